Context: an optimization exercise on an open-source flow, tuned for small area, a short achievable clock period and few clock cycles. The choices shown serve that exercise and are no tape-out recipe. Where RTL was checked, it was by simulation tests only, not by an equivalence proof against the original. Runs are listed by start time; runs that overlapped did not see each other's results, and the first one shown may already differ from the original design. The series may have gaps, and a smaller design here may also do less where the tests do not look. No functional check of the RTL was part of run 1.

**design/flow/config.mk**
```make
export PLATFORM = sky130hd
export DESIGN_NAME = muldiv_unit
export DESIGN_NICKNAME = muldiv_unit
export VERILOG_FILES = /design/flow/design.v
export SDC_FILE = /design/flow/constraint.sdc
export NUM_CORES = 4
export LEC_CHECK = 0
export CAP_MARGIN = 20
export CORE_MARGIN = 2
export CORE_UTILIZATION = 40
export SLEW_MARGIN = 20
```
**design/flow/constraint.sdc**
```tcl
create_clock -name core_clock -period 150.0 [get_ports {clk_i}]
set_input_delay 30.0000 -clock core_clock [delete_from_list [all_inputs] [get_ports {clk_i}]]
set_output_delay 30.0000 -clock core_clock [all_outputs]
set_load 0.01 [all_outputs]
```
**design/flow/design.v**
```verilog
module muldiv_unit (
    input  logic        clk_i,
    input  logic        rst_n_i,
    input  logic        start_i,
    input  logic [31:0] operand_a_i,
    input  logic [31:0] operand_b_i,
    input  logic [2:0]  muldiv_op_i,
    output logic [31:0] result_o,
    output logic        busy_o,
    output logic        done_o
);
    localparam int K  = 4;                  
    localparam int DW = 32 + K - 1;         
    localparam int NC = (32 + K - 1) / K;   
    localparam int CW = $clog2(NC + 1);
    logic          busy_q, done_q, first_q;
    logic          mul_q, sgn_q, rem_q;
    logic          neg_q, prev_q;
    logic [CW-1:0] cnt_q;
    logic [31:0]   x_q;       
    logic [DW-1:0] y_q;       
    logic [31:0]   z_q;       
    logic        sa, sb, bz;
    logic [31:0] abs_a, abs_b;
    logic [4:0]  la, lb;
    logic        az;
    logic signed [6:0] nq;
    logic [CW-1:0] c0;
    logic [DW-1:0] d0;
    assign sa    = sgn_q & x_q[31];
    assign sb    = sgn_q & y_q[31];
    assign abs_a = sa ? (~x_q + 32'd1) : x_q;
    assign abs_b = sb ? (~y_q[31:0] + 32'd1) : y_q[31:0];
    assign bz    = (y_q[31:0] == 32'd0);
    assign az    = (abs_a == 32'd0);
    always_comb begin
        la = 5'd0;
        lb = 5'd0;
        for (int i = 0; i < 32; i++) begin
            if (abs_a[i]) la = 5'(i);
            if (abs_b[i]) lb = 5'(i);
        end
    end
    assign nq = $signed({2'b00, la}) - $signed({2'b00, lb}) + 7'sd1;
    always_comb begin
        c0 = CW'(1);
        if (!az && !bz && nq > 0)
            c0 = CW'((nq + K - 1) / K);
    end
    always_comb begin
        d0 = '0;
        for (int c = 1; c <= NC; c++)
            if (c0 == CW'(c)) d0 = DW'({{(K-1){1'b0}}, abs_b} << (c * K - 1));
    end
    logic [31:0]   s   [0:K];
    logic [DW-1:0] dv;
    logic [K-1:0]  qb;
    logic [31:0]   t   [0:K-1];
    logic          co  [0:K-1];
    logic [2*K:0]  ybits;
    assign dv    = first_q ? d0 : y_q;
    assign ybits = {y_q[2*K-1:0], prev_q};
    always_comb begin
        logic [31:0] xs, pp, ib;
        logic [32:0] sum;
        logic        one, two, ng, hi;
        s[0] = mul_q ? z_q : (first_q ? abs_a : x_q);
        for (int j = 0; j < K; j++) begin
            one = ybits[2*j+1] ^ ybits[2*j];
            two = (ybits[2*j+2] & ~ybits[2*j+1] & ~ybits[2*j]) |
                  (~ybits[2*j+2] & ybits[2*j+1] & ybits[2*j]);
            ng  = ybits[2*j+2];
            xs  = x_q << (2 * j);
            pp  = ({32{one}} & xs) | ({32{two}} & (xs << 1));
            hi  = (j < K - 1) ? |(dv >> (32 + j)) : 1'b0;
            if (mul_q) ib = pp ^ {32{ng}};
            else       ib = ~(dv >> j);
            sum   = {1'b0, s[j]} + {1'b0, ib} + {32'd0, (mul_q ? ng : 1'b1)};
            t[j]  = sum[31:0];
            co[j] = sum[32];
            qb[K-1-j] = co[j] & ~hi;
            s[j+1] = (mul_q || qb[K-1-j]) ? t[j] : s[j];
        end
    end
    logic [31:0] qn, sel, res;
    logic        last, mterm, negn;
    logic [31:0] ynext;
    assign qn    = (z_q << K) | 32'(qb);
    assign negn  = first_q ? (sgn_q & (rem_q ? sa : (sa ^ sb))) : neg_q;
    assign sel   = rem_q ? s[K] : qn;
    assign res   = (negn ? (~sel + 32'd1) : sel) | {32{first_q & bz & ~rem_q}};
    assign last  = first_q ? (c0 == CW'(1)) : (cnt_q == CW'(1));
    assign ynext = $signed(y_q[31:0]) >>> (2 * K);
    assign mterm = (ynext == {32{y_q[2*K-1]}});
    always_ff @(posedge clk_i or negedge rst_n_i) begin
        if (!rst_n_i) begin
            busy_q  <= 1'b0;
            done_q  <= 1'b0;
            first_q <= 1'b0;
        end else begin
            if (!busy_q && !done_q) begin
                if (start_i) begin
                    busy_q  <= (muldiv_op_i <= 3'd4);
                    done_q  <= (muldiv_op_i >  3'd4);
                    first_q <= 1'b1;
                end
            end else if (busy_q) begin
                first_q <= 1'b0;
                if (mul_q ? mterm : last) begin
                    busy_q <= 1'b0;
                    done_q <= 1'b1;
                end
            end else begin
                done_q <= 1'b0;
            end
        end
    end
    always_ff @(posedge clk_i) begin
        if (!busy_q && !done_q) begin
            x_q    <= operand_a_i;
            y_q    <= DW'(operand_b_i);
            z_q    <= 32'd0;
            prev_q <= 1'b0;
            mul_q  <= (muldiv_op_i == 3'd0);
            sgn_q  <= (muldiv_op_i == 3'd1) || (muldiv_op_i == 3'd3);
            rem_q  <= (muldiv_op_i == 3'd3) || (muldiv_op_i == 3'd4);
        end else if (busy_q) begin
            if (mul_q) begin
                x_q    <= x_q << (2 * K);
                y_q    <= DW'(ynext);
                prev_q <= y_q[2*K-1];
                z_q    <= s[K];
            end else begin
                x_q   <= s[K];
                y_q   <= dv >> K;
                z_q   <= last ? res : qn;
                neg_q <= negn;
                cnt_q <= first_q ? (c0 - CW'(1)) : (cnt_q - CW'(1));
            end
        end
    end
    assign busy_o   = busy_q;
    assign done_o   = done_q;
    assign result_o = z_q;
endmodule
```
**design/flow/run.sh**
```bash
#!/bin/bash
# synth_recipe.tcl (not shown) runs the flow's synth.tcl, then flattens the netlist and writes it again
# the make line also repeats each setting of config.mk as NAME=value (left out here)
make -C /OpenROAD-flow-scripts/flow DESIGN_CONFIG=/design/flow/config.mk WORK_HOME=/design/flow/orfs CLKGATE_MAP_FILE= SYNTH_SCRIPT=/design/flow/synth_recipe.tcl finish
```
==> results of run 1 <==
-- routing by layer --
layer | global-route usage [%] | up-vias
met2 | 56.35 | 2184
met3 | 11.64 | 519
met5 | 0 | -
met4 | 26.48 | 4
li1 | - | 12940
met1 | 50.34 | 13820
-- registers in the layout (all words and copies together), names as in the netlist --
name,cells
x_q,32
neg_q,1
prev_q,1
cnt_q,4
mul_q,1
sgn_q,1
y_q,32
z_q,32
done_q,1
rem_q,1
first_q,1
busy_q,1
-- cell usage in the layout (no fill, tap or decap), types with 72 or more instances in the layout --
cell type and n:
a21oi_1 436, nor2_1 350, nand2_1 301, xnor2_1 266
o21ai_0 193, ha_1 149, a22oi_1 142, buf_4 119
clkdlybuf4s50_1 103, inv_1 100, nand3_1 85, a21o_1 78
edfxtp_1 72
-- final timing paths --
kind	depth (start not counted)	endpoint
hold / removal	2	z_q[24]
min in group asynchronous	1	busy_q
hold reg to reg	2	z_q[24]
setup reg to reg	103	z_q[31]
max in group asynchronous	1	done_q
setup / recovery	1	done_o
-- Yosys cell counts, types with 28 or more instances --
cell,n
dfxtp_1,33
a21oi_1,438
nand3_1,85
nor3_1,52
a22oi_1,142
a21boi_0,28
a31oi_1,40
mux2i_1,32
clkbuf_1,223
nand4_1,45
o221ai_1,36
nor2b_1,35
o22ai_1,37
inv_1,103
a211oi_1,34
o21a_1,38
xor2_1,67
a21o_1,78
nand2b_1,35
nor2_1,352
nand2_1,302
edfxtp_1,72
o31ai_1,41
xnor2_1,266
ha_1,150
mux2_2,44
o21ai_0,197
nor4_1,32
-- layout make-up --
cell class,instances,share of cell area (%)
Antenna cell,1,0.009424
Clock buffer,10,0.9424
Clock inverter,6,0.2733
Inverter,110,1.555
Multi-Input combinational cell,3010,75.37
Sequential cell,108,10.91
Tap cell,782,3.685
Timing Repair Buffer,222,7.247
-- cell families (layout without fill, tap and decap cells) --
group | Yosys count | after routing | synth area share, %
AO/OA/AOI/OAI | 1344 | 1344 | 36.18
XOR/XNOR | 334 | 334 | 12.05
adder cells (fa/ha/maj) | 159 | 159 | 8.411
buffers and inverters | 382 | 348 | 6.185
flip-flops | 108 | 108 | 11.91
multiplexers | 77 | 77 | 3.445
other | 0 | 1 | 0
AND/OR/NAND/NOR | 1096 | 1096 | 21.82
-- through the flow --
stage,setup WS (ns),area [sq um],instances,utilization [%]
floorplan,119.51,24340,3500,-
global placement,118.80,26230,4232,43.53
detailed placement,118.76,26230,4232,43.53
CTS,118.31,26550,4248,44.07
global route,118.27,26550,4248,44.07
finish,118.29,26550,4249,44.07
==> flow_metrics.tcl, run 1 <==
set metrics [dict create \
    outcome "timing/DRC/antenna clean" \
    start_util_pct 40.40 \
    highest_layer "met5" \
    cts_setup_buffers 0 \
    syn-cell-area_sq_um 24340 \
    worst-r2r-setup-slack_ns 120.15 \
    crit_path_start "done_q" \
    hold_violations 0 \
    rsz0062_at_grt "no" \
    dr_wl_met2_mm 50.99 \
    insertion_delay_ns 0.42 \
    synth_edf_count 72 \
    clk_pin_slew_ns 0.09 \
    via_per_inst 6.936 \
    drtAntennaViolNets 0 \
    cp_slowest_stage_delay_ns 0.65 \
    gp_congestion 1.071 \
    std_cell_rows 90 \
    crit_arrival_ns 1.71 \
    slew_viol_final 0 \
    io_buffers 103 \
    root_buffer "clkbuf_16" \
    register_area_sq_um 2898 \
    timing.fmax_ghz 0.03154 \
    async_reset_ff_share_pct 2.778 \
    syn_nets 3728 \
    die_w_microns 250.7 \
    r2r_start "y_q[1]" \
    layout.nets 3689 \
    drtIter0Drc 4420 \
    maxCapViolCount 0 \
    tns_ns 0 \
    dr.pass1.iters 6 \
    drc 0 \
    synth_area_leaders "xnor2_1, a21oi_1, edfxtp_1" \
    yosys_register_bits 108 \
    startpoint_type "register" \
    grt_max_degree 78 \
    yosys_warnings 4 \
    ys_seq_area_share_pct 11.91 \
    grt_overflow_total 0 \
    vias 29470 \
    critPathMaxFanout 10 \
    worstPathRequired_ns 120.00 \
    synth_area_per_cell_sq_um 6.953 \
    post-route-period-util_pct 21.14 \
    dp_hpwl_mm 97.83 \
    critical_path_class "reg -> out" \
    layout-drive-gt1-share_pct 7.617 \
    synthCells 3500 \
    grt_pass1_wl_mm 184.5 \
    grt_antenna_before_repair 3 \
    core-area_sq_um 60250 \
    yosysTopAreaCellShare_pct 9.573 \
    h-tree-depth 3 \
    ctsHoldBuffers 0 \
    grt_use_total_pct 39.21 \
    min_from "z_q[24]" \
    max_slew_margin_pct 14.79 \
    yosysTopAreaCell "xnor2_1" \
    cts_resized 0 \
    ys.flop_type "edfxtp_1" \
    final-setup-viol-count 0 \
    wl_mm 127.2 \
    clk_path_buf_depth 2 \
    grt_pass1_vias 27080 \
    cts_tree "yes" \
    whs_ns 0.5896 \
    critPathTopFamily "flip-flops" \
    cts_sinks 108 \
    cts_buffers 9 \
    fillCellCount 6346 \
    endpoint_kind "primary output" \
    crit_chain "clkdlybuf4s50_1" \
    hp-class "reg -> reg" \
    area_growth_pct 9.105 \
    ioPinCount 104 \
    finalClockSkew_ns 0.01530 \
    multiInputGateArea_sq_um 20010 \
    wl_per_cell_microns 29.95 \
    wl_met3_mm 17.18 \
    dieArea_sq_um 62830 \
    synth_cell_types 111 \
    cp_slowest_cell "dfrtp_1" \
    worstMarginPinSlew_ns 1.278 \
    dieHeight_microns 250.7 \
    drt-met1-wl_mm 48.95 \
    critPathBufInv 1 \
    period_needed_ns 31.71 \
]
Power of run 1 is not shown: default switching activity piles up to over one toggle a cycle in this logic, so the estimate is an artifact.
==> run 2: changes to the inputs <==
==> design/flow/design.v (replaced) <==
module muldiv_unit (
    input  logic        clk_i,
    input  logic        rst_n_i,
    input  logic        start_i,
    input  logic [31:0] operand_a_i,
    input  logic [31:0] operand_b_i,
    input  logic [2:0]  muldiv_op_i,
    output logic [31:0] result_o,
    output logic        busy_o,
    output logic        done_o
);
    localparam int K  = 4;                  
    localparam int DW = 33 + K - 1;         
    localparam int NC = (32 + K - 1) / K;   
    localparam int CW = 4;                  
    localparam int EW = 3;                  
    function automatic logic [32:0] add33(input logic [32:0] a,
                                          input logic [32:0] b,
                                          input logic        cin);
        logic [32:0] g, p, gg, pp;
        logic [32:0] c;
        g  = a & b;
        p  = a ^ b;
        gg = g;
        pp = p;
        gg[0] = g[0] | (p[0] & cin);
        for (int d = 1; d < 33; d = d * 2)
            for (int i = 2 * d - 1; i < 33; i = i + 2 * d) begin
                gg[i] = gg[i] | (pp[i] & gg[i-d]);
                pp[i] = pp[i] & pp[i-d];
            end
        for (int d = 16; d >= 1; d = d / 2)
            for (int i = 3 * d - 1; i < 33; i = i + 2 * d) begin
                gg[i] = gg[i] | (pp[i] & gg[i-d]);
                pp[i] = pp[i] & pp[i-d];
            end
        c[0] = cin;
        for (int i = 1; i < 33; i++) c[i] = gg[i-1];
        add33 = p ^ c;
    endfunction
    logic          busy_q, done_q, first_q, fix_q, negc_q;
    logic          mul_q, sgn_q, rem_q;
    logic          neg_q, prev_q, rs_q;
    logic [CW-1:0] cnt_q;
    logic [31:0]   x_q;       
    logic [DW-1:0] y_q;       
    logic [31:0]   z_q;       
    logic        sa, sb, bz, az, nz;
    logic [31:0] nx, abs_a, bm;
    logic [4:0]  la, lb;
    logic signed [6:0] nq;
    logic [CW-1:0] c0;
    logic [EW-1:0] e0;
    logic [DW-1:0] d0;
    assign sa    = sgn_q & x_q[31];
    assign sb    = sgn_q & y_q[31];
    assign nx    = ~x_q + 32'd1;
    assign abs_a = (sa | negc_q) ? nx : x_q;
    assign bm    = sb ? ~y_q[31:0] : y_q[31:0];
    assign bz    = (y_q[31:0] == 32'd0);
    assign az    = (abs_a == 32'd0);
    always_comb begin
        la = 5'd0;
        lb = 5'd0;
        for (int i = 0; i < 32; i++) begin
            if (abs_a[i]) la = 5'(i);
            if (bm[i])    lb = 5'(i);
        end
    end
    assign nq = $signed({2'b00, la}) - $signed({2'b00, lb}) + 7'sd1;
    assign nz = az || (nq <= 0);
    always_comb begin
        c0 = CW'(1);
        e0 = EW'(K);
        if (bz) begin
            e0 = EW'(K - 1);
        end else if (!nz) begin
            c0 = CW'((nq + K - 1) / K);
            e0 = EW'(((nq + K - 1) / K) * K - nq);
        end
    end
    always_comb begin
        d0 = '0;
        for (int c = 1; c <= NC; c++)
            if (c0 == CW'(c))
                d0 = DW'($signed({sb, y_q[31:0]})) << (c * K - 1);
    end
    logic [32:0]   s   [0:K];
    logic [DW-1:0] dv;
    logic [K-1:0]  qb;
    logic [2*K:0]  ybits;
    assign dv    = first_q ? d0 : y_q;
    assign ybits = {y_q[2*K-1:0], prev_q};
    always_comb begin
        logic [31:0] xs;
        logic [32:0] dj, ab;
        logic        one, two, inv, skip;
        if (first_q) s[0] = mul_q ? 33'd0 : {1'b0, abs_a};
        else         s[0] = mul_q ? {1'b0, z_q} : {rs_q, x_q};
        for (int j = 0; j < K; j++) begin
            xs   = x_q << (2 * j);
            dj   = 33'($signed(dv) >>> j);
            skip = (first_q && (EW'(j) < e0)) || (fix_q && j > 0);
            one  = 1'b0;
            two  = 1'b0;
            if (mul_q) begin
                one = ybits[2*j+1] ^ ybits[2*j];
                two = (ybits[2*j+2] & ~ybits[2*j+1] & ~ybits[2*j]) |
                      (~ybits[2*j+2] & ybits[2*j+1] & ybits[2*j]);
                inv = ybits[2*j+2];
                ab  = {1'b0, ({32{one}} & xs) | ({32{two}} & (xs << 1))};
            end else begin
                inv = ~skip & ~(s[j][32] ^ sb);
                ab  = {33{~skip}} & dj;
            end
            s[j+1]    = add33(s[j], ab ^ {33{inv}}, inv);
            qb[K-1-j] = ~skip & ~s[j+1][32];
        end
    end
    logic [31:0] qn, sel;
    logic        last, fin, mterm, negn, rfix;
    logic [31:0] ynext;
    assign qn    = (z_q << K) | 32'(qb);
    assign sel   = rem_q ? s[K][31:0] : qn;
    assign negn  = first_q ? (sgn_q & (rem_q ? sa : (sa ^ sb))) | (bz & ~rem_q)
                           : neg_q;
    assign last  = first_q ? (c0 == CW'(1)) : (cnt_q == CW'(1));
    assign fin   = fix_q | last;
    assign rfix  = rem_q & ~fix_q & s[K][32];
    assign ynext = $signed(y_q[31:0]) >>> (2 * K);
    assign mterm = (ynext == {32{y_q[2*K-1]}});
    logic idle_q;
    always_ff @(posedge clk_i or negedge rst_n_i) begin
        if (!rst_n_i) begin
            idle_q  <= 1'b1;
            busy_q  <= 1'b0;
            done_q  <= 1'b0;
            first_q <= 1'b0;
            fix_q   <= 1'b0;
            negc_q  <= 1'b0;
        end else begin
            if (idle_q) begin
                if (start_i) begin
                    idle_q  <= 1'b0;
                    busy_q  <= (muldiv_op_i <= 3'd4);
                    done_q  <= (muldiv_op_i >  3'd4);
                    first_q <= 1'b1;
                end
            end else if (busy_q) begin
                first_q <= 1'b0;
                if (negc_q) begin
                    negc_q <= 1'b0;
                    busy_q <= 1'b0;
                    done_q <= 1'b1;
                end else if (mul_q) begin
                    if (mterm) begin
                        busy_q <= 1'b0;
                        done_q <= 1'b1;
                    end
                end else if (fin) begin
                    fix_q <= rfix;
                    if (!rfix) begin
                        if (negn) negc_q <= 1'b1;
                        else begin
                            busy_q <= 1'b0;
                            done_q <= 1'b1;
                        end
                    end
                end
            end else begin
                done_q <= 1'b0;
                idle_q <= 1'b1;
            end
        end
    end
    always_ff @(posedge clk_i) begin
        if (!busy_q) begin
            x_q    <= operand_a_i;
            y_q    <= DW'(operand_b_i);
            z_q    <= 32'd0;
            prev_q <= 1'b0;
            rs_q   <= 1'b0;
            mul_q  <= (muldiv_op_i == 3'd0);
            sgn_q  <= (muldiv_op_i == 3'd1) || (muldiv_op_i == 3'd3);
            rem_q  <= (muldiv_op_i == 3'd3) || (muldiv_op_i == 3'd4);
        end else if (negc_q) begin
            z_q    <= abs_a;
        end else if (mul_q) begin
            x_q    <= x_q << (2 * K);
            y_q    <= DW'(ynext);
            prev_q <= y_q[2*K-1];
            z_q    <= s[K][31:0];
        end else begin
            neg_q  <= negn;
            cnt_q  <= first_q ? (c0 - CW'(1)) : (cnt_q - CW'(1));
            if (!fin) begin
                x_q  <= s[K][31:0];
                rs_q <= s[K][32];
                y_q  <= $signed(dv) >>> K;
                z_q  <= qn;
            end else if (rfix) begin
                x_q  <= s[K][31:0];
                rs_q <= 1'b1;
                y_q  <= $signed(dv) >>> (K - 1);
            end else if (negn) begin
                x_q  <= sel;
            end else begin
                z_q  <= sel;
            end
        end
    end
    assign busy_o   = busy_q;
    assign done_o   = done_q;
    assign result_o = z_q;
endmodule
--- a/design/flow/config.mk
+++ b/design/flow/config.mk
@@ -5,7 +5,8 @@
 export SDC_FILE = /design/flow/constraint.sdc
 export NUM_CORES = 4
 export LEC_CHECK = 0
+export ABC_AREA = 1
 export CAP_MARGIN = 20
 export CORE_MARGIN = 2
-export CORE_UTILIZATION = 40
+export CORE_UTILIZATION = 55
 export SLEW_MARGIN = 20
==> flow_metrics.tcl, run 2 <==
set metrics [dict create \
    cp_slowest_stage_delay_ns 0.92 \
    synth_area_per_cell_sq_um 6.434 \
    wl_mm 90.81 \
    io_buffers 103 \
    endpoint_kind "register" \
    ys_seq_area_share_pct 14.31 \
    hp-class "reg -> reg" \
    layout-drive-gt1-share_pct 5.913 \
    dp_hpwl_mm 67.78 \
    slew_viol_final 0 \
    dieHeight_microns 199.7 \
    crit_path_frequent_cell "nand2_1" \
    maxCapViolCount 0 \
    start_util_pct 55.91 \
    insertion_delay_ns 0.48 \
    max_slew_margin_pct 22.74 \
    area_growth_pct 8.668 \
    rsz0062_at_grt "no" \
    grt_pass1_vias 23010 \
    cts_tree "yes" \
    synth_area_leaders "nand2_1, edfxtp_1, ha_1" \
    cts_sinks 113 \
    layout_common_cells "nand2_1, inv_1, o21ai_0, a21oi_1, nor2_1" \
    layout.nets 3524 \
    hold_violations 0 \
    gp_congestion 1.048 \
    timing.fmax_ghz 0.03093 \
    post-route-period-util_pct 21.56 \
    drc 0 \
    drtAntennaViolNets 0 \
    drtIter0Drc 3759 \
    synthCells 3273 \
    period_needed_ns 32.33 \
    crit_arrival_ns 32.67 \
    cp_slowest_cell "dfrtp_1" \
    ys_top_cells_by_count "nand2_1, inv_1, o21ai_0" \
    grt_overflow_total 0 \
    core-area_sq_um 37670 \
    yosysTopAreaCellShare_pct 13.31 \
    yosysTopAreaCell "nand2_1" \
    syn_nets 3546 \
    startpoint_type "register" \
    yosys_register_bits 113 \
    cts_resized 0 \
    h-tree-depth 4 \
    grt_antenna_before_repair 0 \
    final-setup-viol-count 0 \
    layout_commonest_cell "nand2_1" \
    cts_setup_buffers 0 \
    dr.pass1.iters 6 \
    grt_use_total_pct 45.27 \
    clk_pin_slew_ns 0.06 \
    grt_max_degree 116 \
    yosys_warnings 2 \
    worstPathRequired_ns 150.33 \
    die_w_microns 199.7 \
    cts_buffers 17 \
    critPathMaxFanout 53 \
    outcome "timing/DRC/antenna clean" \
    clk_path_buf_depth 2 \
    async_reset_ff_share_pct 5.310 \
    fillCellCount 3685 \
    ctsHoldBuffers 0 \
    std_cell_rows 71 \
    top_register "y_q" \
    worstMarginPinSlew_ns 1.159 \
    top_regs "y_q (33), x_q (32), z_q (32)" \
    largest_reg_flops 33 \
    ys.flop_type "edfxtp_1" \
    dieArea_sq_um 39870 \
    synth_cell_types 58 \
    grt_pass1_wl_mm 135.2 \
    synth_edf_count 72 \
    root_buffer "clkbuf_16" \
    ioPinCount 104 \
    via_per_inst 6.611 \
    vias 24960 \
    tns_ns 0 \
    yosys.cell_count.top_type "nand2_1" \
    syn-cell-area_sq_um 21060 \
    finalClockSkew_ns 0.01950 \
    critical_path_class "reg -> reg" \
    wl_per_cell_microns 24.05 \
]
-- run 2: cell families after synthesis --
logic type                 synth area share (%)
and+or+nand+nor                           24.04
AOI/OAI and AO/OA                         26.91
buffers and inverters                     11.09
xor gates and xnor gates                  9.067
adders and majority gates                 14.38
DFF                                       14.31
muxes                                    0.1901
-- run 2: metal layers --
metal	vias to the layer above	part of all wire [%]	wire length, microns	global-route usage, %
met5	-	0	0	0
met4	0	6.6	5952	26.42
met3	408	15	13640	13.76
met2	1866	41	36830	65.69
met1	11580	38	34390	59.12
li1	11110	-	-	-
-- run 2: final timing paths --
kind,from,endpoint,slack (ns),cells after the start
worst max-delay path,negc_q,z_q[11],117.67,145
worst min-delay path,y_q[34],y_q[34],0.49,2
worst max register to register,negc_q,z_q[11],117.67,145
worst min register to register,y_q[34],y_q[34],0.49,2
max in group asynchronous,rst_n_i,idle_q,119.95,1
min in group asynchronous,rst_n_i,negc_q,29.77,1
-- run 2: layout make-up --
| cell class | count | area (sq um) | area share (%) |
|---|---|---|---|
| Inverter | 384 | 1448 | 6.326 |
| Antenna cell | 1 | 2.502 | 0.01093 |
| Sequential cell | 113 | 3015 | 13.18 |
| Tap cell | 511 | 639.4 | 2.794 |
| Multi-Input combinational cell | 2572 | 15720 | 68.69 |
| Timing Repair Buffer | 163 | 1501 | 6.561 |
| Clock buffer | 22 | 475.5 | 2.078 |
| Clock inverter | 10 | 83.83 | 0.3663 |
-- run 2: worst max-delay path, delay by kind of cell (launching register included) --
family                   cells  cell delay [ns]
AO/OA/AOI/OAI               50            15.58
XOR/XNOR                     3             0.62
adder cells (fa/ha/maj)      9             3.39
buffers and inverters       19             2.87
flip-flops                   1             0.92
AND/OR/NAND/NOR             64             8.66
-- run 2: stage by stage --
step	setup WS [ns]	area [sq um]	hold WS, ns	util, %	std cells
after floorplan	119.49	21060	0.4491	-	3273
after global placement	118.26	22300	0.4688	59.19	3742
after detailed placement	118.23	22320	0.4720	59.26	3743
after CTS	117.73	22880	0.4802	60.75	3775
after global routing	115.86	22880	0.5026	60.75	3775
final	117.67	22880	0.4854	60.76	3776
Testbench counts for the RTL of run 2, summed over its fixed seeds: cycles 74,658.
Power of run 2 is left out for the same reason.
==> run 3: changes to the inputs <==
--- a/design/flow/design.v
+++ b/design/flow/design.v
@@ -45,10 +45,11 @@
     logic [31:0]   x_q;       
     logic [DW-1:0] y_q;       
     logic [31:0]   z_q;       
-    logic        sa, sb, bz, az, nz;
-    logic [31:0] nx, abs_a, bm;
-    logic [4:0]  la, lb;
-    logic signed [6:0] nq;
+    logic        sa, sb, bz, az, nz, pa, pb;
+    logic [31:0] nx, abs_a, am, bm;
+    logic [4:0]  ma, mb, la, lb;
+    logic signed [5:0] df;
+    logic [4:0]  du;
     logic [CW-1:0] c0;
     logic [EW-1:0] e0;
     logic [DW-1:0] d0;
@@ -56,27 +57,33 @@
     assign sb    = sgn_q & y_q[31];
     assign nx    = ~x_q + 32'd1;
     assign abs_a = (sa | negc_q) ? nx : x_q;
-    assign bm    = sb ? ~y_q[31:0] : y_q[31:0];
     assign bz    = (y_q[31:0] == 32'd0);
-    assign az    = (abs_a == 32'd0);
-    always_comb begin
-        la = 5'd0;
-        lb = 5'd0;
+    assign az    = (x_q == 32'd0);
+    assign am = sa ? ~x_q : x_q;
+    assign bm = sb ? ~y_q[31:0] : y_q[31:0];
+    assign pa = sa && (am != 32'd0) && (((am >> 1) & ~am) == 32'd0);
+    assign pb = sb && (bm != 32'd0) && (((bm >> 1) & ~bm) == 32'd0);
+    always_comb begin
+        ma = 5'd0;
+        mb = 5'd0;
         for (int i = 0; i < 32; i++) begin
-            if (abs_a[i]) la = 5'(i);
-            if (bm[i])    lb = 5'(i);
-        end
-    end
-    assign nq = $signed({2'b00, la}) - $signed({2'b00, lb}) + 7'sd1;
-    assign nz = az || (nq <= 0);
+            if (am[i]) ma = 5'(i);
+            if (bm[i]) mb = 5'(i);
+        end
+    end
+    assign la = ma + 5'(pa);
+    assign lb = mb + 5'(pb);
+    assign df = $signed({1'b0, la}) - $signed({1'b0, lb});
+    assign du = df[4:0];
+    assign nz = az || df[5];
     always_comb begin
         c0 = CW'(1);
         e0 = EW'(K);
         if (bz) begin
             e0 = EW'(K - 1);
         end else if (!nz) begin
-            c0 = CW'((nq + K - 1) / K);
-            e0 = EW'(((nq + K - 1) / K) * K - nq);
+            c0 = CW'(du / K) + CW'(1);
+            e0 = EW'(K - 1) - EW'(du % K);
         end
     end
     always_comb begin
@@ -129,84 +136,99 @@
     assign rfix  = rem_q & ~fix_q & s[K][32];
     assign ynext = $signed(y_q[31:0]) >>> (2 * K);
     assign mterm = (ynext == {32{y_q[2*K-1]}});
-    logic idle_q;
+    logic idle_q, ld_q;
+    logic idle_d, busy_d, done_d, first_d, fix_d, negc_d;
+    always_comb begin
+        idle_d  = idle_q;
+        busy_d  = busy_q;
+        done_d  = done_q;
+        first_d = first_q;
+        fix_d   = fix_q;
+        negc_d  = negc_q;
+        if (idle_q) begin
+            if (start_i) begin
+                idle_d  = 1'b0;
+                busy_d  = (muldiv_op_i <= 3'd4);
+                done_d  = (muldiv_op_i >  3'd4);
+                first_d = 1'b1;
+            end
+        end else if (!ld_q) begin
+            first_d = 1'b0;
+            if (negc_q) begin
+                negc_d = 1'b0;
+                busy_d = 1'b0;
+                done_d = 1'b1;
+            end else if (mul_q) begin
+                if (mterm) begin
+                    busy_d = 1'b0;
+                    done_d = 1'b1;
+                end
+            end else if (fin) begin
+                fix_d = rfix;
+                if (!rfix) begin
+                    if (negn) negc_d = 1'b1;
+                    else begin
+                        busy_d = 1'b0;
+                        done_d = 1'b1;
+                    end
+                end
+            end
+        end else begin
+            done_d = 1'b0;
+            idle_d = 1'b1;
+        end
+    end
     always_ff @(posedge clk_i or negedge rst_n_i) begin
         if (!rst_n_i) begin
             idle_q  <= 1'b1;
+            ld_q    <= 1'b1;
             busy_q  <= 1'b0;
             done_q  <= 1'b0;
             first_q <= 1'b0;
             fix_q   <= 1'b0;
             negc_q  <= 1'b0;
         end else begin
-            if (idle_q) begin
-                if (start_i) begin
-                    idle_q  <= 1'b0;
-                    busy_q  <= (muldiv_op_i <= 3'd4);
-                    done_q  <= (muldiv_op_i >  3'd4);
-                    first_q <= 1'b1;
-                end
-            end else if (busy_q) begin
-                first_q <= 1'b0;
-                if (negc_q) begin
-                    negc_q <= 1'b0;
-                    busy_q <= 1'b0;
-                    done_q <= 1'b1;
-                end else if (mul_q) begin
-                    if (mterm) begin
-                        busy_q <= 1'b0;
-                        done_q <= 1'b1;
-                    end
-                end else if (fin) begin
-                    fix_q <= rfix;
-                    if (!rfix) begin
-                        if (negn) negc_q <= 1'b1;
-                        else begin
-                            busy_q <= 1'b0;
-                            done_q <= 1'b1;
-                        end
-                    end
-                end
-            end else begin
-                done_q <= 1'b0;
-                idle_q <= 1'b1;
-            end
+            idle_q  <= idle_d;
+            ld_q    <= !busy_d;
+            busy_q  <= busy_d;
+            done_q  <= done_d;
+            first_q <= first_d;
+            fix_q   <= fix_d;
+            negc_q  <= negc_d;
         end
     end
     always_ff @(posedge clk_i) begin
-        if (!busy_q) begin
-            x_q    <= operand_a_i;
-            y_q    <= DW'(operand_b_i);
-            z_q    <= 32'd0;
+        if (ld_q) begin
+            x_q <= operand_a_i;
+            y_q <= DW'(operand_b_i);
+            z_q <= 32'd0;
+        end else if (mul_q) begin
+            x_q <= x_q << (2 * K);
+            y_q <= DW'(ynext);
+            z_q <= s[K][31:0];
+        end else begin
+            x_q <= (fin && !rfix && negn && !rem_q) ? qn : s[K][31:0];
+            y_q <= (fin && rfix) ? DW'($signed(dv) >>> (K - 1)) : DW'($signed(dv) >>> K);
+            if (negc_q)
+                z_q <= abs_a;
+            else if (fin && !rfix && !negn && rem_q)
+                z_q <= s[K][31:0];
+            else
+                z_q <= qn;
+        end
+    end
+    always_ff @(posedge clk_i) begin
+        if (ld_q) begin
             prev_q <= 1'b0;
             rs_q   <= 1'b0;
             mul_q  <= (muldiv_op_i == 3'd0);
             sgn_q  <= (muldiv_op_i == 3'd1) || (muldiv_op_i == 3'd3);
             rem_q  <= (muldiv_op_i == 3'd3) || (muldiv_op_i == 3'd4);
-        end else if (negc_q) begin
-            z_q    <= abs_a;
-        end else if (mul_q) begin
-            x_q    <= x_q << (2 * K);
-            y_q    <= DW'(ynext);
+        end else begin
             prev_q <= y_q[2*K-1];
-            z_q    <= s[K][31:0];
-        end else begin
+            rs_q   <= s[K][32] | (fin & rfix);
             neg_q  <= negn;
             cnt_q  <= first_q ? (c0 - CW'(1)) : (cnt_q - CW'(1));
-            if (!fin) begin
-                x_q  <= s[K][31:0];
-                rs_q <= s[K][32];
-                y_q  <= $signed(dv) >>> K;
-                z_q  <= qn;
-            end else if (rfix) begin
-                x_q  <= s[K][31:0];
-                rs_q <= 1'b1;
-                y_q  <= $signed(dv) >>> (K - 1);
-            end else if (negn) begin
-                x_q  <= sel;
-            end else begin
-                z_q  <= sel;
-            end
         end
     end
     assign busy_o   = busy_q;
==> flow_metrics.tcl, run 3 <==
set metrics [dict create \
    ys_seq_area_share_pct 12.14 \
    maxCapViolCount 0 \
    critPathMaxFanout 2 \
    yosysTopAreaCell "nand2_1" \
    layout_common_cells "nand2_1, inv_1, o21ai_0, xor2_1, a21oi_1" \
    grt_overflow_total 0 \
    dr.pass1.iters 7 \
    synth_area_leaders "nand2_1, xor2_1, dfxtp_1" \
    drtIter0Drc 3537 \
    top_register "y_q" \
    start_util_pct 55.79 \
    dp_hpwl_mm 66.97 \
    yosysTopAreaCellShare_pct 11.01 \
    synth_edf_count 9 \
    tns_ns 0 \
    grt_max_degree 106 \
    wl_per_cell_microns 25.73 \
    cts_tree "yes" \
    gp_congestion 1.056 \
    yosys.cell_count.top_type "nand2_1" \
    insertion_delay_ns 0.47 \
    cp_slowest_stage_delay_ns 0.58 \
    synthCells 3037 \
    grt_antenna_before_repair 0 \
    crit_arrival_ns 1.49 \
    synth_area_per_cell_sq_um 6.534 \
    cts_setup_buffers 0 \
    ys_top_cells_by_count "nand2_1, inv_1, o21ai_0" \
    syn_nets 3310 \
    die_w_microns 193.9 \
    register_area_sq_um 2410 \
    endpoint_kind "primary output" \
    grt_pass1_wl_mm 133.4 \
    max_slew_margin_pct 25.94 \
    use_met2_pct 68.06 \
    post-route-period-util_pct 21.00 \
    yosys_register_bits 114 \
    final-setup-viol-count 0 \
    layout-drive-gt1-share_pct 5.117 \
    core-area_sq_um 35570 \
    via_per_inst 6.759 \
    outcome "timing/DRC/antenna clean" \
    top_regs "y_q (33), x_q (32), z_q (32)" \
    yosys_warnings 2 \
    multiInputGateArea_sq_um 15260 \
    slew_viol_final 0 \
    async_reset_ff_share_pct 6.140 \
    synthXorXnorAreaFrac_pct 12.71 \
    synth_mux_area_share_pct 0.05044 \
    worstPathRequired_ns 120.00 \
    grt_pass1_vias 22350 \
    cts_resized 0 \
    ctsHoldBuffers 0 \
    critical_path_class "reg -> out" \
    hp-class "reg -> reg" \
    synthAdderAreaFrac_pct 15.26 \
    root_buffer "clkbuf_16" \
    hold_violations 0 \
    worstMarginPinSlew_ns 1.110 \
    gr-usage-met1_pct 59.68 \
    cts_buffers 17 \
    timing.fmax_ghz 0.03175 \
    period_needed_ns 31.49 \
    drtAntennaViolNets 0 \
    layout_commonest_cell "nand2_1" \
    synth-compound-area-share_pct 27.78 \
    clk_pin_slew_ns 0.08 \
    met3_usage_pct 14.99 \
    fillCellCount 3358 \
    antenna_cells 0 \
    rsz0062_at_grt "no" \
    finalClockSkew_ns 0.02222 \
    ys.flop_type "dfxtp_1" \
    wl_mm 89.80 \
    synth_top_family_by_area "compound AO/OA/AOI/OAI gates" \
    grt.busiest_layer "met2" \
    std_cell_rows 69 \
    drc 0 \
    ioPinCount 104 \
    clk_path_buf_depth 2 \
    syn-cell-area_sq_um 19840 \
    critPathTopFamily "buffers and inverters" \
    dieHeight_microns 193.9 \
    synthSimpleGateAreaFrac_pct 20.86 \
    h-tree-depth 4 \
    layout.nets 3290 \
    vias 23590 \
    dieArea_sq_um 37610 \
    synth_cell_types 60 \
    cts_sinks 114 \
    grt_use_total_pct 46.36 \
    io_buffers 103 \
    cp_slowest_cell "clkdlybuf4s50_1" \
    startpoint_type "register" \
    crit_chain "clkdlybuf4s50_1" \
    critPathBufInv 1 \
    area_growth_pct 9.306 \
    largest_reg_flops 33 \
]
run 3: tightest hold or removal path: cells and delay by family, from the launching register on:
| kind | cells | cell delay, ns |
|---|---|---|
| and+or+nand+nor | 1 | 0.05 |
| AOI/OAI and AO/OA | 1 | 0.07 |
| DFF | 1 | 0.36 |
run 3: worst paths after layout:
path | cells past startpoint | slack, ns | to | startpoint
max | 1 | 118.51 | result_o[31] | z_q[31]
min | 2 | 0.52 | done_q | done_q
max reg2reg | 130 | 121.22 | z_q[30] | sgn_q
min reg2reg | 2 | 0.52 | done_q | done_q
max in group asynchronous | 1 | 119.89 | ld_q | rst_n_i
min in group asynchronous | 1 | 29.81 | done_q | rst_n_i
run 3: final cells by class:
| type | count | share of cell area (%) |
|---|---|---|
| multi-input combinational | 2355 | 70.33 |
| tap | 461 | 2.659 |
| inverter | 377 | 6.541 |
| clock inverter | 11 | 0.8076 |
| clock buffer | 20 | 2.111 |
| timing repair buffer | 152 | 6.437 |
| sequential | 114 | 11.11 |
run 3: per-layer routing:
layer	up-vias	routed length (microns)	share of wire, %
li1	10330	-	-
met1	10900	33580	37
met2	1862	36730	41
met3	493	13470	15
met4	0	6007	6.7
met5	-	0	0
run 3: logic make-up (layout without fill, tap and decap cells):
kind of cell | Yosys count | count (layout)
flops | 114 | 114
mux | 1 | 1
buf+inv | 568 | 560
compound gates | 894 | 894
fa+ha+maj | 203 | 203
xor+xnor | 288 | 288
simple gates | 969 | 969
run 3: per-stage QoR:
stage	hold WS [ns]	std cells	area, sq um	util, %	worst slack, ns
after floorplan	0.5134	3037	19840	-	119.40
after global placement	0.4760	3458	21050	59.17	118.87
after detailed placement	0.5025	3459	21050	59.18	118.78
after CTS	0.5179	3490	21680	60.96	118.55
after global routing	0.5417	3490	21690	60.98	118.52
final	0.5199	3490	21690	60.98	118.51
Testbench counts for the RTL of run 3, summed over its fixed seeds: cycles 74,649.
Power of run 3 is left out for the same reason.
==> run 4: changes to the inputs <==
--- a/design/flow/config.mk
+++ b/design/flow/config.mk
@@ -6,7 +6,8 @@
 export NUM_CORES = 4
 export LEC_CHECK = 0
 export ABC_AREA = 1
-export CAP_MARGIN = 20
+export CAP_MARGIN = 10
 export CORE_MARGIN = 2
 export CORE_UTILIZATION = 55
-export SLEW_MARGIN = 20
+export CTS_BUF_LIST = sky130_fd_sc_hd__clkbuf_4 sky130_fd_sc_hd__clkbuf_8
+export SLEW_MARGIN = 10
==> flow_metrics.tcl, run 4 <==
set metrics [dict create \
    crit_chain "clkdlybuf4s50_1" \
    fillCellCount 3412 \
    critPathTopFamily "buffers and inverters" \
    cp_slowest_stage_delay_ns 0.58 \
    grt_pass1_vias 22360 \
    layout_common_cells "nand2_1, inv_1, o21ai_0, xor2_1, a21oi_1" \
    yosysTopAreaCellShare_pct 11.01 \
    critPathBufInv 1 \
    startpoint_type "register" \
    cts_setup_buffers 0 \
    grt_max_degree 106 \
    clk_pin_slew_ns 0.11 \
    outcome "timing/DRC/antenna clean" \
    yosys_register_bits 114 \
    synth_cell_types 60 \
    area_growth_pct 8.298 \
    layout.nets 3289 \
    yosys.cell_count.top_type "nand2_1" \
    std_cell_rows 69 \
    h-tree-depth 4 \
    synth_area_leaders "nand2_1, xor2_1, dfxtp_1" \
    cts_buffers 17 \
    drc 0 \
    r2r_start "sgn_q" \
    dieHeight_microns 193.9 \
    vias 23570 \
    max_slew_margin_pct 14.57 \
    io_buffers 103 \
    dr.pass1.iters 13 \
    ioPinCount 104 \
    final-setup-viol-count 0 \
    start_util_pct 55.79 \
    hp-class "reg -> reg" \
    layout_commonest_cell "nand2_1" \
    worstPathRequired_ns 120.00 \
    async_reset_ff_share_pct 6.140 \
    yosysTopAreaCell "nand2_1" \
    cp_slowest_cell "clkdlybuf4s50_1" \
    syn-cell-area_sq_um 19840 \
    rsz0062_at_grt "no" \
    dp_hpwl_mm 67.01 \
    core-area_sq_um 35570 \
    cts_sinks 114 \
    dieArea_sq_um 37610 \
    slew_viol_final 0 \
    min_from "done_q" \
    worstMarginPinSlew_ns 1.281 \
    yosys_warnings 2 \
    path_depth 1 \
    antenna_cells 0 \
    whs_ns 0.5210 \
    finalClockSkew_ns 0.03197 \
    whs_path_depth 2 \
    crit_path_start "z_q[31]" \
    hold_violations 0 \
    synth_area_per_cell_sq_um 6.534 \
    drt-met1-wl_mm 33.86 \
    wl_per_cell_microns 25.84 \
    drtIter0Drc 3651 \
    die_w_microns 193.9 \
    top_register "y_q" \
    insertion_delay_ns 0.53 \
    grt_pass1_wl_mm 134.0 \
    ctsHoldBuffers 0 \
    largest_reg_flops 33 \
    grt_overflow_total 0 \
    dr_wl_met2_mm 37.15 \
    ys_seq_area_share_pct 12.14 \
    via_per_inst 6.755 \
    synth_edf_count 9 \
    syn_nets 3310 \
    layout-drive-gt1-share_pct 5.183 \
    ys_top_cells_by_count "nand2_1, inv_1, o21ai_0" \
    post-route-period-util_pct 21.03 \
    grt_use_total_pct 46.47 \
    cts_tree "yes" \
    gp_congestion 1.056 \
    clk_path_buf_depth 2 \
    period_needed_ns 31.55 \
    endpoint_kind "primary output" \
    root_buffer "clkbuf_8" \
    synthCells 3037 \
    maxCapViolCount 0 \
    drtAntennaViolNets 0 \
    r2r_cells 130 \
    cts_resized 0 \
    timing.fmax_ghz 0.03169 \
    wl_mm 90.18 \
    critical_path_class "reg -> out" \
    highest_layer "met4" \
    crit_arrival_ns 1.55 \
    critPathMaxFanout 2 \
    grt_antenna_before_repair 1 \
    top_regs "y_q (33), x_q (32), z_q (32)" \
    ys.flop_type "dfxtp_1" \
    tns_ns 0 \
    wl_met3_mm 13.68 \
]
## run 4: cell types whose count changed in the layout (fill, tap and decap cells not counted), sizes merged
cell      before  now
buf           49   48
clkinvlp       3    4
## run 4: per-stage QoR
stage	instances	cell area [sq um]	setup slack (ns)	util, %
3_5_place_dp	3458	21050	118.79	59.17
5_1_grt	3490	21490	118.46	60.42
6_report	3490	21490	118.45	60.42
2_1_floorplan	3037	19840	119.40	-
3_3_place_gp	3458	21050	118.87	59.17
4_1_cts	3490	21490	118.48	60.42
## run 4: routing by layer
layer  up-vias  GRT usage (%)
li1      10310              -
met1     10860          60.19
met2      1918          68.73
met3       485          15.20
met4         0          24.30
met5         -              0
## run 4: path summary, 6_finish.rpt
check | end | slack, ns
worst max-delay path | result_o[31] | 118.45
max in group asynchronous | ld_q | 119.95
worst min register to register | done_q | 0.52
worst max register to register | y_q[8] | 120.95
worst min-delay path | done_q | 0.52
min in group asynchronous | done_q | 29.75
## run 4: cell families (layout without fill, tap and decap cells)
| family | count (synthesis) | in the layout | share of synthesized area [%] |
|---|---|---|---|
| and+or+nand+nor | 969 | 969 | 20.86 |
| adders and majority gates | 203 | 203 | 15.26 |
| muxes | 1 | 1 | 0.05044 |
| AOI/OAI and AO/OA | 894 | 894 | 27.78 |
| DFF | 114 | 114 | 12.14 |
| buffers and inverters | 568 | 560 | 11.20 |
| xor gates and xnor gates | 288 | 288 | 12.71 |
## run 4: final cells by class
class | instances | area (sq um) | area share [%]
multi-input cells | 2355 | 15250 | 70.97
inverters | 377 | 1418 | 6.596
well taps | 461 | 576.8 | 2.684
clock buffers | 20 | 262.8 | 1.223
repair buffers | 151 | 1391 | 6.474
clock inverters | 12 | 181.4 | 0.8442
flip-flops and latches | 114 | 2410 | 11.21
Power of run 4 is left out for the same reason.
==> run 5: changes to the inputs <==
--- a/design/flow/design.v
+++ b/design/flow/design.v
@@ -10,8 +10,8 @@
     output logic        done_o
 );
     localparam int K  = 4;                  
-    localparam int DW = 33 + K - 1;         
-    localparam int NC = (32 + K - 1) / K;   
+    localparam int DW = 33 + K;             
+    localparam int NC = (32 + K) / K;       
     localparam int CW = 4;                  
     localparam int EW = 3;                  
     function automatic logic [32:0] add33(input logic [32:0] a,
@@ -46,17 +46,15 @@
     logic [DW-1:0] y_q;       
     logic [31:0]   z_q;       
     logic        sa, sb, bz, az, nz, pa, pb;
-    logic [31:0] nx, abs_a, am, bm;
+    logic [31:0] am, bm;
     logic [4:0]  ma, mb, la, lb;
     logic signed [5:0] df;
-    logic [4:0]  du;
+    logic [5:0]  du;
     logic [CW-1:0] c0;
     logic [EW-1:0] e0;
     logic [DW-1:0] d0;
     assign sa    = sgn_q & x_q[31];
-    assign sb    = sgn_q & y_q[31];
-    assign nx    = ~x_q + 32'd1;
-    assign abs_a = (sa | negc_q) ? nx : x_q;
+    assign sb    = sgn_q & (first_q ? y_q[31] : y_q[DW-1]);
     assign bz    = (y_q[31:0] == 32'd0);
     assign az    = (x_q == 32'd0);
     assign am = sa ? ~x_q : x_q;
@@ -74,13 +72,13 @@
     assign la = ma + 5'(pa);
     assign lb = mb + 5'(pb);
     assign df = $signed({1'b0, la}) - $signed({1'b0, lb});
-    assign du = df[4:0];
+    assign du = {1'b0, df[4:0]} + 6'd1;
     assign nz = az || df[5];
     always_comb begin
         c0 = CW'(1);
-        e0 = EW'(K);
+        e0 = EW'(K - 1);
         if (bz) begin
-            e0 = EW'(K - 1);
+            e0 = EW'(K - 2);
         end else if (!nz) begin
             c0 = CW'(du / K) + CW'(1);
             e0 = EW'(K - 1) - EW'(du % K);
@@ -102,15 +100,20 @@
         logic [31:0] xs;
         logic [32:0] dj, ab;
         logic        one, two, inv, skip;
-        if (first_q) s[0] = mul_q ? 33'd0 : {1'b0, abs_a};
-        else         s[0] = mul_q ? {1'b0, z_q} : {rs_q, x_q};
+        if (first_q || negc_q) s[0] = 33'd0;
+        else                   s[0] = mul_q ? {1'b0, z_q} : {rs_q, x_q};
         for (int j = 0; j < K; j++) begin
             xs   = x_q << (2 * j);
             dj   = 33'($signed(dv) >>> j);
-            skip = (first_q && (EW'(j) < e0)) || (fix_q && j > 0);
+            skip = (first_q && j > 0 && (EW'(j) <= e0)) ||
+                   ((fix_q || negc_q) && j > 0);
             one  = 1'b0;
             two  = 1'b0;
-            if (mul_q) begin
+            if (j == 0 && !mul_q && (first_q || negc_q)) begin
+                one = 1'b1;
+                inv = (sa & ~nz) | negc_q;
+                ab  = {sa, x_q};
+            end else if (mul_q) begin
                 one = ybits[2*j+1] ^ ybits[2*j];
                 two = (ybits[2*j+2] & ~ybits[2*j+1] & ~ybits[2*j]) |
                       (~ybits[2*j+2] & ybits[2*j+1] & ybits[2*j]);
@@ -121,7 +124,7 @@
                 ab  = {33{~skip}} & dj;
             end
             s[j+1]    = add33(s[j], ab ^ {33{inv}}, inv);
-            qb[K-1-j] = ~skip & ~s[j+1][32];
+            qb[K-1-j] = ~skip & ~s[j+1][32] & ~(j == 0 && first_q);
         end
     end
     logic [31:0] qn, sel;
@@ -129,11 +132,11 @@
     logic [31:0] ynext;
     assign qn    = (z_q << K) | 32'(qb);
     assign sel   = rem_q ? s[K][31:0] : qn;
-    assign negn  = first_q ? (sgn_q & (rem_q ? sa : (sa ^ sb))) | (bz & ~rem_q)
+    assign negn  = first_q ? (sgn_q & ~nz & (rem_q ? sa : (sa ^ sb))) | (bz & ~rem_q)
                            : neg_q;
     assign last  = first_q ? (c0 == CW'(1)) : (cnt_q == CW'(1));
     assign fin   = fix_q | last;
-    assign rfix  = rem_q & ~fix_q & s[K][32];
+    assign rfix  = rem_q & ~fix_q & s[K][32] & ~(first_q & nz);
     assign ynext = $signed(y_q[31:0]) >>> (2 * K);
     assign mterm = (ynext == {32{y_q[2*K-1]}});
     logic idle_q, ld_q;
@@ -209,9 +212,7 @@
         end else begin
             x_q <= (fin && !rfix && negn && !rem_q) ? qn : s[K][31:0];
             y_q <= (fin && rfix) ? DW'($signed(dv) >>> (K - 1)) : DW'($signed(dv) >>> K);
-            if (negc_q)
-                z_q <= abs_a;
-            else if (fin && !rfix && !negn && rem_q)
+            if (negc_q || (fin && !rfix && !negn && rem_q))
                 z_q <= s[K][31:0];
             else
                 z_q <= qn;
==> design/flow/config.mk (replaced) <==
export PLATFORM = sky130hd
export DESIGN_NAME = muldiv_unit
export DESIGN_NICKNAME = muldiv_unit
export VERILOG_FILES = /design/flow/design.v
export SDC_FILE = /design/flow/constraint.sdc
export NUM_CORES = 4
export LEC_CHECK = 0
export ABC_AREA = 1
export CAP_MARGIN = 20
export CORE_MARGIN = 2
export CORE_UTILIZATION = 50
export SLEW_MARGIN = 20
==> flow_metrics.tcl, run 5 <==
set metrics [dict create \
    period_needed_ns 31.43 \
    top_regs "y_q (34), x_q (32), z_q (32)" \
    ys_seq_area_share_pct 12.76 \
    synth_top_family_by_area "compound AO/OA/AOI/OAI gates" \
    dieArea_sq_um 39660 \
    yosys_register_bits 115 \
    largest_reg_flops 34 \
    post-route-period-util_pct 20.95 \
    die_w_microns 199.2 \
    synth_mux_area_share_pct 0.1643 \
    maxCapViolCount 0 \
    critPathMaxFanout 4 \
    min_from "done_q" \
    yosys.cell_count.top_type "nand2_1" \
    cts_resized 0 \
    core-area_sq_um 37580 \
    r2r_start "first_q" \
    grt_use_total_pct 41.33 \
    slew_viol_final 0 \
    layout-drive-gt1-share_pct 4.713 \
    synth-compound-area-share_pct 25.39 \
    drc 0 \
    worstPathRequired_ns 120.00 \
    dp_hpwl_mm 61.92 \
    grt_pass1_vias 20700 \
    yosys_warnings 2 \
    synthSimpleGateAreaFrac_pct 22.83 \
    synth_area_per_cell_sq_um 6.493 \
    wl_mm 82.06 \
    dr.pass1.iters 8 \
    grt_antenna_before_repair 2 \
    grt_pass1_wl_mm 122.8 \
    whs_ns 0.4776 \
    ys_top_cells_by_count "nand2_1, inv_1, o21ai_0" \
    syn_nets 3206 \
    hp-class "reg -> reg" \
    synthCells 2933 \
    dieHeight_microns 199.2 \
    timing.fmax_ghz 0.03182 \
    grt_max_degree 90 \
    worstMarginPinSlew_ns 1.170 \
    tns_ns 0 \
    std_cell_rows 71 \
    path_depth 1 \
    wl_per_cell_microns 23.70 \
    area_growth_pct 10.46 \
    h-tree-depth 4 \
    synth_edf_count 9 \
    r2r_cells 125 \
    critPathBufInv 1 \
    drtIter0Drc 2437 \
    synthXorXnorAreaFrac_pct 12.10 \
    crit_chain "clkdlybuf4s50_1" \
    io_buffers 103 \
    clk_path_buf_depth 2 \
    layout.nets 3209 \
    ys.flop_type "dfxtp_1" \
    clk_pin_slew_ns 0.06 \
    crit_path_start "z_q[6]" \
    via_per_inst 6.310 \
    cp_slowest_stage_delay_ns 0.56 \
    crit_arrival_ns 1.43 \
    drtAntennaViolNets 0 \
    root_buffer "clkbuf_16" \
    gp_congestion 0.9972 \
    cts_tree "yes" \
    critical_path_class "reg -> out" \
    layout_common_cells "nand2_1, inv_1, o21ai_0, nor2_1, nand3_1" \
    outcome "timing/DRC/antenna clean" \
    yosysTopAreaCell "dfxtp_1" \
    vias 21850 \
    grt_overflow_total 0 \
    layout_commonest_cell "nand2_1" \
    critPathTopFamily "buffers and inverters" \
    final-setup-viol-count 0 \
    cts_sinks 115 \
    ioPinCount 104 \
    startpoint_type "register" \
    yosysTopAreaCellShare_pct 10.41 \
    rsz0062_at_grt "no" \
    syn-cell-area_sq_um 19040 \
    synth_area_leaders "dfxtp_1, nand2_1, ha_1" \
    insertion_delay_ns 0.48 \
    max_slew_margin_pct 21.16 \
    whs_path_depth 2 \
    synth_cell_types 68 \
    cts_setup_buffers 0 \
    cts_buffers 17 \
    async_reset_ff_share_pct 6.087 \
    ctsHoldBuffers 0 \
    start_util_pct 50.68 \
    top_register "y_q" \
    endpoint_kind "primary output" \
    cp_slowest_cell "clkdlybuf4s50_1" \
    finalClockSkew_ns 0.01942 \
    hold_violations 0 \
    synthAdderAreaFrac_pct 15.90 \
]
run 5: changes by cell type in the layout (fill, tap and decap cells not counted), moves of 22 or more:
cell | previous run | this run
xor2_1 | 234 | 136
nand2_1 | 581 | 494
o22ai_1 | 67 | 96
a21oi_1 | 189 | 141
nor2_1 | 160 | 228
xnor2_1 | 54 | 124
nand3_1 | 109 | 165
a221oi_1 | 73 | 11
o221ai_1 | 37 | 59
run 5: routing by layer:
metal	up-vias	part of all wire (%)	track usage (%)
met5	-	0.0097	0
met1	10180	38	50.18
met3	312	11	10.77
met2	1363	45	66.69
li1	9996	-	-
met4	2	5.7	22.55
run 5: kinds of logic (layout without fill, tap and decap cells):
logic type / after synthesis / after routing
mux: 3 / 3
other cells: 0 / 3
simple gates: 1010 / 1010
buf+inv: 538 / 554
flops: 115 / 115
xor+xnor: 261 / 261
fa+ha+maj: 203 / 203
compound gates: 803 / 803
run 5: layout make-up:
cell class,count,area (sq um)
inverter,382,1439
antenna,3,7.507
sequential,115,2430
clock inverter,13,171.4
tap,511,639.4
timing repair buffer,140,1309
fill,3865,16540
clock buffer,19,464.2
multi-input combinational,2280,14580
run 5: path summary, 6_finish.rpt:
kind	to	slack (ns)
worst max-delay path	result_o[6]	118.57
worst min-delay path	done_q	0.48
worst max register to register	z_q[1]	120.40
worst min register to register	done_q	0.48
max in group asynchronous	idle_q	119.90
min in group asynchronous	busy_q	29.79
run 5: through the flow:
step	area (sq um)	setup WS, ns	std cells	utilization, %
after floorplan	19040	119.42	2933	-
after global placement	20390	118.80	3428	54.27
after detailed placement	20390	118.79	3428	54.27
after CTS	21030	118.57	3460	55.96
after global routing	21030	118.32	3460	55.96
final	21040	118.57	3463	55.98
run 5: worst reg2reg max path: cells and delay by family, from the launching register on:
family / cells / cell delay, ns
AOI/OAI and AO/OA: 41 / 12.32
xor gates and xnor gates: 5 / 1.30
and+or+nand+nor: 52 / 9.29
buffers and inverters: 19 / 3.91
adders and majority gates: 8 / 2.30
DFF: 1 / 0.32
Testbench counts for the RTL of run 5, summed over its fixed seeds: cycles 74,670.
Power of run 5 is left out for the same reason.
==> run 6: changes to the inputs <==
==> design/flow/flow/run.sh (new file) <==
#!/bin/bash
set -euo pipefail
bash standard.sh finish "BUFFER_PORTS_ARGS=-buffer_cell sky130_fd_sc_hd__buf_1" > standard.log 2>&1
==> design/flow/standard.sh (new file) <==
#!/bin/bash
# synth_recipe.tcl (not shown) runs the flow's synth.tcl, then flattens the netlist and writes it again
# the make line also repeats each setting of config.mk as NAME=value (left out here)
make -C /OpenROAD-flow-scripts/flow DESIGN_CONFIG=/design/flow/config.mk WORK_HOME=/design/flow/orfs CLKGATE_MAP_FILE= SYNTH_SCRIPT=/design/flow/synth_recipe.tcl "${@:-finish}"
removed: design/flow/run.sh
==> flow_metrics.tcl, run 6 <==
set metrics [dict create \
    wl_per_cell_microns 23.80 \
    slew_viol_final 0 \
    critical_path_class "reg -> out" \
    clk_pin_slew_ns 0.07 \
    outcome "timing/DRC/antenna clean" \
    cts_setup_buffers 0 \
    crit_path_start "z_q[0]" \
    insertion_delay_ns 0.50 \
    synth_area_per_cell_sq_um 6.493 \
    synth_cell_types 68 \
    ys_top_cells_by_count "nand2_1, inv_1, o21ai_0" \
    dp_hpwl_mm 61.89 \
    dieArea_sq_um 39660 \
    antenna_cells 0 \
    fin_util_pct 54.18 \
    grt_max_degree 93 \
    grt_antenna_before_repair 2 \
    synthCells 2933 \
    layout.nets 3214 \
    critPathMaxFanout 4 \
    dieHeight_microns 199.2 \
    ys.flop_type "dfxtp_1" \
    layout-drive-gt1-share_pct 4.909 \
    hold_violations 0 \
    yosys_warnings 2 \
    hp-class "reg -> reg" \
    layout_commonest_cell "nand2_1" \
    dr.pass1.iters 7 \
    std_cell_rows 71 \
    via_per_inst 6.317 \
    tns_ns 0 \
    h-tree-depth 4 \
    max_slew_margin_pct 24.87 \
    core-area_sq_um 37580 \
    worstPathRequired_ns 120.00 \
    ys_seq_area_share_pct 12.76 \
    crit_arrival_ns 1.05 \
    use_met2_pct 66.43 \
    io_buffers 103 \
    yosys.cell_count.top_type "nand2_1" \
    pre_cts_slack_ns 119.22 \
    vias 21890 \
    grt_overflow_total 0 \
    grt_pass1_wl_mm 123.3 \
    area_growth_pct 6.912 \
    crit_chain "buf_1" \
    ioPinCount 104 \
    yosysTopAreaCell "dfxtp_1" \
    syn_nets 3206 \
    finalClockSkew_ns 0.01573 \
    post-route-period-util_pct 20.70 \
    synth_edf_count 9 \
    cts_tree "yes" \
    grt_pass1_vias 20490 \
    wl_mm 82.47 \
    top_regs "y_q (34), x_q (32), z_q (32)" \
    yosys_register_bits 115 \
    drc 0 \
    worstMarginPinSlew_ns 1.115 \
    root_buffer "clkbuf_16" \
    maxCapViolCount 0 \
    critPathBufInv 1 \
    async_reset_ff_share_pct 6.087 \
    largest_reg_flops 34 \
    gr-usage-met1_pct 51.45 \
    start_util_pct 50.68 \
    gp_congestion 0.9950 \
    timing.fmax_ghz 0.03221 \
    endpoint_kind "primary output" \
    final-setup-viol-count 0 \
    clk_path_buf_depth 2 \
    grt.busiest_layer "met2" \
    worst_slack_ns 118.95 \
    cp_slowest_stage_delay_ns 0.38 \
    layout_common_cells "nand2_1, inv_1, o21ai_0, nor2_1, nand3_1" \
    cp_slowest_cell "dfxtp_1" \
    synth_area_leaders "dfxtp_1, nand2_1, ha_1" \
    ctsHoldBuffers 0 \
    met3_usage_pct 9.181 \
    critPathTopFamily "flip-flops" \
    die_w_microns 199.2 \
    cts_resized 0 \
    r2r_start "first_q" \
    rsz0062_at_grt "no" \
    startpoint_type "register" \
    drtIter0Drc 2534 \
    cts_buffers 17 \
    cts_sinks 115 \
    top_register "y_q" \
    grt_use_total_pct 41.97 \
    drtAntennaViolNets 0 \
    period_needed_ns 31.05 \
    min_from "done_q" \
    yosysTopAreaCellShare_pct 10.41 \
    syn-cell-area_sq_um 19040 \
]
-- run 6: cell counts after synthesis --
Identical to the previous run, type by type.
-- run 6: per-stage QoR --
stage          hold WS [ns]  instances  area (sq um)
6_report             0.4885       3465         20360
5_1_grt              0.5093       3465         20360
4_1_cts              0.4962       3465         20360
3_5_place_dp         0.4810       3433         19790
3_3_place_gp         0.4746       3433         19790
2_1_floorplan        0.4586       2933         19040
-- run 6: routing by layer --
layer	wire, microns	up-vias
li1	-	10010
met2	36380	1262
met4	5547	4
met3	8442	319
met5	26	-
met1	32070	10300
-- run 6: worst paths after layout --
kind                                    end  slack (ns)  cells past startpoint
worst max-delay path            result_o[0]      118.95                      1
worst min-delay path                 done_q        0.49                      2
worst max register to register      y_q[28]      120.21                    122
worst min register to register       done_q        0.49                      2
max in group asynchronous              ld_q      120.28                      1
min in group asynchronous           first_q       29.39                      1
-- run 6: kinds of logic after synthesis --
family / Yosys count / synth area share (%)
AND/OR/NAND/NOR: 1010 / 22.83
AO/OA/AOI/OAI: 803 / 25.39
buffers and inverters: 538 / 10.86
XOR/XNOR: 261 / 12.10
adder cells (fa/ha/maj): 203 / 15.90
flip-flops: 115 / 12.76
multiplexers: 3 / 0.1643
-- run 6: area by class of cell --
class / count / area (sq um)
Clock inverter: 15 / 146.4
Sequential cell: 115 / 2430
Multi-Input combinational cell: 2280 / 14580
Clock buffer: 17 / 425.4
Fill cell: 3908 / 17220
Timing Repair Buffer: 145 / 701.9
Inverter: 382 / 1439
Tap cell: 511 / 639.4
-- run 6: tightest hold or removal path, cell delays in order (launching register included) --
cell and delay, ns:
dfrtp_1 0.35, nand2_1 0.06, nand2_1 0.05
Power of run 6 is left out for the same reason.
==> run 7: changes to the inputs <==
--- a/design/flow/design.v
+++ b/design/flow/design.v
@@ -11,6 +11,7 @@
 );
     localparam int K  = 4;                  
     localparam int DW = 33 + K;             
+    localparam int YW = 33;                 
     localparam int NC = (32 + K) / K;       
     localparam int CW = 4;                  
     localparam int EW = 3;                  
@@ -43,7 +44,7 @@
     logic          neg_q, prev_q, rs_q;
     logic [CW-1:0] cnt_q;
     logic [31:0]   x_q;       
-    logic [DW-1:0] y_q;       
+    logic [YW-1:0] y_q;       
     logic [31:0]   z_q;       
     logic        sa, sb, bz, az, nz, pa, pb;
     logic [31:0] am, bm;
@@ -54,7 +55,7 @@
     logic [EW-1:0] e0;
     logic [DW-1:0] d0;
     assign sa    = sgn_q & x_q[31];
-    assign sb    = sgn_q & (first_q ? y_q[31] : y_q[DW-1]);
+    assign sb    = sgn_q & (first_q ? y_q[31] : y_q[YW-1]);
     assign bz    = (y_q[31:0] == 32'd0);
     assign az    = (x_q == 32'd0);
     assign am = sa ? ~x_q : x_q;
@@ -94,7 +95,7 @@
     logic [DW-1:0] dv;
     logic [K-1:0]  qb;
     logic [2*K:0]  ybits;
-    assign dv    = first_q ? d0 : y_q;
+    assign dv    = first_q ? d0 : DW'($signed(y_q));
     assign ybits = {y_q[2*K-1:0], prev_q};
     always_comb begin
         logic [31:0] xs;
@@ -203,15 +204,15 @@
     always_ff @(posedge clk_i) begin
         if (ld_q) begin
             x_q <= operand_a_i;
-            y_q <= DW'(operand_b_i);
+            y_q <= YW'(operand_b_i);
             z_q <= 32'd0;
         end else if (mul_q) begin
             x_q <= x_q << (2 * K);
-            y_q <= DW'(ynext);
+            y_q <= YW'(ynext);
             z_q <= s[K][31:0];
         end else begin
             x_q <= (fin && !rfix && negn && !rem_q) ? qn : s[K][31:0];
-            y_q <= (fin && rfix) ? DW'($signed(dv) >>> (K - 1)) : DW'($signed(dv) >>> K);
+            y_q <= (fin && rfix) ? YW'($signed(dv) >>> (K - 1)) : YW'($signed(dv) >>> K);
             if (negc_q || (fin && !rfix && !negn && rem_q))
                 z_q <= s[K][31:0];
             else
--- a/design/flow/config.mk
+++ b/design/flow/config.mk
@@ -9,4 +9,5 @@
 export CAP_MARGIN = 20
 export CORE_MARGIN = 2
 export CORE_UTILIZATION = 50
+export CTS_BUF_LIST = sky130_fd_sc_hd__clkbuf_4 sky130_fd_sc_hd__clkbuf_8
 export SLEW_MARGIN = 20
==> flow_metrics.tcl, run 7 <==
set metrics [dict create \
    clk_pin_slew_ns 0.09 \
    crit_arrival_ns 1.18 \
    grt_pass1_wl_mm 120.8 \
    ys_seq_area_share_pct 12.73 \
    yosys_warnings 2 \
    cts_tree "yes" \
    post-route-period-util_pct 20.79 \
    yosysTopAreaCell "dfxtp_1" \
    r2r_start "first_q" \
    synth_cell_types 68 \
    r2r_end "z_q[31]" \
    via_per_inst 6.278 \
    drtAntennaViolNets 0 \
    layout.nets 3203 \
    grt_overflow_total 0 \
    critical_path_class "reg -> out" \
    whs_ns 0.5001 \
    cts_setup_buffers 0 \
    dieArea_sq_um 39420 \
    h-tree-depth 4 \
    cts_resized 0 \
    layout_commonest_cell "nand2_1" \
    drc 0 \
    largest_reg_flops 33 \
    gp_congestion 1.006 \
    ioPinCount 104 \
    critPathTopFamily "flip-flops" \
    std_cell_rows 71 \
    rsz0062_at_grt "no" \
    dieHeight_microns 198.5 \
    ys.flop_type "dfxtp_1" \
    fillCellCount 3972 \
    layout_common_cells "nand2_1, inv_1, o21ai_0, nor2_1, nand3_1" \
    cp_slowest_cell "dfxtp_1" \
    grt_use_total_pct 40.98 \
    grt_pass1_vias 20080 \
    yosys_register_bits 114 \
    hp-class "reg -> reg" \
    synthCells 2922 \
    dp_hpwl_mm 61.41 \
    top_register "y_q" \
    syn-cell-area_sq_um 18920 \
    cts_buffers 17 \
    r2r_cells 127 \
    endpoint_kind "primary output" \
    critPathMaxFanout 4 \
    drtIter0Drc 2700 \
    yosysTopAreaCellShare_pct 10.37 \
    synth_edf_count 9 \
    wl_per_cell_microns 23.32 \
    worst-r2r-setup-slack_ns 121.29 \
    tns_ns 0 \
    finalClockSkew_ns 0.01477 \
    root_buffer "clkbuf_8" \
    clk_path_buf_depth 2 \
    min_from "done_q" \
    synth_area_per_cell_sq_um 6.477 \
    max_slew_margin_pct 22.39 \
    start_util_pct 50.48 \
    cts_sinks 114 \
    whs_path_depth 2 \
    hold_violations 0 \
    wl_mm 80.56 \
    startpoint_type "register" \
    yosys.cell_count.top_type "nand2_1" \
    critPathBufInv 1 \
    top_regs "y_q (33), x_q (32), z_q (32)" \
    vias 21690 \
    timing.fmax_ghz 0.03207 \
    dr.pass1.iters 8 \
    cp_slowest_stage_delay_ns 0.46 \
    die_w_microns 198.5 \
    crit_chain "buf_1" \
    grt_antenna_before_repair 1 \
    ys_top_cells_by_count "nand2_1, inv_1, o21ai_0" \
    maxCapViolCount 0 \
    final-setup-viol-count 0 \
    period_needed_ns 31.18 \
    layout-drive-gt1-share_pct 5.165 \
    insertion_delay_ns 0.54 \
    core-area_sq_um 37490 \
    worstPathRequired_ns 120.00 \
    grt_max_degree 91 \
    synth_area_leaders "dfxtp_1, nand2_1, ha_1" \
    worstMarginPinSlew_ns 1.161 \
    slew_viol_final 0 \
    syn_nets 3195 \
    async_reset_ff_share_pct 6.140 \
    io_buffers 103 \
    holdPathEnd "done_q" \
    ctsHoldBuffers 0 \
    area_growth_pct 6.235 \
    outcome "timing/DRC/antenna clean" \
]
[run 7: cell count changes after synthesis, sizes merged, moves of 14 or more]
| cell | delta |
|---|---|
| xnor2 | -14 |
| nand2 | +27 |
| o22ai | +19 |
| inv | -19 |
| nand3 | +24 |
| o21ai | -21 |
| clkbuf | +17 |
[run 7: worst max path at each step]
stage                     cells after the start            to      startpoint  slack [ns]
after global placement                        8        busy_q  muldiv_op_i[0]      119.15
after floorplan                               7        busy_q  muldiv_op_i[0]      119.40
after global routing                          1  result_o[15]         z_q[15]      118.81
after CTS                                     1  result_o[15]         z_q[15]      118.82
after detailed placement                      8        busy_q  muldiv_op_i[0]      119.16
final                                         1  result_o[15]         z_q[15]      118.82
[run 7: layout make-up]
cell class	instances	area (sq um)	share of cell area, %
multi-input cells	2295	14570	72.45
repair buffers	150	779.5	3.877
well taps	511	639.4	3.180
clock buffers	17	234.0	1.164
diodes	1	2.502	0.01245
inverters	352	1326	6.597
flip-flops and latches	114	2410	11.99
clock inverters	15	146.4	0.7282
[run 7: layer usage]
metal | up-vias | track usage [%] | share of wire, %
met4 | 2 | 21.67 | 5.6
met3 | 251 | 8.630 | 11
met2 | 1302 | 62.11 | 42
li1 | 9957 | - | -
met5 | - | 0 | 0.016
met1 | 10180 | 54.61 | 41
[run 7: cells by family after synthesis]
logic type               Yosys count  synth area share [%]
AO/OA/AOI/OAI                    775                 24.54
adder cells (fa/ha/maj)          203                 16.00
AND/OR/NAND/NOR                 1057                 24.18
buffers and inverters            513                 10.49
multiplexers                       2                0.1124
flip-flops                       114                 12.73
XOR/XNOR                         258                 11.94
[run 7: metrics by stage]
step	util (%)	instance area (sq um)	setup WS [ns]	std cells
4_1_cts	53.62	20100	118.82	3454
3_5_place_dp	52.61	19720	119.16	3422
6_report	53.63	20100	118.82	3455
3_3_place_gp	52.45	19660	119.15	3420
2_1_floorplan	-	18920	119.40	2922
5_1_grt	53.62	20100	118.81	3454
Testbench counts for the RTL of run 7, summed over its fixed seeds: cycles 74,670.
Power of run 7 is left out for the same reason.
==> run 8: changes to the inputs <==
--- a/design/flow/design.v
+++ b/design/flow/design.v
@@ -11,7 +11,6 @@
 );
     localparam int K  = 4;                  
     localparam int DW = 33 + K;             
-    localparam int YW = 33;                 
     localparam int NC = (32 + K) / K;       
     localparam int CW = 4;                  
     localparam int EW = 3;                  
@@ -44,7 +43,7 @@
     logic          neg_q, prev_q, rs_q;
     logic [CW-1:0] cnt_q;
     logic [31:0]   x_q;       
-    logic [YW-1:0] y_q;       
+    logic [31:0]   y_q;       
     logic [31:0]   z_q;       
     logic        sa, sb, bz, az, nz, pa, pb;
     logic [31:0] am, bm;
@@ -53,9 +52,8 @@
     logic [5:0]  du;
     logic [CW-1:0] c0;
     logic [EW-1:0] e0;
-    logic [DW-1:0] d0;
     assign sa    = sgn_q & x_q[31];
-    assign sb    = sgn_q & (first_q ? y_q[31] : y_q[YW-1]);
+    assign sb    = sgn_q & y_q[31];
     assign bz    = (y_q[31:0] == 32'd0);
     assign az    = (x_q == 32'd0);
     assign am = sa ? ~x_q : x_q;
@@ -85,17 +83,18 @@
             e0 = EW'(K - 1) - EW'(du % K);
         end
     end
-    always_comb begin
-        d0 = '0;
+    logic [CW-1:0] rc;
+    logic [DW-1:0] dv;
+    assign rc = first_q ? c0 : cnt_q;
+    always_comb begin
+        dv = '0;
         for (int c = 1; c <= NC; c++)
-            if (c0 == CW'(c))
-                d0 = DW'($signed({sb, y_q[31:0]})) << (c * K - 1);
+            if (rc == CW'(c))
+                dv = DW'($signed({sb, y_q})) << (c * K - 1);
     end
     logic [32:0]   s   [0:K];
-    logic [DW-1:0] dv;
     logic [K-1:0]  qb;
     logic [2*K:0]  ybits;
-    assign dv    = first_q ? d0 : DW'($signed(y_q));
     assign ybits = {y_q[2*K-1:0], prev_q};
     always_comb begin
         logic [31:0] xs;
@@ -107,7 +106,7 @@
             xs   = x_q << (2 * j);
             dj   = 33'($signed(dv) >>> j);
             skip = (first_q && j > 0 && (EW'(j) <= e0)) ||
-                   ((fix_q || negc_q) && j > 0);
+                   (negc_q && j > 0) || (fix_q && j < K - 1);
             one  = 1'b0;
             two  = 1'b0;
             if (j == 0 && !mul_q && (first_q || negc_q)) begin
@@ -135,7 +134,7 @@
     assign sel   = rem_q ? s[K][31:0] : qn;
     assign negn  = first_q ? (sgn_q & ~nz & (rem_q ? sa : (sa ^ sb))) | (bz & ~rem_q)
                            : neg_q;
-    assign last  = first_q ? (c0 == CW'(1)) : (cnt_q == CW'(1));
+    assign last  = (rc == CW'(1));
     assign fin   = fix_q | last;
     assign rfix  = rem_q & ~fix_q & s[K][32] & ~(first_q & nz);
     assign ynext = $signed(y_q[31:0]) >>> (2 * K);
@@ -204,15 +203,14 @@
     always_ff @(posedge clk_i) begin
         if (ld_q) begin
             x_q <= operand_a_i;
-            y_q <= YW'(operand_b_i);
+            y_q <= operand_b_i;
             z_q <= 32'd0;
         end else if (mul_q) begin
             x_q <= x_q << (2 * K);
-            y_q <= YW'(ynext);
+            y_q <= ynext;
             z_q <= s[K][31:0];
         end else begin
             x_q <= (fin && !rfix && negn && !rem_q) ? qn : s[K][31:0];
-            y_q <= (fin && rfix) ? YW'($signed(dv) >>> (K - 1)) : YW'($signed(dv) >>> K);
             if (negc_q || (fin && !rfix && !negn && rem_q))
                 z_q <= s[K][31:0];
             else
@@ -230,7 +228,7 @@
             prev_q <= y_q[2*K-1];
             rs_q   <= s[K][32] | (fin & rfix);
             neg_q  <= negn;
-            cnt_q  <= first_q ? (c0 - CW'(1)) : (cnt_q - CW'(1));
+            cnt_q  <= (fin && rfix) ? CW'(1) : (rc - CW'(1));
         end
     end
     assign busy_o   = busy_q;
==> flow_metrics.tcl, run 8 <==
set metrics [dict create \
    yosys.cell_count.top_type "nand2_1" \
    gp_congestion 0.9841 \
    worst-r2r-setup-slack_ns 123.66 \
    crit_arrival_ns 1.13 \
    finalClockSkew_ns 0.04207 \
    cp_slowest_cell "dfxtp_1" \
    tns_ns 0 \
    r2r_cells 124 \
    drc 0 \
    syn_nets 3139 \
    multiInputGateArea_sq_um 13770 \
    outcome "timing/DRC/antenna clean" \
    whs_ns 0.5157 \
    layout_common_cells "nand2_1, inv_1, o21ai_0, nor2_1, nand3_1" \
    critPathBufInv 1 \
    critical_path_class "reg -> out" \
    wl_mm 75.39 \
    grt_max_degree 89 \
    area_growth_pct 4.990 \
    yosys_warnings 2 \
    grt_pass1_vias 19390 \
    worstMarginPinSlew_ns 1.104 \
    start_util_pct 51.06 \
    clk_pin_slew_ns 0.09 \
    yosysTopAreaCell "nand2_1" \
    pre_cts_slack_ns 119.25 \
    ys_top_cells_by_count "nand2_1, inv_1, o21ai_0" \
    layout_commonest_cell "nand2_1" \
    rsz0062_at_grt "no" \
    insertion_delay_ns 0.54 \
    hold_violations 0 \
    endpoint_kind "primary output" \
    syn-cell-area_sq_um 18780 \
    wl_per_cell_microns 22.61 \
    worst_slack_ns 118.87 \
    std_cell_rows 70 \
    min_from "done_q" \
    fillCellCount 3884 \
    dieHeight_microns 197.8 \
    startpoint_type "register" \
    ctsHoldBuffers 0 \
    whs_path_depth 2 \
    dieArea_sq_um 39130 \
    synth_edf_count 40 \
    synth_area_per_cell_sq_um 6.542 \
    critPathMaxFanout 4 \
    maxCapViolCount 0 \
    register_area_sq_um 2704 \
    clk_path_buf_depth 2 \
    via_per_inst 6.107 \
    r2r_start "sgn_q" \
    root_buffer "clkbuf_8" \
    synth_area_leaders "nand2_1, ha_1, inv_1" \
    r2r_end "z_q[20]" \
    slew_viol_final 0 \
    yosys_register_bits 113 \
    yosysTopAreaCellShare_pct 9.913 \
    final-setup-viol-count 0 \
    grt_antenna_before_repair 2 \
    die_w_microns 197.8 \
    h-tree-depth 4 \
    dr.pass1.iters 8 \
    period_needed_ns 31.13 \
    grt_pass1_wl_mm 114.5 \
    io_buffers 103 \
    synth_cell_types 59 \
    layout-drive-gt1-share_pct 4.084 \
    ys_seq_area_share_pct 14.38 \
    cp_slowest_stage_delay_ns 0.42 \
    synthCells 2871 \
    drtAntennaViolNets 0 \
    cts_tree "yes" \
    vias 20370 \
    holdPathEnd "done_q" \
    worstPathRequired_ns 120.00 \
    cts_resized 0 \
    cts_buffers 17 \
    ioPinCount 104 \
    grt_overflow_total 0 \
    ys.flop_type "dfxtp_1" \
    critPathTopFamily "flip-flops" \
    drtIter0Drc 2235 \
    top_regs "x_q (32), y_q (32), z_q (32)" \
    max_slew_margin_pct 26.30 \
    crit_chain "buf_1" \
    grt_use_total_pct 38.89 \
    async_reset_ff_share_pct 6.195 \
    dp_hpwl_mm 56.32 \
    post-route-period-util_pct 20.75 \
    path_depth 1 \
    core-area_sq_um 36790 \
    timing.fmax_ghz 0.03212 \
    cts_setup_buffers 0 \
    cts_sinks 113 \
    layout.nets 3121 \
    hp-class "reg -> reg" \
]
-- run 8: cell types whose count changed in the layout (fill, tap and decap cells not counted), moves of 18 or more --
cell / delta
inv_1: +93
o22ai_1: -64
nand3_1: -38
dfxtp_1: -32
edfxtp_1: +31
a21oi_1: -28
a221oi_1: +28
nand2_1: -25
o21ai_0: -24
nor2_1: +19
o21a_1: +18
-- run 8: cell families after synthesis --
kind of cell / after synthesis / share of synthesized area [%]
xor gates and xnor gates: 260 / 12.12
DFF: 113 / 14.38
and+or+nand+nor: 1001 / 22.59
buffers and inverters: 605 / 12.49
AOI/OAI and AO/OA: 694 / 22.75
adders and majority gates: 198 / 15.67
-- run 8: final cells by class --
| cell class | count | share of cell area (%) |
|---|---|---|
| timing repair buffer | 131 | 3.027 |
| multi-input combinational | 2153 | 69.83 |
| inverter | 437 | 8.331 |
| sequential | 113 | 13.71 |
| clock buffer | 17 | 1.187 |
| antenna | 2 | 0.02538 |
| clock inverter | 14 | 0.9201 |
| tap | 468 | 2.970 |
-- run 8: through the flow --
stage	instance area [sq um]	util, %	cells
final	19720	53.61	3335
after global routing	19710	53.59	3333
after CTS	19710	53.59	3333
after detailed placement	19300	52.46	3302
after global placement	19300	52.46	3302
after floorplan	18780	-	2871
-- run 8: worst max path at each step --
stage,from,endpoint
floorplan,muldiv_op_i[0],busy_q
global placement,muldiv_op_i[0],busy_q
detailed placement,muldiv_op_i[0],busy_q
CTS,z_q[12],result_o[12]
global route,z_q[12],result_o[12]
finish,z_q[12],result_o[12]
-- run 8: routing by layer --
metal  track usage, %  vias to the layer above  wire length, microns
met5                0                        -                    10
met2            58.96                     1171                 31480
met4            14.87                        2                  3000
met1            53.85                     9475                 32140
li1                 -                     9532                     -
met3            8.482                      188                  8764
Testbench counts for the RTL of run 8, summed over its fixed seeds: cycles 74,670.
Power of run 8 is left out for the same reason.
==> run 9: changes to the inputs <==
--- a/design/flow/design.v
+++ b/design/flow/design.v
@@ -71,13 +71,13 @@
     assign la = ma + 5'(pa);
     assign lb = mb + 5'(pb);
     assign df = $signed({1'b0, la}) - $signed({1'b0, lb});
-    assign du = {1'b0, df[4:0]} + 6'd1;
+    assign du = {1'b0, df[4:0]} + 6'(sa);
     assign nz = az || df[5];
     always_comb begin
         c0 = CW'(1);
-        e0 = EW'(K - 1);
+        e0 = EW'(K) - EW'(sa);
         if (bz) begin
-            e0 = EW'(K - 2);
+            e0 = EW'(K - 1) - EW'(sa);
         end else if (!nz) begin
             c0 = CW'(du / K) + CW'(1);
             e0 = EW'(K - 1) - EW'(du % K);
@@ -100,16 +100,17 @@
         logic [31:0] xs;
         logic [32:0] dj, ab;
         logic        one, two, inv, skip;
-        if (first_q || negc_q) s[0] = 33'd0;
-        else                   s[0] = mul_q ? {1'b0, z_q} : {rs_q, x_q};
+        if ((first_q && (mul_q || sa)) || negc_q) s[0] = 33'd0;
+        else if (mul_q)                           s[0] = {1'b0, z_q};
+        else                                      s[0] = {rs_q & ~first_q, x_q};
         for (int j = 0; j < K; j++) begin
             xs   = x_q << (2 * j);
             dj   = 33'($signed(dv) >>> j);
-            skip = (first_q && j > 0 && (EW'(j) <= e0)) ||
+            skip = (first_q && EW'(j) >= EW'(sa) && EW'(j) < e0 + EW'(sa)) ||
                    (negc_q && j > 0) || (fix_q && j < K - 1);
             one  = 1'b0;
             two  = 1'b0;
-            if (j == 0 && !mul_q && (first_q || negc_q)) begin
+            if (j == 0 && !mul_q && ((first_q && sa) || negc_q)) begin
                 one = 1'b1;
                 inv = (sa & ~nz) | negc_q;
                 ab  = {sa, x_q};
@@ -124,7 +125,7 @@
                 ab  = {33{~skip}} & dj;
             end
             s[j+1]    = add33(s[j], ab ^ {33{inv}}, inv);
-            qb[K-1-j] = ~skip & ~s[j+1][32] & ~(j == 0 && first_q);
+            qb[K-1-j] = ~skip & ~s[j+1][32] & ~(j == 0 && first_q && sa);
         end
     end
     logic [31:0] qn, sel;
--- a/design/flow/config.mk
+++ b/design/flow/config.mk
@@ -8,6 +8,6 @@
 export ABC_AREA = 1
 export CAP_MARGIN = 20
 export CORE_MARGIN = 2
-export CORE_UTILIZATION = 50
-export CTS_BUF_LIST = sky130_fd_sc_hd__clkbuf_4 sky130_fd_sc_hd__clkbuf_8
+export CORE_UTILIZATION = 60
+export CTS_BUF_LIST = sky130_fd_sc_hd__clkbuf_8
 export SLEW_MARGIN = 20
==> flow_metrics.tcl, run 9 <==
set metrics [dict create \
    layout_common_cells "nand2_1, inv_1, o21ai_0, nor2_1, ha_1" \
    vias 21100 \
    cts_setup_buffers 0 \
    cts_resized 0 \
    grt_max_degree 101 \
    clk_path_buf_depth 2 \
    outcome "timing/DRC/antenna clean" \
    timing.fmax_ghz 0.03212 \
    wl_mm 72.53 \
    worst_slack_ns 118.87 \
    core-area_sq_um 31310 \
    r2r_cells 116 \
    start_util_pct 60.39 \
    grt_antenna_before_repair 3 \
    critical_path_class "reg -> out" \
    synth_cell_types 60 \
    top_regs "x_q (32), y_q (32), z_q (32)" \
    cts_sinks 113 \
    ys.flop_type "dfxtp_1" \
    worstMarginPinSlew_ns 1.315 \
    grt_use_total_pct 43.69 \
    drc 0 \
    path_depth 1 \
    critPathMaxFanout 4 \
    layout-drive-gt1-share_pct 4.096 \
    post-route-period-util_pct 20.75 \
    gp_congestion 1.031 \
    syn_nets 3139 \
    cp_slowest_cell "dfxtp_1" \
    crit_arrival_ns 1.13 \
    clk_pin_slew_ns 0.08 \
    layout.nets 3138 \
    dieArea_sq_um 32950 \
    dp_hpwl_mm 54.81 \
    hp-class "reg -> reg" \
    worstPathRequired_ns 120.00 \
    die_w_microns 181.5 \
    worst-r2r-setup-slack_ns 124.66 \
    period_needed_ns 31.13 \
    r2r_end "x_q[31]" \
    layout_commonest_cell "nand2_1" \
    rsz0062_at_grt "no" \
    synth_area_per_cell_sq_um 6.590 \
    yosysTopAreaCell "nand2_1" \
    cts_buffers 17 \
    wl_per_cell_microns 22.09 \
    ctsHoldBuffers 0 \
    yosys_warnings 2 \
    yosys.cell_count.top_type "nand2_1" \
    via_per_inst 6.425 \
    critPathTopFamily "flip-flops" \
    std_cell_rows 65 \
    dieHeight_microns 181.5 \
    yosys_register_bits 113 \
    maxCapViolCount 0 \
    async_reset_ff_share_pct 6.195 \
    io_buffers 103 \
    synth_area_leaders "nand2_1, ha_1, inv_1" \
    crit_chain "buf_1" \
    grt_pass1_wl_mm 110.8 \
    final-setup-viol-count 0 \
    slew_viol_final 0 \
    root_buffer "clkbuf_8" \
    endpoint "result_o[13]" \
    h-tree-depth 4 \
    pre_cts_slack_ns 119.20 \
    fin_util_pct 63.19 \
    register_area_sq_um 2704 \
    max_slew_margin_pct 11.41 \
    drtIter0Drc 2865 \
    yosysTopAreaCellShare_pct 9.886 \
    ys_top_cells_by_count "nand2_1, inv_1, o21ai_0" \
    cp_slowest_stage_delay_ns 0.44 \
    grt_pass1_vias 19420 \
    ys_seq_area_share_pct 14.28 \
    fillCellCount 3028 \
    finalClockSkew_ns 0.02230 \
    dr.pass1.iters 7 \
    synth_edf_count 40 \
    tns_ns 0 \
    ioPinCount 104 \
    insertion_delay_ns 0.51 \
    hold_violations 0 \
    grt_overflow_total 0 \
    area_growth_pct 4.645 \
    endpoint_kind "primary output" \
    startpoint_type "register" \
    cts_tree "yes" \
    drtAntennaViolNets 0 \
    critPathBufInv 1 \
    r2r_start "sgn_q" \
    crit_path_start "z_q[13]" \
    syn-cell-area_sq_um 18910 \
    synthCells 2869 \
    multiInputGateArea_sq_um 13990 \
]
[run 9: cells by family (layout without fill, tap and decap cells)]
family	after synthesis	in the layout	synth area share (%)
XOR/XNOR	261	261	12.13
AND/OR/NAND/NOR	965	965	21.66
adder cells (fa/ha/maj)	200	200	15.70
buffers and inverters	575	587	11.82
flip-flops	113	113	14.28
AO/OA/AOI/OAI	755	755	24.42
other	0	1	0
[run 9: layer usage]
metal  share of wire, %  global-route usage [%]  vias up
li1                   -                       -     9577
met3                 15                   13.70      250
met5              0.034                       0        -
met1                 40                   59.82     9777
met4                4.6                   18.28        4
met2                 41                   63.40     1491
[run 9: worst min path at each step]
stage	start	end	slack, ns	cells after the start
floorplan	fix_q	fix_q	0.50	2
global placement	done_q	done_q	0.49	2
detailed placement	z_q[2]	z_q[6]	0.51	2
CTS	z_q[2]	z_q[6]	0.52	2
global route	z_q[2]	z_q[6]	0.54	2
finish	z_q[2]	z_q[6]	0.52	2
[run 9: per-stage QoR]
stage	cells	instance area [sq um]	hold WS (ns)
2_1_floorplan	2869	18910	0.4953
3_3_place_gp	3251	19380	0.4895
3_5_place_dp	3251	19380	0.5056
4_1_cts	3283	19780	0.5169
5_1_grt	3283	19780	0.5421
6_report	3284	19790	0.5185
[run 9: layout make-up]
class	count	area share, %
Multi-Input combinational cell	2181	70.72
Sequential cell	113	13.67
Inverter	426	8.100
Timing Repair Buffer	129	2.940
Tap cell	402	2.542
Clock buffer	18	1.252
Clock inverter	14	0.7651
Antenna cell	1	0.01265
Testbench counts for the RTL of run 9, summed over its fixed seeds: cycles 73,970.
Power of run 9 is left out for the same reason.
==> run 10: changes to the inputs <==
--- a/design/flow/config.mk
+++ b/design/flow/config.mk
@@ -8,6 +8,6 @@
 export ABC_AREA = 1
 export CAP_MARGIN = 20
 export CORE_MARGIN = 2
-export CORE_UTILIZATION = 60
-export CTS_BUF_LIST = sky130_fd_sc_hd__clkbuf_8
+export CORE_UTILIZATION = 50
+export CTS_BUF_LIST = sky130_fd_sc_hd__clkbuf_4 sky130_fd_sc_hd__clkbuf_8
 export SLEW_MARGIN = 20
==> flow_metrics.tcl, run 10 <==
set metrics [dict create \
    ioPinCount 104 \
    dieHeight_microns 198.5 \
    grt_pass1_vias 18830 \
    maxCapViolCount 0 \
    antenna_cells 0 \
    synth_area_per_cell_sq_um 6.590 \
    cts_resized 0 \
    critical_path_class "reg -> out" \
    clk_pin_slew_ns 0.08 \
    holdPathEnd "done_q" \
    grt_pass1_wl_mm 115.0 \
    crit_chain "buf_1" \
    via_per_inst 6.074 \
    ys_top_cells_by_count "nand2_1, inv_1, o21ai_0" \
    layout-drive-gt1-share_pct 4.229 \
    cp_slowest_cell "dfxtp_1" \
    critPathBufInv 1 \
    r2r_end "x_q[31]" \
    tns_ns 0 \
    startpoint_type "register" \
    whs_path_depth 2 \
    die_w_microns 198.5 \
    layout.nets 3142 \
    min_from "done_q" \
    dieArea_sq_um 39390 \
    synth_cell_types 60 \
    yosys.cell_count.top_type "nand2_1" \
    slew_viol_final 0 \
    async_reset_ff_share_pct 6.195 \
    grt_overflow_total 0 \
    period_needed_ns 31.15 \
    clk_path_buf_depth 2 \
    fin_area_sq_um 20000 \
    top_regs "x_q (32), y_q (32), z_q (32)" \
    dr.pass1.iters 6 \
    start_util_pct 50.44 \
    final-setup-viol-count 0 \
    yosys_register_bits 113 \
    yosys_warnings 2 \
    root_buffer "clkbuf_8" \
    layout_common_cells "nand2_1, inv_1, o21ai_0, nor2_1, ha_1" \
    hold_violations 0 \
    wl_mm 76.61 \
    cts_buffers 17 \
    insertion_delay_ns 0.53 \
    finalClockSkew_ns 0.01725 \
    drtIter0Drc 2566 \
    placed_area_sq_um 19560 \
    hp-class "reg -> reg" \
    critPathTopFamily "flip-flops" \
    grt_use_total_pct 38.98 \
    grt_max_degree 151 \
    core-area_sq_um 37490 \
    syn_nets 3139 \
    gp_congestion 0.9872 \
    outcome "timing/DRC/antenna clean" \
    r2r_start "sgn_q" \
    vias 20630 \
    drtAntennaViolNets 0 \
    whs_ns 0.4916 \
    area_growth_pct 5.790 \
    wl_per_cell_microns 22.56 \
    endpoint_kind "primary output" \
    ctsHoldBuffers 0 \
    r2r_cells 123 \
    syn-cell-area_sq_um 18910 \
    ys_seq_area_share_pct 14.28 \
    dp_hpwl_mm 58.14 \
    rsz0062_at_grt "no" \
    worstPathRequired_ns 120.00 \
    grt_antenna_before_repair 0 \
    timing.fmax_ghz 0.03210 \
    worstMarginPinSlew_ns 0.9988 \
    layout_commonest_cell "nand2_1" \
    max_slew_margin_pct 33.17 \
    synthCells 2869 \
    yosysTopAreaCell "nand2_1" \
    synth_edf_count 40 \
    cts_sinks 113 \
    cp_slowest_stage_delay_ns 0.44 \
    cts_setup_buffers 0 \
    worst-r2r-setup-slack_ns 125.27 \
    cts_tree "yes" \
    crit_arrival_ns 1.15 \
    io_buffers 103 \
    drc 0 \
    synth_area_leaders "nand2_1, ha_1, inv_1" \
    yosysTopAreaCellShare_pct 9.886 \
    std_cell_rows 71 \
    post-route-period-util_pct 20.77 \
    critPathMaxFanout 4 \
    ys.flop_type "dfxtp_1" \
    h-tree-depth 4 \
]
-- run 10: cell type report --
class | count | area, sq um
clock inverter | 13 | 183.9
timing repair buffer | 133 | 624.3
multi-input combinational | 2181 | 13990
tap | 511 | 639.4
clock buffer | 19 | 255.2
inverter | 426 | 1603
sequential | 113 | 2704
fill | 3982 | 17490
-- run 10: logic make-up after synthesis --
group	Yosys count	synth area share, %
AND/OR/NAND/NOR	965	21.66
AO/OA/AOI/OAI	755	24.42
buffers and inverters	575	11.82
XOR/XNOR	261	12.13
adder cells (fa/ha/maj)	200	15.70
flip-flops	113	14.28
-- run 10: metal layers --
metal / track usage, % / wire length (microns) / share of wire, %
met5: 0 / 0 / 0
met4: 12.08 / 2237 / 2.9
met3: 9.834 / 9616 / 13
met2: 56.31 / 31500 / 41
met1: 56.47 / 33260 / 43
-- run 10: worst max-delay path by stage --
stage,startpoint,endpoint,slack [ns],cells past startpoint
after floorplan,start_i,busy_q,119.37,5
after global placement,start_i,busy_q,119.20,6
after detailed placement,start_i,busy_q,119.19,6
after CTS,z_q[11],result_o[11],118.81,1
after global routing,z_q[11],result_o[11],118.79,1
final,z_q[9],result_o[9],118.85,1
-- run 10: metrics by stage --
step | util (%) | cells | setup WS, ns
after floorplan | - | 2869 | 119.37
after global placement | 52.19 | 3364 | 119.20
after detailed placement | 52.19 | 3364 | 119.19
after CTS | 53.36 | 3396 | 118.81
after global routing | 53.36 | 3396 | 118.79
final | 53.36 | 3396 | 118.85
Power of run 10 is left out for the same reason.
==> run 11: changes to the inputs <==
--- a/design/flow/config.mk
+++ b/design/flow/config.mk
@@ -8,6 +8,6 @@
 export ABC_AREA = 1
 export CAP_MARGIN = 20
 export CORE_MARGIN = 2
-export CORE_UTILIZATION = 50
-export CTS_BUF_LIST = sky130_fd_sc_hd__clkbuf_4 sky130_fd_sc_hd__clkbuf_8
+export CORE_UTILIZATION = 66
+export CTS_BUF_LIST = sky130_fd_sc_hd__clkbuf_8
 export SLEW_MARGIN = 20
==> flow_metrics.tcl, run 11 <==
set metrics [dict create \
    clk_pin_slew_ns 0.08 \
    timing.fmax_ghz 0.03213 \
    die_w_microns 173.3 \
    layout-drive-gt1-share_pct 3.926 \
    period_needed_ns 31.12 \
    post-route-period-util_pct 20.75 \
    critPathTopFamily "flip-flops" \
    via_per_inst 6.545 \
    max_slew_margin_pct 23.05 \
    critPathMaxFanout 4 \
    grt_use_total_pct 46.25 \
    grt_max_degree 156 \
    drc 0 \
    start_util_pct 67.50 \
    dp_hpwl_mm 53.01 \
    syn_nets 3139 \
    layout.nets 3135 \
    outcome "timing/DRC/antenna clean" \
    insertion_delay_ns 0.50 \
    layout_commonest_cell "nand2_1" \
    yosysTopAreaCell "nand2_1" \
    clk_path_buf_depth 2 \
    grt_antenna_before_repair 3 \
    drtAntennaViolNets 0 \
    final-setup-viol-count 0 \
    crit_arrival_ns 1.12 \
    synth_area_leaders "nand2_1, ha_1, inv_1" \
    vias 21320 \
    yosysTopAreaCellShare_pct 9.886 \
    fin_area_sq_um 19750 \
    synthAdderAreaFrac_pct 15.70 \
    cp_slowest_cell "dfxtp_1" \
    synth_mux_area_share_pct 0 \
    fillCellCount 2482 \
    layout_common_cells "nand2_1, inv_1, o21ai_0, nor2_1, ha_1" \
    top_regs "x_q (32), y_q (32), z_q (32)" \
    worstMarginPinSlew_ns 1.150 \
    tns_ns 0 \
    std_cell_rows 61 \
    dieHeight_microns 173.3 \
    yosys_register_bits 113 \
    ys_seq_area_share_pct 14.28 \
    slew_viol_final 0 \
    cts_sinks 113 \
    drtIter0Drc 3689 \
    critical_path_class "reg -> out" \
    root_buffer "clkbuf_8" \
    maxCapViolCount 0 \
    cts_tree "yes" \
    syn-cell-area_sq_um 18910 \
    gp_congestion 1.086 \
    synth_area_per_cell_sq_um 6.590 \
    yosys_warnings 2 \
    async_reset_ff_share_pct 6.195 \
    critPathBufInv 1 \
    startpoint_type "register" \
    finalClockSkew_ns 0.01647 \
    rsz0062_at_grt "no" \
    synth_cell_types 60 \
    synthSimpleGateAreaFrac_pct 21.66 \
    cp_slowest_stage_delay_ns 0.44 \
    synthXorXnorAreaFrac_pct 12.13 \
    io_buffers 103 \
    hp-class "reg -> reg" \
    synth_edf_count 40 \
    wl_per_cell_microns 21.65 \
    grt_pass1_vias 19730 \
    dr.pass1.iters 8 \
    ctsHoldBuffers 0 \
    synth-compound-area-share_pct 24.42 \
    placed_area_sq_um 19340 \
    endpoint_kind "primary output" \
    core-area_sq_um 28010 \
    area_growth_pct 4.460 \
    h-tree-depth 4 \
    yosys.cell_count.top_type "nand2_1" \
    worstPathRequired_ns 120.00 \
    wl_mm 70.53 \
    synth_top_family_by_area "compound AO/OA/AOI/OAI gates" \
    ys.flop_type "dfxtp_1" \
    dieArea_sq_um 30020 \
    cts_buffers 17 \
    hold_violations 0 \
    synthCells 2869 \
    grt_pass1_wl_mm 109.2 \
    crit_chain "buf_1" \
    grt_overflow_total 0 \
    ioPinCount 104 \
    cts_resized 0 \
    cts_setup_buffers 0 \
    ys_top_cells_by_count "nand2_1, inv_1, o21ai_0" \
]
-- run 11: worst paths after layout --
check,from,endpoint,slack (ns),cells after the start
worst min-delay path,done_q,done_q,0.52,2
worst max register to register,sgn_q,x_q[13],125.02,117
worst min register to register,done_q,done_q,0.52,2
worst max-delay path,z_q[13],result_o[13],118.88,1
max in group asynchronous,rst_n_i,idle_q,120.29,1
min in group asynchronous,rst_n_i,done_q,29.39,1
-- run 11: layout make-up --
cell class	instances	area (sq um)	share of cell area (%)
tap	378	473.0	2.395
clock buffer	17	234.0	1.185
multi-input combinational	2181	13990	70.85
inverter	426	1603	8.115
clock inverter	15	167.7	0.8489
sequential	113	2704	13.69
timing repair buffer	126	571.8	2.895
antenna	2	5.005	0.02534
-- run 11: worst min-delay path, delay by kind of cell (launching register included) --
kind	cells	cell delay, ns
DFF	1	0.37
AOI/OAI and AO/OA	1	0.06
and+or+nand+nor	1	0.05
-- run 11: cells by family after synthesis --
| family | Yosys count |
|---|---|
| simple gates | 965 |
| compound gates | 755 |
| buf+inv | 575 |
| xor+xnor | 261 |
| fa+ha+maj | 200 |
| flops | 113 |
-- run 11: routing by layer --
metal,GRT usage (%),routed length (microns),part of all wire [%]
met5,0,13,0.018
met4,21.08,3886,5.5
met3,16.56,11750,17
met2,66.75,28120,40
met1,61.71,26760,38
-- run 11: metrics by stage --
| step | setup slack (ns) | util, % | hold slack [ns] | cells |
|---|---|---|---|---|
| floorplan | 119.37 | - | 0.4953 | 2869 |
| global placement | 119.21 | 69.06 | 0.5040 | 3224 |
| detailed placement | 119.19 | 69.06 | 0.4880 | 3224 |
| CTS | 118.88 | 70.50 | 0.5166 | 3256 |
| global route | 118.86 | 70.50 | 0.5646 | 3256 |
| finish | 118.88 | 70.51 | 0.5179 | 3258 |
Power of run 11 is left out for the same reason.
==> run 12: changes to the inputs <==
--- a/design/flow/design.v
+++ b/design/flow/design.v
@@ -45,19 +45,19 @@
     logic [31:0]   x_q;       
     logic [31:0]   y_q;       
     logic [31:0]   z_q;       
-    logic        sa, sb, bz, az, nz, pa, pb;
+    logic        sa, sb, wb, bz, nz, pa, pb;
     logic [31:0] am, bm;
     logic [4:0]  ma, mb, la, lb;
     logic signed [5:0] df;
     logic [5:0]  du;
-    logic [CW-1:0] c0;
+    logic [CW-1:0] c0, cm;
     logic [EW-1:0] e0;
     assign sa    = sgn_q & x_q[31];
     assign sb    = sgn_q & y_q[31];
+    assign wb    = (sgn_q | mul_q) & y_q[31];
     assign bz    = (y_q[31:0] == 32'd0);
-    assign az    = (x_q == 32'd0);
     assign am = sa ? ~x_q : x_q;
-    assign bm = sb ? ~y_q[31:0] : y_q[31:0];
+    assign bm = wb ? ~y_q[31:0] : y_q[31:0];
     assign pa = sa && (am != 32'd0) && (((am >> 1) & ~am) == 32'd0);
     assign pb = sb && (bm != 32'd0) && (((bm >> 1) & ~bm) == 32'd0);
     always_comb begin
@@ -72,7 +72,8 @@
     assign lb = mb + 5'(pb);
     assign df = $signed({1'b0, la}) - $signed({1'b0, lb});
     assign du = {1'b0, df[4:0]} + 6'(sa);
-    assign nz = az || df[5];
+    assign nz = df[5];
+    assign cm = CW'((mb + 5'd1) / (2 * K)) + CW'(1);
     always_comb begin
         c0 = CW'(1);
         e0 = EW'(K) - EW'(sa);
@@ -85,7 +86,7 @@
     end
     logic [CW-1:0] rc;
     logic [DW-1:0] dv;
-    assign rc = first_q ? c0 : cnt_q;
+    assign rc = first_q ? (mul_q ? cm : c0) : cnt_q;
     always_comb begin
         dv = '0;
         for (int c = 1; c <= NC; c++)
@@ -129,7 +130,7 @@
         end
     end
     logic [31:0] qn, sel;
-    logic        last, fin, mterm, negn, rfix;
+    logic        last, fin, negn, rfix;
     logic [31:0] ynext;
     assign qn    = (z_q << K) | 32'(qb);
     assign sel   = rem_q ? s[K][31:0] : qn;
@@ -139,7 +140,6 @@
     assign fin   = fix_q | last;
     assign rfix  = rem_q & ~fix_q & s[K][32] & ~(first_q & nz);
     assign ynext = $signed(y_q[31:0]) >>> (2 * K);
-    assign mterm = (ynext == {32{y_q[2*K-1]}});
     logic idle_q, ld_q;
     logic idle_d, busy_d, done_d, first_d, fix_d, negc_d;
     always_comb begin
@@ -163,7 +163,7 @@
                 busy_d = 1'b0;
                 done_d = 1'b1;
             end else if (mul_q) begin
-                if (mterm) begin
+                if (last) begin
                     busy_d = 1'b0;
                     done_d = 1'b1;
                 end
--- a/design/flow/config.mk
+++ b/design/flow/config.mk
@@ -9,5 +9,5 @@
 export CAP_MARGIN = 20
 export CORE_MARGIN = 2
 export CORE_UTILIZATION = 66
-export CTS_BUF_LIST = sky130_fd_sc_hd__clkbuf_8
+export CTS_BUF_LIST = sky130_fd_sc_hd__clkbuf_8 sky130_fd_sc_hd__clkbuf_16
 export SLEW_MARGIN = 20
==> flow_metrics.tcl, run 12 <==
set metrics [dict create \
    outcome "timing/DRC/antenna clean" \
    finalClockSkew_ns 0.01464 \
    h-tree-depth 4 \
    via_per_inst 6.624 \
    grt_antenna_before_repair 1 \
    synth-compound-area-share_pct 24.47 \
    core-area_sq_um 27780 \
    syn_nets 3077 \
    synthCells 2806 \
    ys_seq_area_share_pct 14.49 \
    wl_per_cell_microns 22.09 \
    worstPathRequired_ns 120.00 \
    grt_overflow_total 0 \
    grt_pass1_wl_mm 108.2 \
    critical_path_class "reg -> out" \
    synth_area_per_cell_sq_um 6.643 \
    final-setup-viol-count 0 \
    synth_top_family_by_area "compound AO/OA/AOI/OAI gates" \
    wl_mm 70.82 \
    critPathMaxFanout 3 \
    yosys_register_bits 113 \
    area_growth_pct 6.149 \
    grt_max_degree 85 \
    fin_area_sq_um 19790 \
    critPathBufInv 1 \
    hp-class "reg -> reg" \
    syn-cell-area_sq_um 18640 \
    top_regs "x_q (32), y_q (32), z_q (32)" \
    yosysTopAreaCellShare_pct 9.747 \
    synth_edf_count 40 \
    max_slew_margin_pct 23.91 \
    layout_common_cells "nand2_1, inv_1, o21ai_0, nor2_1, xor2_1" \
    synth_mux_area_share_pct 0 \
    yosys.cell_count.top_type "nand2_1" \
    post-route-period-util_pct 20.70 \
    drtAntennaViolNets 0 \
    yosys_warnings 2 \
    timing.fmax_ghz 0.03220 \
    crit_chain "buf_1" \
    grt_pass1_vias 19660 \
    async_reset_ff_share_pct 6.195 \
    rsz0062_at_grt "no" \
    ioPinCount 104 \
    cts_resized 0 \
    worstMarginPinSlew_ns 1.140 \
    std_cell_rows 61 \
    grt_use_total_pct 47.82 \
    root_buffer "clkbuf_16" \
    synthAdderAreaFrac_pct 15.99 \
    layout-drive-gt1-share_pct 4.952 \
    gp_congestion 1.053 \
    insertion_delay_ns 0.45 \
    dieArea_sq_um 29600 \
    dpl.cell_count 3173 \
    period_needed_ns 31.05 \
    cp_slowest_cell "dfxtp_1" \
    endpoint_kind "primary output" \
    slew_viol_final 0 \
    startpoint_type "register" \
    critPathTopFamily "flip-flops" \
    layout_commonest_cell "nand2_1" \
    yosysTopAreaCell "nand2_1" \
    cts_buffers 17 \
    synthXorXnorAreaFrac_pct 12.31 \
    placed_area_sq_um 19160 \
    drc 0 \
    synth_area_leaders "nand2_1, ha_1, o21ai_0" \
    finalNonFillerCells 3206 \
    io_buffers 103 \
    dp_hpwl_mm 52.91 \
    tns_ns 0 \
    clk_path_buf_depth 2 \
    maxCapViolCount 0 \
    cp_slowest_stage_delay_ns 0.40 \
    ys.flop_type "dfxtp_1" \
    synthSimpleGateAreaFrac_pct 20.88 \
    cts_sinks 113 \
    clk_pin_slew_ns 0.06 \
    hold_violations 0 \
    ctsHoldBuffers 0 \
    start_util_pct 67.09 \
    die_w_microns 172.1 \
    synth_cell_types 54 \
    vias 21240 \
    dr.pass1.iters 9 \
    crit_arrival_ns 1.05 \
    cts_tree "yes" \
    dieHeight_microns 172.1 \
    layout.nets 3086 \
    ys_top_cells_by_count "nand2_1, inv_1, o21ai_0" \
    cts_setup_buffers 0 \
    drtIter0Drc 3503 \
]
## run 12: changes by cell type in the layout (fill, tap and decap cells not counted), moves of 14 or more
cell	change
a21oi_1	+21
inv_1	-28
nand3_1	+25
o21ai_1	-15
inv_2	+20
nor2_1	-54
o21bai_1	-19
clkbuf_16	+19
nand2_1	-14
o211ai_1	-16
clkbuf_8	-14
o221ai_1	+23
## run 12: final timing paths
kind | from | to | slack [ns] | cells past startpoint
max in group asynchronous | rst_n_i | ld_q | 120.22 | 1
setup reg to reg | mul_q | z_q[8] | 122.32 | 136
min in group asynchronous | rst_n_i | first_q | 29.46 | 1
setup / recovery | z_q[25] | result_o[25] | 118.95 | 1
hold / removal | z_q[20] | z_q[24] | 0.52 | 2
hold reg to reg | z_q[20] | z_q[24] | 0.52 | 2
## run 12: cells by family (layout without fill, tap and decap cells)
kind of cell | count (synthesis) | in the layout
AO/OA/AOI/OAI | 742 | 742
XOR/XNOR | 262 | 262
adder cells (fa/ha/maj) | 201 | 201
buffers and inverters | 573 | 594
flip-flops | 113 | 113
other | 0 | 1
AND/OR/NAND/NOR | 915 | 915
## run 12: per-stage QoR
step                worst slack, ns  hold WS (ns)  utilization [%]
finish                       118.95        0.5183            71.22
detailed placement           119.22        0.5115            68.96
global placement             119.25        0.4985            68.96
CTS                          118.96        0.5199            71.15
floorplan                    119.46        0.4888                -
global route                 118.89        0.5413            71.21
## run 12: worst reg2reg max path: cells and delay by family, from the launching register on
family	cells	cell delay, ns
AO/OA/AOI/OAI	43	9.93
AND/OR/NAND/NOR	56	8.21
buffers and inverters	21	4.55
adder cells (fa/ha/maj)	9	2.67
XOR/XNOR	7	1.71
flip-flops	1	0.52
## run 12: cell type report
type                    count  area, sq um
multi-input cells        2120        13750
fillers                  2462         7996
flip-flops and latches    113         2704
inverters                 426         1600
repair buffers            137        645.6
clock buffers              22        516.7
well taps                 378        473.0
clock inverters             9        92.59
diodes                      1        2.502
## run 12: layer usage
layer	global-route usage, %	share of wire (%)
met1	62.25	38
met2	70.67	42
met3	16.21	15
met4	23.71	5.0
met5	0	0
Testbench counts for the RTL of run 12, summed over its fixed seeds: cycles 73,972.
Power of run 12 is left out for the same reason.
==> run 13: changes to the inputs <==
--- a/design/flow/config.mk
+++ b/design/flow/config.mk
@@ -9,5 +9,5 @@
 export CAP_MARGIN = 20
 export CORE_MARGIN = 2
 export CORE_UTILIZATION = 66
-export CTS_BUF_LIST = sky130_fd_sc_hd__clkbuf_8 sky130_fd_sc_hd__clkbuf_16
+export CTS_BUF_LIST = sky130_fd_sc_hd__clkbuf_8
 export SLEW_MARGIN = 20
==> flow_metrics.tcl, run 13 <==
set metrics [dict create \
    syn_nets 3077 \
    critical_path_class "reg -> out" \
    h-tree-depth 4 \
    grt_antenna_before_repair 0 \
    ctsHoldBuffers 0 \
    wl_mm 70.14 \
    gp_congestion 1.053 \
    cp_slowest_cell "dfxtp_1" \
    wl_per_cell_microns 21.89 \
    yosysTopAreaCellShare_pct 9.747 \
    worstMarginPinSlew_ns 1.158 \
    vias 21110 \
    crit_arrival_ns 1.11 \
    timing.fmax_ghz 0.03214 \
    final-setup-viol-count 0 \
    root_buffer "clkbuf_8" \
    cts_resized 0 \
    die_w_microns 172.1 \
    layout.nets 3086 \
    clk_path_buf_depth 2 \
    ys_seq_area_share_pct 14.49 \
    async_reset_ff_share_pct 6.195 \
    ys_top_cells_by_count "nand2_1, inv_1, o21ai_0" \
    dpl.cell_count 3173 \
    period_needed_ns 31.11 \
    worstPathRequired_ns 120.00 \
    dp_hpwl_mm 52.91 \
    grt_use_total_pct 47.29 \
    finalClockSkew_ns 0.02141 \
    cts_tree "yes" \
    yosys_warnings 2 \
    whs_ns 0.5202 \
    worst-r2r-setup-slack_ns 122.59 \
    layout_commonest_cell "nand2_1" \
    synth_area_leaders "nand2_1, ha_1, o21ai_0" \
    via_per_inst 6.587 \
    hp-class "reg -> reg" \
    dieArea_sq_um 29600 \
    yosys.cell_count.top_type "nand2_1" \
    cts_sinks 113 \
    ys.flop_type "dfxtp_1" \
    drtIter0Drc 3543 \
    endpoint_kind "primary output" \
    critPathTopFamily "flip-flops" \
    cts_buffers 17 \
    startpoint_type "register" \
    drtAntennaViolNets 0 \
    ioPinCount 104 \
    grt_pass1_vias 19470 \
    core-area_sq_um 27780 \
    start_util_pct 67.09 \
    top_regs "x_q (32), y_q (32), z_q (32)" \
    critPathBufInv 1 \
    grt_overflow_total 0 \
    yosys_register_bits 113 \
    cp_slowest_stage_delay_ns 0.42 \
    outcome "timing/DRC/antenna clean" \
    syn-cell-area_sq_um 18640 \
    grt_pass1_wl_mm 107.0 \
    dr.pass1.iters 7 \
    crit_chain "buf_1" \
    tns_ns 0 \
    critPathMaxFanout 4 \
    hold_violations 0 \
    std_cell_rows 61 \
    synth_area_per_cell_sq_um 6.643 \
    layout_common_cells "nand2_1, inv_1, o21ai_0, nor2_1, xor2_1" \
    maxCapViolCount 0 \
    layout-drive-gt1-share_pct 4.952 \
    synthCells 2806 \
    area_growth_pct 5.162 \
    insertion_delay_ns 0.51 \
    grt_max_degree 85 \
    post-route-period-util_pct 20.74 \
    finalNonFillerCells 3205 \
    io_buffers 103 \
    yosysTopAreaCell "nand2_1" \
    cts_setup_buffers 0 \
    dieHeight_microns 172.1 \
    synth_edf_count 40 \
    clk_pin_slew_ns 0.08 \
    rsz0062_at_grt "no" \
    antenna_cells 0 \
    drc 0 \
    slew_viol_final 0 \
    max_slew_margin_pct 22.74 \
    synth_cell_types 54 \
]
[run 13: cell count changes in the layout (fill, tap and decap cells not counted)]
cell / before / now
clkbuf_16: 19 / 0
clkbuf_8: 3 / 20
bufinv_16: 1 / 3
diode_2: 1 / 0
[run 13: logic make-up after synthesis]
| family | count (synthesis) | share of synthesized area, % |
|---|---|---|
| compound gates | 742 | 24.47 |
| simple gates | 915 | 20.88 |
| buf+inv | 573 | 11.86 |
| fa+ha+maj | 201 | 15.99 |
| xor+xnor | 262 | 12.31 |
| flops | 113 | 14.49 |
[run 13: worst paths after layout]
| check | start | to | depth (start not counted) |
|---|---|---|---|
| min | z_q[12] | z_q[16] | 2 |
| max | z_q[14] | result_o[14] | 1 |
| min reg2reg | z_q[12] | z_q[16] | 2 |
| max reg2reg | mul_q | z_q[6] | 134 |
| min in group asynchronous | rst_n_i | first_q | 1 |
| max in group asynchronous | rst_n_i | ld_q | 1 |
[run 13: layer usage]
metal,track usage [%],up-vias,wire length (microns)
li1,-,9462,-
met4,23.31,0,3710
met1,61.78,9690,26520
met5,0,-,0
met2,70.23,1648,29180
met3,15.31,312,10730
[run 13: through the flow]
| step | instance area (sq um) | worst slack, ns | utilization [%] |
|---|---|---|---|
| after global placement | 19160 | 119.25 | 68.96 |
| final | 19600 | 118.89 | 70.55 |
| after detailed placement | 19160 | 119.22 | 68.96 |
| after floorplan | 18640 | 119.46 | - |
| after global routing | 19600 | 118.83 | 70.55 |
| after CTS | 19590 | 118.89 | 70.50 |
[run 13: area by class of cell]
class	count	area (sq um)
flip-flops and latches	113	2704
repair buffers	137	645.6
inverters	426	1600
clock buffers	20	275.3
fillers	2508	8180
clock inverters	11	152.6
multi-input cells	2120	13750
well taps	378	473.0
Power of run 13 is left out for the same reason.
==> run 14: changes to the inputs <==
--- a/design/flow/design.v
+++ b/design/flow/design.v
@@ -45,7 +45,7 @@
     logic [31:0]   x_q;       
     logic [31:0]   y_q;       
     logic [31:0]   z_q;       
-    logic        sa, sb, wb, bz, nz, pa, pb;
+    logic        sa, sb, wb, bz, nz, pa;
     logic [31:0] am, bm;
     logic [4:0]  ma, mb, la, lb;
     logic signed [5:0] df;
@@ -59,7 +59,6 @@
     assign am = sa ? ~x_q : x_q;
     assign bm = wb ? ~y_q[31:0] : y_q[31:0];
     assign pa = sa && (am != 32'd0) && (((am >> 1) & ~am) == 32'd0);
-    assign pb = sb && (bm != 32'd0) && (((bm >> 1) & ~bm) == 32'd0);
     always_comb begin
         ma = 5'd0;
         mb = 5'd0;
@@ -69,7 +68,7 @@
         end
     end
     assign la = ma + 5'(pa);
-    assign lb = mb + 5'(pb);
+    assign lb = mb;
     assign df = $signed({1'b0, la}) - $signed({1'b0, lb});
     assign du = {1'b0, df[4:0]} + 6'(sa);
     assign nz = df[5];
==> flow_metrics.tcl, run 14 <==
set metrics [dict create \
    critPathTopFamily "flip-flops" \
    layout_commonest_cell "nand2_1" \
    dieArea_sq_um 29250 \
    cts_setup_buffers 0 \
    yosys_warnings 2 \
    grt_max_degree 112 \
    drtAntennaViolNets 0 \
    io_buffers 103 \
    antenna_cells 0 \
    syn_nets 2992 \
    async_reset_ff_share_pct 6.195 \
    cts_resized 0 \
    grt_use_total_pct 46.53 \
    area_growth_pct 4.858 \
    dr.pass1.iters 10 \
    cts_buffers 17 \
    slew_viol_final 0 \
    die_w_microns 171.0 \
    hp-class "reg -> reg" \
    drtIter0Drc 3362 \
    fillCellCount 2461 \
    wl_per_cell_microns 21.99 \
    start_util_pct 66.65 \
    ys.flop_type "dfxtp_1" \
    final-setup-viol-count 0 \
    critPathMaxFanout 4 \
    max_slew_margin_pct 29.96 \
    synth_area_leaders "ha_1, nand2_1, inv_1" \
    synth_top_family_by_area "compound AO/OA/AOI/OAI gates" \
    yosys.cell_count.top_type "nand2_1" \
    layout-drive-gt1-share_pct 5.211 \
    timing.fmax_ghz 0.03212 \
    layout_common_cells "nand2_1, inv_1, o21ai_0, nor2_1, ha_1" \
    gp_congestion 1.035 \
    ctsHoldBuffers 0 \
    worstMarginPinSlew_ns 1.050 \
    cp_slowest_cell "dfxtp_1" \
    yosysTopAreaCellShare_pct 9.308 \
    via_per_inst 6.547 \
    synth-compound-area-share_pct 25.34 \
    clk_path_buf_depth 2 \
    crit_chain "buf_1" \
    outcome "timing/DRC/antenna clean" \
    synthCells 2723 \
    h-tree-depth 4 \
    drc 0 \
    synth_edf_count 40 \
    grt_overflow_total 0 \
    period_needed_ns 31.14 \
    grt_pass1_vias 18950 \
    syn-cell-area_sq_um 18420 \
    dp_hpwl_mm 51.39 \
    synth_mux_area_share_pct 0 \
    worstPathRequired_ns 120.00 \
    finalClockSkew_ns 0.02584 \
    critPathBufInv 1 \
    wl_mm 68.64 \
    clk_pin_slew_ns 0.10 \
    hold_violations 0 \
    rsz0062_at_grt "no" \
    core-area_sq_um 27630 \
    crit_arrival_ns 1.14 \
    grt_pass1_wl_mm 104.3 \
    yosysTopAreaCell "ha_1" \
    synthAdderAreaFrac_pct 16.05 \
    synth_cell_types 60 \
    cts_sinks 113 \
    dieHeight_microns 171.0 \
    synthSimpleGateAreaFrac_pct 20.13 \
    layout.nets 3000 \
    tns_ns 0 \
    insertion_delay_ns 0.48 \
    synthXorXnorAreaFrac_pct 12.18 \
    startpoint_type "register" \
    root_buffer "clkbuf_8" \
    maxCapViolCount 0 \
    yosys_register_bits 113 \
    cp_slowest_stage_delay_ns 0.47 \
    multiInputGateArea_sq_um 13610 \
    critical_path_class "reg -> out" \
    top_regs "x_q (32), y_q (32), z_q (32)" \
    vias 20440 \
    ioPinCount 104 \
    register_area_sq_um 2704 \
    std_cell_rows 61 \
    endpoint_kind "primary output" \
    ys_top_cells_by_count "nand2_1, inv_1, o21ai_0" \
    cts_tree "yes" \
    synth_area_per_cell_sq_um 6.763 \
    post-route-period-util_pct 20.76 \
    ys_seq_area_share_pct 14.66 \
    grt_antenna_before_repair 0 \
]
run 14: logic make-up (layout without fill, tap and decap cells):
group           Yosys count  in the layout
simple gates            861            861
fa+ha+maj               199            199
xor+xnor                256            256
flops                   113            113
buf+inv                 548            569
compound gates          746            746
run 14: final timing paths:
kind,from,to,slack (ns),cells past startpoint
setup / recovery,z_q[20],result_o[20],118.86,1
max in group asynchronous,rst_n_i,idle_q,120.30,1
hold / removal,done_q,done_q,0.49,2
setup reg to reg,sgn_q,x_q[13],122.86,136
min in group asynchronous,rst_n_i,fix_q,29.39,1
hold reg to reg,done_q,done_q,0.49,2
run 14: cell type report:
class	instances	share of cell area, %
Clock buffer	18	1.283
Clock inverter	14	0.7452
Inverter	406	7.912
Multi-Input combinational cell	2062	70.48
Sequential cell	113	14.00
Tap cell	378	2.449
Timing Repair Buffer	131	3.130
run 14: routing by layer:
layer / GRT usage [%] / up-vias / part of all wire [%]
met4: 23.91 / 0 / 5.5
met5: 0 / - / 0
met2: 67.69 / 1565 / 41
li1: - / 9202 / -
met3: 14.41 / 313 / 16
met1: 61.82 / 9360 / 38
run 14: through the flow:
step,worst slack [ns],util (%),hold slack (ns),area (sq um),cells
after detailed placement,119.02,68.45,0.4766,18910,3090
after CTS,118.89,69.87,0.4996,19300,3122
after global routing,118.80,69.89,0.5418,19310,3122
after global placement,119.09,68.40,0.4631,18900,3089
final,118.86,69.89,0.4939,19310,3122
after floorplan,119.35,-,0.4888,18420,2723
Testbench counts for the RTL of run 14, summed over its fixed seeds: cycles 73,981.
Power of run 14 is left out for the same reason.
==> run 15: changes to the inputs <==
--- a/design/flow/config.mk
+++ b/design/flow/config.mk
@@ -10,4 +10,6 @@
 export CORE_MARGIN = 2
 export CORE_UTILIZATION = 66
 export CTS_BUF_LIST = sky130_fd_sc_hd__clkbuf_8
+export CTS_CLUSTER_DIAMETER = 80
+export CTS_CLUSTER_SIZE = 40
 export SLEW_MARGIN = 20
==> flow_metrics.tcl, run 15 <==
set metrics [dict create \
    synthAdderAreaFrac_pct 16.05 \
    wl_per_cell_microns 21.99 \
    drtAntennaViolNets 0 \
    final-setup-viol-count 0 \
    io_buffers 103 \
    cts_buffers 17 \
    r2r_start "sgn_q" \
    hold_violations 0 \
    crit_chain "buf_1" \
    cts_tree "yes" \
    root_buffer "clkbuf_8" \
    yosysTopAreaCell "ha_1" \
    async_reset_ff_share_pct 6.195 \
    antenna_cells 0 \
    grt_max_degree 112 \
    insertion_delay_ns 0.48 \
    yosys_warnings 2 \
    ys.flop_type "dfxtp_1" \
    synthCells 2723 \
    ys_top_cells_by_count "nand2_1, inv_1, o21ai_0" \
    cp_slowest_cell "dfxtp_1" \
    synth_top_family_by_area "compound AO/OA/AOI/OAI gates" \
    yosys_register_bits 113 \
    synth_cell_types 60 \
    dr.pass1.iters 10 \
    dieHeight_microns 171.0 \
    dp_hpwl_mm 51.39 \
    start_util_pct 66.65 \
    critPathMaxFanout 4 \
    vias 20440 \
    hp-class "reg -> reg" \
    tns_ns 0 \
    endpoint_kind "primary output" \
    h-tree-depth 4 \
    maxCapViolCount 0 \
    slew_viol_final 0 \
    layout-drive-gt1-share_pct 5.211 \
    grt_overflow_total 0 \
    worstPathRequired_ns 120.00 \
    ioPinCount 104 \
    layout_common_cells "nand2_1, inv_1, o21ai_0, nor2_1, ha_1" \
    outcome "timing/DRC/antenna clean" \
    cts_resized 0 \
    syn_nets 2992 \
    timing.fmax_ghz 0.03212 \
    startpoint_type "register" \
    yosysTopAreaCellShare_pct 9.308 \
    grt_use_total_pct 46.53 \
    synth_mux_area_share_pct 0 \
    synth_area_leaders "ha_1, nand2_1, inv_1" \
    worstMarginPinSlew_ns 1.050 \
    area_growth_pct 4.858 \
    synthXorXnorAreaFrac_pct 12.18 \
    std_cell_rows 61 \
    post-route-period-util_pct 20.76 \
    wl_mm 68.64 \
    critPathBufInv 1 \
    gr-usage-met1_pct 61.82 \
    ys_seq_area_share_pct 14.66 \
    rsz0062_at_grt "no" \
    core-area_sq_um 27630 \
    max_slew_margin_pct 29.96 \
    critPathTopFamily "flip-flops" \
    die_w_microns 171.0 \
    period_needed_ns 31.14 \
    gp_congestion 1.035 \
    cts_sinks 113 \
    yosys.cell_count.top_type "nand2_1" \
    met3_usage_pct 14.41 \
    finalClockSkew_ns 0.02584 \
    grt_pass1_vias 18950 \
    grt_pass1_wl_mm 104.3 \
    grt_antenna_before_repair 0 \
    drtIter0Drc 3362 \
    crit_path_start "z_q[20]" \
    cp_slowest_stage_delay_ns 0.47 \
    ctsHoldBuffers 0 \
    clk_path_buf_depth 2 \
    use_met2_pct 67.69 \
    min_from "done_q" \
    syn-cell-area_sq_um 18420 \
    crit_arrival_ns 1.14 \
    dieArea_sq_um 29250 \
    synth_edf_count 40 \
    synthSimpleGateAreaFrac_pct 20.13 \
    synth-compound-area-share_pct 25.34 \
    grt.busiest_layer "met2" \
    via_per_inst 6.547 \
    synth_area_per_cell_sq_um 6.763 \
    cts_setup_buffers 0 \
    drc 0 \
    critical_path_class "reg -> out" \
    top_regs "x_q (32), y_q (32), z_q (32)" \
    layout.nets 3000 \
    clk_pin_slew_ns 0.10 \
    layout_commonest_cell "nand2_1" \
]
run 15: cell counts after synthesis:
Identical to the previous run, type by type.
run 15: cell families after synthesis:
group                      after synthesis
and+or+nand+nor                        861
AOI/OAI and AO/OA                      746
buffers and inverters                  548
xor gates and xnor gates               256
adders and majority gates              199
DFF                                    113
run 15: area by class of cell:
type | instances | area, sq um
Multi-Input combinational cell | 2062 | 13610
Sequential cell | 113 | 2704
Inverter | 406 | 1528
Tap cell | 378 | 473.0
Fill cell | 2461 | 8319
Clock buffer | 18 | 247.7
Clock inverter | 14 | 143.9
Timing Repair Buffer | 131 | 604.3
run 15: worst min-delay path, stage by stage, from the launching register on:
cell and delay (ns):
dfrtp_1 0.36, nand2_1 0.06, nand2_1 0.05
run 15: worst paths after layout:
kind                           endpoint  slack (ns)  depth (start not counted)
setup / recovery           result_o[20]      118.86                          1
hold / removal                   done_q        0.49                          2
setup reg to reg                x_q[13]      122.86                        136
hold reg to reg                  done_q        0.49                          2
max in group asynchronous        idle_q      120.30                          1
min in group asynchronous         fix_q       29.39                          1
run 15: layer usage:
metal	wire [microns]	vias to the layer above	part of all wire, %
li1	-	9202	-
met1	26160	9360	38
met2	27840	1565	41
met3	10840	313	16
met4	3797	0	5.5
met5	0	-	0
run 15: through the flow:
step / utilization, % / std cells / hold WS [ns] / instance area, sq um / worst slack (ns)
4_1_cts: 69.87 / 3122 / 0.4996 / 19300 / 118.89
5_1_grt: 69.89 / 3122 / 0.5418 / 19310 / 118.80
3_5_place_dp: 68.45 / 3090 / 0.4766 / 18910 / 119.02
3_3_place_gp: 68.40 / 3089 / 0.4631 / 18900 / 119.09
6_report: 69.89 / 3122 / 0.4939 / 19310 / 118.86
2_1_floorplan: - / 2723 / 0.4888 / 18420 / 119.35
Power of run 15 is left out for the same reason.
==> run 16: changes to the inputs <==
==> design/flow/config.mk (replaced) <==
export PLATFORM = sky130hd
export DESIGN_NAME = muldiv_unit
export DESIGN_NICKNAME = muldiv_unit
export VERILOG_FILES = /design/flow/design.v
export SDC_FILE = /design/flow/constraint.sdc
export NUM_CORES = 4
export LEC_CHECK = 0
export ABC_AREA = 1
export CAP_MARGIN = 0
export CORE_MARGIN = 2
export CORE_UTILIZATION = 66
export CTS_BUF_LIST = sky130_fd_sc_hd__clkbuf_8
export SLEW_MARGIN = 0
==> flow_metrics.tcl, run 16 <==
set metrics [dict create \
    cts_setup_buffers 0 \
    worstMarginPinSlew_ns 1.219 \
    maxCapViolCount 0 \
    synth_top_family_by_area "compound AO/OA/AOI/OAI gates" \
    dieArea_sq_um 29250 \
    r2r_cells 135 \
    synth_area_leaders "ha_1, nand2_1, inv_1" \
    cp_slowest_stage_delay_ns 0.53 \
    critPathMaxFanout 4 \
    synth_cell_types 60 \
    insertion_delay_ns 0.49 \
    synth_mux_area_share_pct 0 \
    hp-class "reg -> reg" \
    start_util_pct 66.65 \
    drtIter0Drc 3041 \
    cts_tree "yes" \
    layout_common_cells "nand2_1, inv_1, o21ai_0, nor2_1, ha_1" \
    yosys_warnings 2 \
    layout-drive-gt1-share_pct 5.140 \
    timing.fmax_ghz 0.03204 \
    top_regs "x_q (32), y_q (32), z_q (32)" \
    tns_ns 0 \
    grt_max_degree 112 \
    crit_chain "buf_1" \
    dp_hpwl_mm 51.43 \
    clk_path_buf_depth 2 \
    std_cell_rows 61 \
    period_needed_ns 31.21 \
    drc 0 \
    area_growth_pct 4.763 \
    register_area_sq_um 2704 \
    dieHeight_microns 171.0 \
    worst_slack_ns 118.79 \
    grt_overflow_total 0 \
    r2r_start "sgn_q" \
    max_slew_margin_pct 17.88 \
    async_reset_ff_share_pct 6.195 \
    yosysTopAreaCell "ha_1" \
    startpoint_type "register" \
    core-area_sq_um 27630 \
    ys.flop_type "dfxtp_1" \
    yosysTopAreaCellShare_pct 9.308 \
    grt_pass1_vias 18950 \
    gp_congestion 1.035 \
    synthAdderAreaFrac_pct 16.05 \
    cts_resized 0 \
    via_per_inst 6.542 \
    clk_pin_slew_ns 0.10 \
    worst-r2r-setup-slack_ns 122.88 \
    synth_edf_count 40 \
    pre_cts_slack_ns 119.02 \
    multiInputGateArea_sq_um 13600 \
    slew_viol_final 0 \
    fin_util_pct 69.83 \
    yosys_register_bits 113 \
    crit_path_start "z_q[22]" \
    syn_nets 2992 \
    yosys.cell_count.top_type "nand2_1" \
    fillCellCount 2538 \
    whs_ns 0.4882 \
    hold_violations 0 \
    finalClockSkew_ns 0.02619 \
    ys_seq_area_share_pct 14.66 \
    ctsHoldBuffers 0 \
    outcome "timing/DRC/antenna clean" \
    layout_commonest_cell "nand2_1" \
    synthCells 2723 \
    synthXorXnorAreaFrac_pct 12.18 \
    die_w_microns 171.0 \
    critical_path_class "reg -> out" \
    cts_sinks 113 \
    critPathBufInv 1 \
    cts_buffers 17 \
    root_buffer "clkbuf_8" \
    endpoint_kind "primary output" \
    synthSimpleGateAreaFrac_pct 20.13 \
    crit_arrival_ns 1.21 \
    post-route-period-util_pct 20.81 \
    synth-compound-area-share_pct 25.34 \
    grt_antenna_before_repair 1 \
    r2r_end "x_q[13]" \
    endpoint "result_o[22]" \
    path_depth 1 \
    final-setup-viol-count 0 \
    io_buffers 103 \
    wl_per_cell_microns 21.84 \
    vias 20420 \
    grt_use_total_pct 46.41 \
    cp_slowest_cell "dfxtp_1" \
    wl_mm 68.19 \
    dr.pass1.iters 7 \
    drtAntennaViolNets 0 \
    syn-cell-area_sq_um 18420 \
    ioPinCount 104 \
    grt_pass1_wl_mm 103.9 \
    worstPathRequired_ns 120.00 \
    critPathTopFamily "flip-flops" \
    ys_top_cells_by_count "nand2_1, inv_1, o21ai_0" \
    synth_area_per_cell_sq_um 6.763 \
    rsz0062_at_grt "no" \
    h-tree-depth 4 \
    layout.nets 2999 \
]
run 16: cell counts after synthesis:
No cell type changed its count.
run 16: routing by layer:
layer  GRT usage (%)  vias to the layer above  routed length (microns)
li1                -                     9190                        -
met2           67.67                     1527                    27780
met3           15.73                      316                    10540
met4           23.91                        0                     3901
met5               0                        -                        0
met1           60.68                     9390                    25980
run 16: through the flow:
step | instance area (sq um) | instances
finish | 19290 | 3122
global placement | 18900 | 3089
detailed placement | 18900 | 3089
CTS | 19290 | 3121
floorplan | 18420 | 2723
global route | 19290 | 3121
run 16: cells by family after synthesis:
kind of cell	after synthesis
AND/OR/NAND/NOR	861
AO/OA/AOI/OAI	746
buffers and inverters	548
XOR/XNOR	256
adder cells (fa/ha/maj)	199
flip-flops	113
run 16: worst register-to-register path, delay by kind of cell (launching register included):
kind | cells | cell delay (ns)
DFF | 1 | 0.54
adders and majority gates | 9 | 2.58
buffers and inverters | 24 | 4.49
xor gates and xnor gates | 9 | 2.36
and+or+nand+nor | 56 | 8.16
AOI/OAI and AO/OA | 37 | 8.91
run 16: how the worst min path moves through the flow:
stage,from,end,slack [ns],cells after the start
2_1_floorplan,x_q[5],x_q[13],0.49,2
3_5_place_dp,done_q,done_q,0.47,2
6_report,done_q,done_q,0.49,2
4_1_cts,done_q,done_q,0.49,2
3_3_place_gp,done_q,done_q,0.46,2
5_1_grt,done_q,done_q,0.53,2
run 16: area by class of cell:
type	instances	area share [%]
clock buffer	18	1.284
sequential	113	14.02
antenna	1	0.01297
multi-input combinational	2062	70.52
clock inverter	14	0.7458
tap	378	2.452
inverter	406	7.919
timing repair buffer	130	3.055
Power of run 16 is left out for the same reason.

-- static timing again, ports no longer ideal --
No port has a modelled driver above. Below, the same layouts with a new extraction and two added sets of constraints.
Step 1, drivers: a clkbuf_16 drives clk_i and a buf_2 each remaining input, both assumed.
Step 2 also shifts input and output timing later by t, the mid clock arrival at the registers, as if the neighbouring blocks saw the same clock.
Three values: ideal, step 1, step 2; two values: the first two.
run | t, ns | setup slack, ns | latest minus earliest clock arrival (ns) | worst data-port slew with drivers (ns) | cell pins on the clock port's net
run 1 | 0.484 | 118.292 / 118.222 / 118.707 | 0.015 / 0.015 | 0.06 | 1
run 2 | 0.524 | 117.666 / 117.638 / 117.666 | 0.019 / 0.019 | 0.04 | 1
run 3 | 0.520 | 118.506 / 118.447 / 118.768 | 0.022 / 0.023 | 0.05 | 1
run 4 | 0.566 | 118.448 / 118.394 / 118.786 | 0.032 / 0.032 | 0.05 | 1
run 5 | 0.518 | 118.569 / 118.519 / 118.770 | 0.020 / 0.019 | 0.05 | 1
run 6 | 0.543 | 118.952 / 118.900 / 119.205 | 0.016 / 0.016 | 0.04 | 1
run 7 | 0.587 | 118.818 / 118.767 / 119.126 | 0.015 / 0.015 | 0.04 | 1
run 8 | 0.579 | 118.868 / 118.812 / 119.224 | 0.042 / 0.042 | 0.04 | 1
run 9 | 0.555 | 118.870 / 118.818 / 119.190 | 0.022 / 0.022 | 0.04 | 1
run 10 | 0.579 | 118.850 / 118.794 / 119.174 | 0.017 / 0.017 | 0.05 | 1
run 11 | 0.542 | 118.881 / 118.828 / 119.182 | 0.016 / 0.017 | 0.04 | 1
run 12 | 0.500 | 118.948 / 118.894 / 119.202 | 0.015 / 0.014 | 0.05 | 1
run 13 | 0.550 | 118.891 / 118.840 / 119.217 | 0.021 / 0.021 | 0.06 | 1
run 14 | 0.519 | 118.864 / 118.816 / 119.034 | 0.025 / 0.026 | 0.09 | 1
run 15 | 0.519 | 118.864 / 118.816 / 119.034 | 0.025 / 0.026 | 0.09 | 1
run 16 | 0.531 | 118.792 / 118.740 / 119.058 | 0.026 / 0.026 | 0.12 | 1
After both steps setup and hold are still met in every run listed.
